From an optimization exercise on the open Yosys and OpenROAD flow, aimed at small area and a short achievable clock period; shortcuts taken in it are not production practice. At most, simulation tests tie the RTL to the original design; equivalence was not proved. The runs stand in the order in which they began. Some may have run side by side, so a run need not build on the results above it, and the first need not be the original design. Some runs may be left out. An edit can pass the tests and still lose a function that they never use. Function not checked in runs 1 and 2: the RTL went through the layout flow alone. No driver is modelled on the clock port, so clocking that relies on it looks cheaper here than on a real chip.

<file path="flow/config.mk">
export PLATFORM = sky130hd
export DESIGN_NAME = multiplicacao_matrizes
export DESIGN_NICKNAME = multiplicacao_matrizes
export VERILOG_FILES = /design/flow/design.v
export SDC_FILE = /design/flow/constraint.sdc
export NUM_CORES = 8
export LEC_CHECK = 0
export CAP_MARGIN = 20
export CORE_MARGIN = 2
export CORE_UTILIZATION = 50
export PLACE_DENSITY = 0.6
export SLEW_MARGIN = 20
export SYNTH_HIERARCHICAL = 1
</file>
<file path="flow/constraint.sdc">
create_clock -name core_clock -period 18.0 [get_ports {clk}]
set_input_delay 3.6000 -clock core_clock [delete_from_list [all_inputs] [get_ports {clk}]]
set_output_delay 3.6000 -clock core_clock [all_outputs]
set_load 0.01 [all_outputs]
</file>
<file path="flow/design.v">
module multiplicacao_matrizes (
    input clk,
    input signed [199:0] A_in,
    input signed [199:0] B_in,
    input [1:0] matrix_size_in,   
    output reg [199:0] C_out,
    output reg overflow_flag_out
);
    reg [4:0] en;
    always @(*) begin
        case (matrix_size_in)
            2'b00: en = 5'b00011;
            2'b01: en = 5'b00111;
            2'b10: en = 5'b01111;
            default: en = 5'b11111;
        endcase
    end
    reg [199:0] A, B;
    integer r, c;
    always @(posedge clk) begin
        for (r = 0; r < 5; r = r + 1)
            for (c = 0; c < 5; c = c + 1) begin
                A[(r*5+c)*8 +: 8] <= A_in[(r*5+c)*8 +: 8] & {8{en[r] & en[c]}};
                B[(r*5+c)*8 +: 8] <= B_in[(r*5+c)*8 +: 8] & {8{en[r] & en[c]}};
            end
    end
    wire [399:0] S;
    wire [24:0] ovf;
    genvar i, j;
    generate
        for (i = 0; i < 5; i = i + 1) begin : row
            for (j = 0; j < 5; j = j + 1) begin : col
                dot5 u (
                    .a0(A[(i*5+0)*8 +: 8]), .a1(A[(i*5+1)*8 +: 8]), .a2(A[(i*5+2)*8 +: 8]),
                    .a3(A[(i*5+3)*8 +: 8]), .a4(A[(i*5+4)*8 +: 8]),
                    .b0(B[(0*5+j)*8 +: 8]), .b1(B[(1*5+j)*8 +: 8]), .b2(B[(2*5+j)*8 +: 8]),
                    .b3(B[(3*5+j)*8 +: 8]), .b4(B[(4*5+j)*8 +: 8]),
                    .s(S[(i*5+j)*16 +: 16])
                );
                assign ovf[i*5+j] = ~((&S[(i*5+j)*16+7 +: 9]) | ~(|S[(i*5+j)*16+7 +: 9]));
            end
        end
    endgenerate
    integer e;
    always @(posedge clk) begin
        for (e = 0; e < 25; e = e + 1)
            C_out[e*8 +: 8] <= S[e*16 +: 8];
        overflow_flag_out <= |ovf;
    end
endmodule
module dot5 (
    input [7:0] a0, a1, a2, a3, a4,
    input [7:0] b0, b1, b2, b3, b4,
    output [15:0] s
);
    wire p0_0_0 = ~(a0[0] & b0[0]);
    wire p0_0_1 = ~(a0[0] & b0[1]);
    wire p0_0_2 = ~(a0[0] & b0[2]);
    wire p0_0_3 = ~(a0[0] & b0[3]);
    wire p0_0_4 = ~(a0[0] & b0[4]);
    wire p0_0_5 = ~(a0[0] & b0[5]);
    wire p0_0_6 = ~(a0[0] & b0[6]);
    wire p0_0_7 = a0[0] & b0[7];
    wire p0_1_0 = ~(a0[1] & b0[0]);
    wire p0_1_1 = ~(a0[1] & b0[1]);
    wire p0_1_2 = ~(a0[1] & b0[2]);
    wire p0_1_3 = ~(a0[1] & b0[3]);
    wire p0_1_4 = ~(a0[1] & b0[4]);
    wire p0_1_5 = ~(a0[1] & b0[5]);
    wire p0_1_6 = ~(a0[1] & b0[6]);
    wire p0_1_7 = a0[1] & b0[7];
    wire p0_2_0 = ~(a0[2] & b0[0]);
    wire p0_2_1 = ~(a0[2] & b0[1]);
    wire p0_2_2 = ~(a0[2] & b0[2]);
    wire p0_2_3 = ~(a0[2] & b0[3]);
    wire p0_2_4 = ~(a0[2] & b0[4]);
    wire p0_2_5 = ~(a0[2] & b0[5]);
    wire p0_2_6 = ~(a0[2] & b0[6]);
    wire p0_2_7 = a0[2] & b0[7];
    wire p0_3_0 = ~(a0[3] & b0[0]);
    wire p0_3_1 = ~(a0[3] & b0[1]);
    wire p0_3_2 = ~(a0[3] & b0[2]);
    wire p0_3_3 = ~(a0[3] & b0[3]);
    wire p0_3_4 = ~(a0[3] & b0[4]);
    wire p0_3_5 = ~(a0[3] & b0[5]);
    wire p0_3_6 = ~(a0[3] & b0[6]);
    wire p0_3_7 = a0[3] & b0[7];
    wire p0_4_0 = ~(a0[4] & b0[0]);
    wire p0_4_1 = ~(a0[4] & b0[1]);
    wire p0_4_2 = ~(a0[4] & b0[2]);
    wire p0_4_3 = ~(a0[4] & b0[3]);
    wire p0_4_4 = ~(a0[4] & b0[4]);
    wire p0_4_5 = ~(a0[4] & b0[5]);
    wire p0_4_6 = ~(a0[4] & b0[6]);
    wire p0_4_7 = a0[4] & b0[7];
    wire p0_5_0 = ~(a0[5] & b0[0]);
    wire p0_5_1 = ~(a0[5] & b0[1]);
    wire p0_5_2 = ~(a0[5] & b0[2]);
    wire p0_5_3 = ~(a0[5] & b0[3]);
    wire p0_5_4 = ~(a0[5] & b0[4]);
    wire p0_5_5 = ~(a0[5] & b0[5]);
    wire p0_5_6 = ~(a0[5] & b0[6]);
    wire p0_5_7 = a0[5] & b0[7];
    wire p0_6_0 = ~(a0[6] & b0[0]);
    wire p0_6_1 = ~(a0[6] & b0[1]);
    wire p0_6_2 = ~(a0[6] & b0[2]);
    wire p0_6_3 = ~(a0[6] & b0[3]);
    wire p0_6_4 = ~(a0[6] & b0[4]);
    wire p0_6_5 = ~(a0[6] & b0[5]);
    wire p0_6_6 = ~(a0[6] & b0[6]);
    wire p0_6_7 = a0[6] & b0[7];
    wire p0_7_0 = a0[7] & b0[0];
    wire p0_7_1 = a0[7] & b0[1];
    wire p0_7_2 = a0[7] & b0[2];
    wire p0_7_3 = a0[7] & b0[3];
    wire p0_7_4 = a0[7] & b0[4];
    wire p0_7_5 = a0[7] & b0[5];
    wire p0_7_6 = a0[7] & b0[6];
    wire p0_7_7 = ~(a0[7] & b0[7]);
    wire p1_0_0 = ~(a1[0] & b1[0]);
    wire p1_0_1 = ~(a1[0] & b1[1]);
    wire p1_0_2 = ~(a1[0] & b1[2]);
    wire p1_0_3 = ~(a1[0] & b1[3]);
    wire p1_0_4 = ~(a1[0] & b1[4]);
    wire p1_0_5 = ~(a1[0] & b1[5]);
    wire p1_0_6 = ~(a1[0] & b1[6]);
    wire p1_0_7 = a1[0] & b1[7];
    wire p1_1_0 = ~(a1[1] & b1[0]);
    wire p1_1_1 = ~(a1[1] & b1[1]);
    wire p1_1_2 = ~(a1[1] & b1[2]);
    wire p1_1_3 = ~(a1[1] & b1[3]);
    wire p1_1_4 = ~(a1[1] & b1[4]);
    wire p1_1_5 = ~(a1[1] & b1[5]);
    wire p1_1_6 = ~(a1[1] & b1[6]);
    wire p1_1_7 = a1[1] & b1[7];
    wire p1_2_0 = ~(a1[2] & b1[0]);
    wire p1_2_1 = ~(a1[2] & b1[1]);
    wire p1_2_2 = ~(a1[2] & b1[2]);
    wire p1_2_3 = ~(a1[2] & b1[3]);
    wire p1_2_4 = ~(a1[2] & b1[4]);
    wire p1_2_5 = ~(a1[2] & b1[5]);
    wire p1_2_6 = ~(a1[2] & b1[6]);
    wire p1_2_7 = a1[2] & b1[7];
    wire p1_3_0 = ~(a1[3] & b1[0]);
    wire p1_3_1 = ~(a1[3] & b1[1]);
    wire p1_3_2 = ~(a1[3] & b1[2]);
    wire p1_3_3 = ~(a1[3] & b1[3]);
    wire p1_3_4 = ~(a1[3] & b1[4]);
    wire p1_3_5 = ~(a1[3] & b1[5]);
    wire p1_3_6 = ~(a1[3] & b1[6]);
    wire p1_3_7 = a1[3] & b1[7];
    wire p1_4_0 = ~(a1[4] & b1[0]);
    wire p1_4_1 = ~(a1[4] & b1[1]);
    wire p1_4_2 = ~(a1[4] & b1[2]);
    wire p1_4_3 = ~(a1[4] & b1[3]);
    wire p1_4_4 = ~(a1[4] & b1[4]);
    wire p1_4_5 = ~(a1[4] & b1[5]);
    wire p1_4_6 = ~(a1[4] & b1[6]);
    wire p1_4_7 = a1[4] & b1[7];
    wire p1_5_0 = ~(a1[5] & b1[0]);
    wire p1_5_1 = ~(a1[5] & b1[1]);
    wire p1_5_2 = ~(a1[5] & b1[2]);
    wire p1_5_3 = ~(a1[5] & b1[3]);
    wire p1_5_4 = ~(a1[5] & b1[4]);
    wire p1_5_5 = ~(a1[5] & b1[5]);
    wire p1_5_6 = ~(a1[5] & b1[6]);
    wire p1_5_7 = a1[5] & b1[7];
    wire p1_6_0 = ~(a1[6] & b1[0]);
    wire p1_6_1 = ~(a1[6] & b1[1]);
    wire p1_6_2 = ~(a1[6] & b1[2]);
    wire p1_6_3 = ~(a1[6] & b1[3]);
    wire p1_6_4 = ~(a1[6] & b1[4]);
    wire p1_6_5 = ~(a1[6] & b1[5]);
    wire p1_6_6 = ~(a1[6] & b1[6]);
    wire p1_6_7 = a1[6] & b1[7];
    wire p1_7_0 = a1[7] & b1[0];
    wire p1_7_1 = a1[7] & b1[1];
    wire p1_7_2 = a1[7] & b1[2];
    wire p1_7_3 = a1[7] & b1[3];
    wire p1_7_4 = a1[7] & b1[4];
    wire p1_7_5 = a1[7] & b1[5];
    wire p1_7_6 = a1[7] & b1[6];
    wire p1_7_7 = ~(a1[7] & b1[7]);
    wire p2_0_0 = ~(a2[0] & b2[0]);
    wire p2_0_1 = ~(a2[0] & b2[1]);
    wire p2_0_2 = ~(a2[0] & b2[2]);
    wire p2_0_3 = ~(a2[0] & b2[3]);
    wire p2_0_4 = ~(a2[0] & b2[4]);
    wire p2_0_5 = ~(a2[0] & b2[5]);
    wire p2_0_6 = ~(a2[0] & b2[6]);
    wire p2_0_7 = a2[0] & b2[7];
    wire p2_1_0 = ~(a2[1] & b2[0]);
    wire p2_1_1 = ~(a2[1] & b2[1]);
    wire p2_1_2 = ~(a2[1] & b2[2]);
    wire p2_1_3 = ~(a2[1] & b2[3]);
    wire p2_1_4 = ~(a2[1] & b2[4]);
    wire p2_1_5 = ~(a2[1] & b2[5]);
    wire p2_1_6 = ~(a2[1] & b2[6]);
    wire p2_1_7 = a2[1] & b2[7];
    wire p2_2_0 = ~(a2[2] & b2[0]);
    wire p2_2_1 = ~(a2[2] & b2[1]);
    wire p2_2_2 = ~(a2[2] & b2[2]);
    wire p2_2_3 = ~(a2[2] & b2[3]);
    wire p2_2_4 = ~(a2[2] & b2[4]);
    wire p2_2_5 = ~(a2[2] & b2[5]);
    wire p2_2_6 = ~(a2[2] & b2[6]);
    wire p2_2_7 = a2[2] & b2[7];
    wire p2_3_0 = ~(a2[3] & b2[0]);
    wire p2_3_1 = ~(a2[3] & b2[1]);
    wire p2_3_2 = ~(a2[3] & b2[2]);
    wire p2_3_3 = ~(a2[3] & b2[3]);
    wire p2_3_4 = ~(a2[3] & b2[4]);
    wire p2_3_5 = ~(a2[3] & b2[5]);
    wire p2_3_6 = ~(a2[3] & b2[6]);
    wire p2_3_7 = a2[3] & b2[7];
    wire p2_4_0 = ~(a2[4] & b2[0]);
    wire p2_4_1 = ~(a2[4] & b2[1]);
    wire p2_4_2 = ~(a2[4] & b2[2]);
    wire p2_4_3 = ~(a2[4] & b2[3]);
    wire p2_4_4 = ~(a2[4] & b2[4]);
    wire p2_4_5 = ~(a2[4] & b2[5]);
    wire p2_4_6 = ~(a2[4] & b2[6]);
    wire p2_4_7 = a2[4] & b2[7];
    wire p2_5_0 = ~(a2[5] & b2[0]);
    wire p2_5_1 = ~(a2[5] & b2[1]);
    wire p2_5_2 = ~(a2[5] & b2[2]);
    wire p2_5_3 = ~(a2[5] & b2[3]);
    wire p2_5_4 = ~(a2[5] & b2[4]);
    wire p2_5_5 = ~(a2[5] & b2[5]);
    wire p2_5_6 = ~(a2[5] & b2[6]);
    wire p2_5_7 = a2[5] & b2[7];
    wire p2_6_0 = ~(a2[6] & b2[0]);
    wire p2_6_1 = ~(a2[6] & b2[1]);
    wire p2_6_2 = ~(a2[6] & b2[2]);
    wire p2_6_3 = ~(a2[6] & b2[3]);
    wire p2_6_4 = ~(a2[6] & b2[4]);
    wire p2_6_5 = ~(a2[6] & b2[5]);
    wire p2_6_6 = ~(a2[6] & b2[6]);
    wire p2_6_7 = a2[6] & b2[7];
    wire p2_7_0 = a2[7] & b2[0];
    wire p2_7_1 = a2[7] & b2[1];
    wire p2_7_2 = a2[7] & b2[2];
    wire p2_7_3 = a2[7] & b2[3];
    wire p2_7_4 = a2[7] & b2[4];
    wire p2_7_5 = a2[7] & b2[5];
    wire p2_7_6 = a2[7] & b2[6];
    wire p2_7_7 = ~(a2[7] & b2[7]);
    wire p3_0_0 = ~(a3[0] & b3[0]);
    wire p3_0_1 = ~(a3[0] & b3[1]);
    wire p3_0_2 = ~(a3[0] & b3[2]);
    wire p3_0_3 = ~(a3[0] & b3[3]);
    wire p3_0_4 = ~(a3[0] & b3[4]);
    wire p3_0_5 = ~(a3[0] & b3[5]);
    wire p3_0_6 = ~(a3[0] & b3[6]);
    wire p3_0_7 = a3[0] & b3[7];
    wire p3_1_0 = ~(a3[1] & b3[0]);
    wire p3_1_1 = ~(a3[1] & b3[1]);
    wire p3_1_2 = ~(a3[1] & b3[2]);
    wire p3_1_3 = ~(a3[1] & b3[3]);
    wire p3_1_4 = ~(a3[1] & b3[4]);
    wire p3_1_5 = ~(a3[1] & b3[5]);
    wire p3_1_6 = ~(a3[1] & b3[6]);
    wire p3_1_7 = a3[1] & b3[7];
    wire p3_2_0 = ~(a3[2] & b3[0]);
    wire p3_2_1 = ~(a3[2] & b3[1]);
    wire p3_2_2 = ~(a3[2] & b3[2]);
    wire p3_2_3 = ~(a3[2] & b3[3]);
    wire p3_2_4 = ~(a3[2] & b3[4]);
    wire p3_2_5 = ~(a3[2] & b3[5]);
    wire p3_2_6 = ~(a3[2] & b3[6]);
    wire p3_2_7 = a3[2] & b3[7];
    wire p3_3_0 = ~(a3[3] & b3[0]);
    wire p3_3_1 = ~(a3[3] & b3[1]);
    wire p3_3_2 = ~(a3[3] & b3[2]);
    wire p3_3_3 = ~(a3[3] & b3[3]);
    wire p3_3_4 = ~(a3[3] & b3[4]);
    wire p3_3_5 = ~(a3[3] & b3[5]);
    wire p3_3_6 = ~(a3[3] & b3[6]);
    wire p3_3_7 = a3[3] & b3[7];
    wire p3_4_0 = ~(a3[4] & b3[0]);
    wire p3_4_1 = ~(a3[4] & b3[1]);
    wire p3_4_2 = ~(a3[4] & b3[2]);
    wire p3_4_3 = ~(a3[4] & b3[3]);
    wire p3_4_4 = ~(a3[4] & b3[4]);
    wire p3_4_5 = ~(a3[4] & b3[5]);
    wire p3_4_6 = ~(a3[4] & b3[6]);
    wire p3_4_7 = a3[4] & b3[7];
    wire p3_5_0 = ~(a3[5] & b3[0]);
    wire p3_5_1 = ~(a3[5] & b3[1]);
    wire p3_5_2 = ~(a3[5] & b3[2]);
    wire p3_5_3 = ~(a3[5] & b3[3]);
    wire p3_5_4 = ~(a3[5] & b3[4]);
    wire p3_5_5 = ~(a3[5] & b3[5]);
    wire p3_5_6 = ~(a3[5] & b3[6]);
    wire p3_5_7 = a3[5] & b3[7];
    wire p3_6_0 = ~(a3[6] & b3[0]);
    wire p3_6_1 = ~(a3[6] & b3[1]);
    wire p3_6_2 = ~(a3[6] & b3[2]);
    wire p3_6_3 = ~(a3[6] & b3[3]);
    wire p3_6_4 = ~(a3[6] & b3[4]);
    wire p3_6_5 = ~(a3[6] & b3[5]);
    wire p3_6_6 = ~(a3[6] & b3[6]);
    wire p3_6_7 = a3[6] & b3[7];
    wire p3_7_0 = a3[7] & b3[0];
    wire p3_7_1 = a3[7] & b3[1];
    wire p3_7_2 = a3[7] & b3[2];
    wire p3_7_3 = a3[7] & b3[3];
    wire p3_7_4 = a3[7] & b3[4];
    wire p3_7_5 = a3[7] & b3[5];
    wire p3_7_6 = a3[7] & b3[6];
    wire p3_7_7 = ~(a3[7] & b3[7]);
    wire p4_0_0 = ~(a4[0] & b4[0]);
    wire p4_0_1 = ~(a4[0] & b4[1]);
    wire p4_0_2 = ~(a4[0] & b4[2]);
    wire p4_0_3 = ~(a4[0] & b4[3]);
    wire p4_0_4 = ~(a4[0] & b4[4]);
    wire p4_0_5 = ~(a4[0] & b4[5]);
    wire p4_0_6 = ~(a4[0] & b4[6]);
    wire p4_0_7 = a4[0] & b4[7];
    wire p4_1_0 = ~(a4[1] & b4[0]);
    wire p4_1_1 = ~(a4[1] & b4[1]);
    wire p4_1_2 = ~(a4[1] & b4[2]);
    wire p4_1_3 = ~(a4[1] & b4[3]);
    wire p4_1_4 = ~(a4[1] & b4[4]);
    wire p4_1_5 = ~(a4[1] & b4[5]);
    wire p4_1_6 = ~(a4[1] & b4[6]);
    wire p4_1_7 = a4[1] & b4[7];
    wire p4_2_0 = ~(a4[2] & b4[0]);
    wire p4_2_1 = ~(a4[2] & b4[1]);
    wire p4_2_2 = ~(a4[2] & b4[2]);
    wire p4_2_3 = ~(a4[2] & b4[3]);
    wire p4_2_4 = ~(a4[2] & b4[4]);
    wire p4_2_5 = ~(a4[2] & b4[5]);
    wire p4_2_6 = ~(a4[2] & b4[6]);
    wire p4_2_7 = a4[2] & b4[7];
    wire p4_3_0 = ~(a4[3] & b4[0]);
    wire p4_3_1 = ~(a4[3] & b4[1]);
    wire p4_3_2 = ~(a4[3] & b4[2]);
    wire p4_3_3 = ~(a4[3] & b4[3]);
    wire p4_3_4 = ~(a4[3] & b4[4]);
    wire p4_3_5 = ~(a4[3] & b4[5]);
    wire p4_3_6 = ~(a4[3] & b4[6]);
    wire p4_3_7 = a4[3] & b4[7];
    wire p4_4_0 = ~(a4[4] & b4[0]);
    wire p4_4_1 = ~(a4[4] & b4[1]);
    wire p4_4_2 = ~(a4[4] & b4[2]);
    wire p4_4_3 = ~(a4[4] & b4[3]);
    wire p4_4_4 = ~(a4[4] & b4[4]);
    wire p4_4_5 = ~(a4[4] & b4[5]);
    wire p4_4_6 = ~(a4[4] & b4[6]);
    wire p4_4_7 = a4[4] & b4[7];
    wire p4_5_0 = ~(a4[5] & b4[0]);
    wire p4_5_1 = ~(a4[5] & b4[1]);
    wire p4_5_2 = ~(a4[5] & b4[2]);
    wire p4_5_3 = ~(a4[5] & b4[3]);
    wire p4_5_4 = ~(a4[5] & b4[4]);
    wire p4_5_5 = ~(a4[5] & b4[5]);
    wire p4_5_6 = ~(a4[5] & b4[6]);
    wire p4_5_7 = a4[5] & b4[7];
    wire p4_6_0 = ~(a4[6] & b4[0]);
    wire p4_6_1 = ~(a4[6] & b4[1]);
    wire p4_6_2 = ~(a4[6] & b4[2]);
    wire p4_6_3 = ~(a4[6] & b4[3]);
    wire p4_6_4 = ~(a4[6] & b4[4]);
    wire p4_6_5 = ~(a4[6] & b4[5]);
    wire p4_6_6 = ~(a4[6] & b4[6]);
    wire p4_6_7 = a4[6] & b4[7];
    wire p4_7_0 = a4[7] & b4[0];
    wire p4_7_1 = a4[7] & b4[1];
    wire p4_7_2 = a4[7] & b4[2];
    wire p4_7_3 = a4[7] & b4[3];
    wire p4_7_4 = a4[7] & b4[4];
    wire p4_7_5 = a4[7] & b4[5];
    wire p4_7_6 = a4[7] & b4[6];
    wire p4_7_7 = ~(a4[7] & b4[7]);
    wire s0, c0;
    fa f1 (p0_0_0, p1_0_0, p2_0_0, s0, c0);
    wire s1, c1;
    ha h2 (p3_0_0, p4_0_0, s1, c1);
    wire s2, c2;
    fa f3 (1'b1, p0_0_1, p0_1_0, s2, c2);
    wire s3, c3;
    fa f4 (p1_0_1, p1_1_0, p2_0_1, s3, c3);
    wire s4, c4;
    fa f5 (p2_1_0, p3_0_1, p3_1_0, s4, c4);
    wire s5, c5;
    fa f6 (p4_0_1, p4_1_0, c1, s5, c5);
    wire s6, c6;
    fa f7 (c0, s2, s3, s6, c6);
    wire s7, c7;
    ha h8 (s4, s5, s7, c7);
    wire s8, c8;
    fa f9 (p0_0_2, p0_1_1, p0_2_0, s8, c8);
    wire s9, c9;
    fa f10 (p1_0_2, p1_1_1, p1_2_0, s9, c9);
    wire s10, c10;
    fa f11 (p2_0_2, p2_1_1, p2_2_0, s10, c10);
    wire s11, c11;
    fa f12 (p3_0_2, p3_1_1, p3_2_0, s11, c11);
    wire s12, c12;
    fa f13 (p4_0_2, p4_1_1, p4_2_0, s12, c12);
    wire s13, c13;
    fa f14 (c2, c3, c4, s13, c13);
    wire s14, c14;
    fa f15 (s10, s11, s12, s14, c14);
    wire s15, c15;
    fa f16 (s8, s9, c5, s15, c15);
    wire s16, c16;
    fa f17 (s13, c6, s14, s16, c16);
    wire s17, c17;
    ha h18 (c7, s15, s17, c17);
    wire s18, c18;
    fa f19 (1'b1, p0_0_3, p0_1_2, s18, c18);
    wire s19, c19;
    fa f20 (p0_2_1, p0_3_0, p1_0_3, s19, c19);
    wire s20, c20;
    fa f21 (p1_1_2, p1_2_1, p1_3_0, s20, c20);
    wire s21, c21;
    fa f22 (p2_0_3, p2_1_2, p2_2_1, s21, c21);
    wire s22, c22;
    fa f23 (p2_3_0, p3_0_3, p3_1_2, s22, c22);
    wire s23, c23;
    fa f24 (p3_2_1, p3_3_0, p4_0_3, s23, c23);
    wire s24, c24;
    fa f25 (p4_1_2, p4_2_1, p4_3_0, s24, c24);
    wire s25, c25;
    fa f26 (c10, c11, c12, s25, c25);
    wire s26, c26;
    fa f27 (c8, c9, s18, s26, c26);
    wire s27, c27;
    fa f28 (s19, s20, s21, s27, c27);
    wire s28, c28;
    fa f29 (s22, s23, s24, s28, c28);
    wire s29, c29;
    fa f30 (c13, s25, c14, s29, c29);
    wire s30, c30;
    fa f31 (s26, s27, s28, s30, c30);
    wire s31, c31;
    fa f32 (c15, c16, s29, s31, c31);
    wire s32, c32;
    ha h33 (c17, s30, s32, c32);
    wire s33, c33;
    fa f34 (1'b1, p0_0_4, p0_1_3, s33, c33);
    wire s34, c34;
    fa f35 (p0_2_2, p0_3_1, p0_4_0, s34, c34);
    wire s35, c35;
    fa f36 (p1_0_4, p1_1_3, p1_2_2, s35, c35);
    wire s36, c36;
    fa f37 (p1_3_1, p1_4_0, p2_0_4, s36, c36);
    wire s37, c37;
    fa f38 (p2_1_3, p2_2_2, p2_3_1, s37, c37);
    wire s38, c38;
    fa f39 (p2_4_0, p3_0_4, p3_1_3, s38, c38);
    wire s39, c39;
    fa f40 (p3_2_2, p3_3_1, p3_4_0, s39, c39);
    wire s40, c40;
    fa f41 (p4_0_4, p4_1_3, p4_2_2, s40, c40);
    wire s41, c41;
    fa f42 (p4_3_1, p4_4_0, c18, s41, c41);
    wire s42, c42;
    fa f43 (c19, c20, c21, s42, c42);
    wire s43, c43;
    fa f44 (c22, c23, c24, s43, c43);
    wire s44, c44;
    fa f45 (s33, s34, s35, s44, c44);
    wire s45, c45;
    fa f46 (s36, s37, s38, s45, c45);
    wire s46, c46;
    fa f47 (s39, s40, c25, s46, c46);
    wire s47, c47;
    fa f48 (s41, s42, s43, s47, c47);
    wire s48, c48;
    fa f49 (c26, c27, c28, s48, c48);
    wire s49, c49;
    fa f50 (s44, s45, c29, s49, c49);
    wire s50, c50;
    fa f51 (s46, c30, s47, s50, c50);
    wire s51, c51;
    fa f52 (s48, c32, s49, s51, c51);
    wire s52, c52;
    ha h53 (c31, s50, s52, c52);
    wire s53, c53;
    fa f54 (1'b1, p0_0_5, p0_1_4, s53, c53);
    wire s54, c54;
    fa f55 (p0_2_3, p0_3_2, p0_4_1, s54, c54);
    wire s55, c55;
    fa f56 (p0_5_0, p1_0_5, p1_1_4, s55, c55);
    wire s56, c56;
    fa f57 (p1_2_3, p1_3_2, p1_4_1, s56, c56);
    wire s57, c57;
    fa f58 (p1_5_0, p2_0_5, p2_1_4, s57, c57);
    wire s58, c58;
    fa f59 (p2_2_3, p2_3_2, p2_4_1, s58, c58);
    wire s59, c59;
    fa f60 (p2_5_0, p3_0_5, p3_1_4, s59, c59);
    wire s60, c60;
    fa f61 (p3_2_3, p3_3_2, p3_4_1, s60, c60);
    wire s61, c61;
    fa f62 (p3_5_0, p4_0_5, p4_1_4, s61, c61);
    wire s62, c62;
    fa f63 (p4_2_3, p4_3_2, p4_4_1, s62, c62);
    wire s63, c63;
    fa f64 (p4_5_0, c33, c34, s63, c63);
    wire s64, c64;
    fa f65 (c35, c36, c37, s64, c64);
    wire s65, c65;
    fa f66 (c38, c39, c40, s65, c65);
    wire s66, c66;
    fa f67 (s53, s54, s55, s66, c66);
    wire s67, c67;
    fa f68 (s56, s57, s58, s67, c67);
    wire s68, c68;
    fa f69 (s59, s60, s61, s68, c68);
    wire s69, c69;
    fa f70 (s62, c41, c42, s69, c69);
    wire s70, c70;
    fa f71 (c43, s63, s64, s70, c70);
    wire s71, c71;
    fa f72 (s65, c44, c45, s71, c71);
    wire s72, c72;
    fa f73 (s66, s67, s68, s72, c72);
    wire s73, c73;
    fa f74 (c46, c47, c48, s73, c73);
    wire s74, c74;
    fa f75 (s69, s70, s71, s74, c74);
    wire s75, c75;
    fa f76 (s72, c49, c50, s75, c75);
    wire s76, c76;
    fa f77 (s73, s74, c52, s76, c76);
    wire s77, c77;
    ha h78 (c51, s75, s77, c77);
    wire s78, c78;
    fa f79 (1'b1, p0_0_6, p0_1_5, s78, c78);
    wire s79, c79;
    fa f80 (p0_2_4, p0_3_3, p0_4_2, s79, c79);
    wire s80, c80;
    fa f81 (p0_5_1, p0_6_0, p1_0_6, s80, c80);
    wire s81, c81;
    fa f82 (p1_1_5, p1_2_4, p1_3_3, s81, c81);
    wire s82, c82;
    fa f83 (p1_4_2, p1_5_1, p1_6_0, s82, c82);
    wire s83, c83;
    fa f84 (p2_0_6, p2_1_5, p2_2_4, s83, c83);
    wire s84, c84;
    fa f85 (p2_3_3, p2_4_2, p2_5_1, s84, c84);
    wire s85, c85;
    fa f86 (p2_6_0, p3_0_6, p3_1_5, s85, c85);
    wire s86, c86;
    fa f87 (p3_2_4, p3_3_3, p3_4_2, s86, c86);
    wire s87, c87;
    fa f88 (p3_5_1, p3_6_0, p4_0_6, s87, c87);
    wire s88, c88;
    fa f89 (p4_1_5, p4_2_4, p4_3_3, s88, c88);
    wire s89, c89;
    fa f90 (p4_4_2, p4_5_1, p4_6_0, s89, c89);
    wire s90, c90;
    fa f91 (c53, c54, c55, s90, c90);
    wire s91, c91;
    fa f92 (c56, c57, c58, s91, c91);
    wire s92, c92;
    fa f93 (c59, c60, c61, s92, c92);
    wire s93, c93;
    fa f94 (c62, s78, s79, s93, c93);
    wire s94, c94;
    fa f95 (s80, s81, s82, s94, c94);
    wire s95, c95;
    fa f96 (s83, s84, s85, s95, c95);
    wire s96, c96;
    fa f97 (s86, s87, s88, s96, c96);
    wire s97, c97;
    fa f98 (s89, c63, c64, s97, c97);
    wire s98, c98;
    fa f99 (c65, s90, s91, s98, c98);
    wire s99, c99;
    fa f100 (s92, c66, c67, s99, c99);
    wire s100, c100;
    fa f101 (c68, s93, s94, s100, c100);
    wire s101, c101;
    fa f102 (s95, s96, c69, s101, c101);
    wire s102, c102;
    fa f103 (c70, c71, s97, s102, c102);
    wire s103, c103;
    fa f104 (c72, s98, s99, s103, c103);
    wire s104, c104;
    fa f105 (s100, c73, s101, s104, c104);
    wire s105, c105;
    fa f106 (s102, c74, s103, s105, c105);
    wire s106, c106;
    fa f107 (c75, s104, s105, s106, c106);
    wire s107, c107;
    ha h108 (c76, c77, s107, c107);
    wire s108, c108;
    fa f109 (1'b1, p0_0_7, p0_1_6, s108, c108);
    wire s109, c109;
    fa f110 (p0_2_5, p0_3_4, p0_4_3, s109, c109);
    wire s110, c110;
    fa f111 (p0_5_2, p0_6_1, p0_7_0, s110, c110);
    wire s111, c111;
    fa f112 (p1_0_7, p1_1_6, p1_2_5, s111, c111);
    wire s112, c112;
    fa f113 (p1_3_4, p1_4_3, p1_5_2, s112, c112);
    wire s113, c113;
    fa f114 (p1_6_1, p1_7_0, p2_0_7, s113, c113);
    wire s114, c114;
    fa f115 (p2_1_6, p2_2_5, p2_3_4, s114, c114);
    wire s115, c115;
    fa f116 (p2_4_3, p2_5_2, p2_6_1, s115, c115);
    wire s116, c116;
    fa f117 (p2_7_0, p3_0_7, p3_1_6, s116, c116);
    wire s117, c117;
    fa f118 (p3_2_5, p3_3_4, p3_4_3, s117, c117);
    wire s118, c118;
    fa f119 (p3_5_2, p3_6_1, p3_7_0, s118, c118);
    wire s119, c119;
    fa f120 (p4_0_7, p4_1_6, p4_2_5, s119, c119);
    wire s120, c120;
    fa f121 (p4_3_4, p4_4_3, p4_5_2, s120, c120);
    wire s121, c121;
    fa f122 (p4_6_1, p4_7_0, c78, s121, c121);
    wire s122, c122;
    fa f123 (c79, c80, c81, s122, c122);
    wire s123, c123;
    fa f124 (c82, c83, c84, s123, c123);
    wire s124, c124;
    fa f125 (c85, c86, c87, s124, c124);
    wire s125, c125;
    fa f126 (c88, c89, s108, s125, c125);
    wire s126, c126;
    fa f127 (s109, s110, s111, s126, c126);
    wire s127, c127;
    fa f128 (s112, s113, s114, s127, c127);
    wire s128, c128;
    fa f129 (s115, s116, s117, s128, c128);
    wire s129, c129;
    fa f130 (s118, s119, s120, s129, c129);
    wire s130, c130;
    fa f131 (c90, c91, c92, s130, c130);
    wire s131, c131;
    fa f132 (s121, s122, s123, s131, c131);
    wire s132, c132;
    fa f133 (s124, c93, c94, s132, c132);
    wire s133, c133;
    fa f134 (c95, c96, s125, s133, c133);
    wire s134, c134;
    fa f135 (s126, s127, s128, s134, c134);
    wire s135, c135;
    fa f136 (s129, c97, c98, s135, c135);
    wire s136, c136;
    fa f137 (c99, s130, c100, s136, c136);
    wire s137, c137;
    fa f138 (s131, s132, s133, s137, c137);
    wire s138, c138;
    fa f139 (s134, c101, c102, s138, c138);
    wire s139, c139;
    fa f140 (s135, c103, s136, s139, c139);
    wire s140, c140;
    fa f141 (s137, c104, s138, s140, c140);
    wire s141, c141;
    fa f142 (c105, s139, s140, s141, c141);
    wire s142, c142;
    ha h143 (c106, c107, s142, c142);
    wire s143, c143;
    fa f144 (p0_1_7, p0_2_6, p0_3_5, s143, c143);
    wire s144, c144;
    fa f145 (p0_4_4, p0_5_3, p0_6_2, s144, c144);
    wire s145, c145;
    fa f146 (p0_7_1, p1_1_7, p1_2_6, s145, c145);
    wire s146, c146;
    fa f147 (p1_3_5, p1_4_4, p1_5_3, s146, c146);
    wire s147, c147;
    fa f148 (p1_6_2, p1_7_1, p2_1_7, s147, c147);
    wire s148, c148;
    fa f149 (p2_2_6, p2_3_5, p2_4_4, s148, c148);
    wire s149, c149;
    fa f150 (p2_5_3, p2_6_2, p2_7_1, s149, c149);
    wire s150, c150;
    fa f151 (p3_1_7, p3_2_6, p3_3_5, s150, c150);
    wire s151, c151;
    fa f152 (p3_4_4, p3_5_3, p3_6_2, s151, c151);
    wire s152, c152;
    fa f153 (p3_7_1, p4_1_7, p4_2_6, s152, c152);
    wire s153, c153;
    fa f154 (p4_3_5, p4_4_4, p4_5_3, s153, c153);
    wire s154, c154;
    fa f155 (p4_6_2, p4_7_1, c108, s154, c154);
    wire s155, c155;
    fa f156 (c109, c110, c111, s155, c155);
    wire s156, c156;
    fa f157 (c112, c113, c114, s156, c156);
    wire s157, c157;
    fa f158 (c115, c116, c117, s157, c157);
    wire s158, c158;
    fa f159 (c118, c119, c120, s158, c158);
    wire s159, c159;
    fa f160 (s143, s144, s145, s159, c159);
    wire s160, c160;
    fa f161 (s146, s147, s148, s160, c160);
    wire s161, c161;
    fa f162 (s149, s150, s151, s161, c161);
    wire s162, c162;
    fa f163 (s152, s153, c121, s162, c162);
    wire s163, c163;
    fa f164 (c122, c123, c124, s163, c163);
    wire s164, c164;
    fa f165 (s154, s155, s156, s164, c164);
    wire s165, c165;
    fa f166 (s157, s158, c125, s165, c165);
    wire s166, c166;
    fa f167 (c126, c127, c128, s166, c166);
    wire s167, c167;
    fa f168 (c129, s159, s160, s167, c167);
    wire s168, c168;
    fa f169 (s161, c130, c131, s168, c168);
    wire s169, c169;
    fa f170 (c132, s162, s163, s169, c169);
    wire s170, c170;
    fa f171 (c133, c134, s164, s170, c170);
    wire s171, c171;
    fa f172 (s165, s166, s167, s171, c171);
    wire s172, c172;
    fa f173 (c135, c136, s168, s172, c172);
    wire s173, c173;
    fa f174 (s169, s170, c137, s173, c173);
    wire s174, c174;
    fa f175 (s171, c138, c139, s174, c174);
    wire s175, c175;
    fa f176 (s172, s173, c140, s175, c175);
    wire s176, c176;
    fa f177 (s174, c142, c141, s176, c176);
    wire s177, c177;
    fa f178 (p0_2_7, p0_3_6, p0_4_5, s177, c177);
    wire s178, c178;
    fa f179 (p0_5_4, p0_6_3, p0_7_2, s178, c178);
    wire s179, c179;
    fa f180 (p1_2_7, p1_3_6, p1_4_5, s179, c179);
    wire s180, c180;
    fa f181 (p1_5_4, p1_6_3, p1_7_2, s180, c180);
    wire s181, c181;
    fa f182 (p2_2_7, p2_3_6, p2_4_5, s181, c181);
    wire s182, c182;
    fa f183 (p2_5_4, p2_6_3, p2_7_2, s182, c182);
    wire s183, c183;
    fa f184 (p3_2_7, p3_3_6, p3_4_5, s183, c183);
    wire s184, c184;
    fa f185 (p3_5_4, p3_6_3, p3_7_2, s184, c184);
    wire s185, c185;
    fa f186 (p4_2_7, p4_3_6, p4_4_5, s185, c185);
    wire s186, c186;
    fa f187 (p4_5_4, p4_6_3, p4_7_2, s186, c186);
    wire s187, c187;
    fa f188 (c143, c144, c145, s187, c187);
    wire s188, c188;
    fa f189 (c146, c147, c148, s188, c188);
    wire s189, c189;
    fa f190 (c149, c150, c151, s189, c189);
    wire s190, c190;
    fa f191 (c152, c153, s177, s190, c190);
    wire s191, c191;
    fa f192 (s178, s179, s180, s191, c191);
    wire s192, c192;
    fa f193 (s181, s182, s183, s192, c192);
    wire s193, c193;
    fa f194 (s184, s185, s186, s193, c193);
    wire s194, c194;
    fa f195 (c154, c155, c156, s194, c194);
    wire s195, c195;
    fa f196 (c157, c158, s187, s195, c195);
    wire s196, c196;
    fa f197 (s188, s189, c159, s196, c196);
    wire s197, c197;
    fa f198 (c160, c161, s190, s197, c197);
    wire s198, c198;
    fa f199 (s191, s192, s193, s198, c198);
    wire s199, c199;
    fa f200 (c162, c163, c164, s199, c199);
    wire s200, c200;
    fa f201 (c165, c166, s194, s200, c200);
    wire s201, c201;
    fa f202 (c167, s195, s196, s201, c201);
    wire s202, c202;
    fa f203 (s197, s198, c168, s202, c202);
    wire s203, c203;
    fa f204 (c169, c170, s199, s203, c203);
    wire s204, c204;
    fa f205 (s200, c171, s201, s204, c204);
    wire s205, c205;
    fa f206 (c172, s202, c173, s205, c205);
    wire s206, c206;
    fa f207 (s203, s204, c174, s206, c206);
    wire s207, c207;
    fa f208 (s205, c175, s206, s207, c207);
    wire s208, c208;
    fa f209 (1'b1, p0_3_7, p0_4_6, s208, c208);
    wire s209, c209;
    fa f210 (p0_5_5, p0_6_4, p0_7_3, s209, c209);
    wire s210, c210;
    fa f211 (p1_3_7, p1_4_6, p1_5_5, s210, c210);
    wire s211, c211;
    fa f212 (p1_6_4, p1_7_3, p2_3_7, s211, c211);
    wire s212, c212;
    fa f213 (p2_4_6, p2_5_5, p2_6_4, s212, c212);
    wire s213, c213;
    fa f214 (p2_7_3, p3_3_7, p3_4_6, s213, c213);
    wire s214, c214;
    fa f215 (p3_5_5, p3_6_4, p3_7_3, s214, c214);
    wire s215, c215;
    fa f216 (p4_3_7, p4_4_6, p4_5_5, s215, c215);
    wire s216, c216;
    fa f217 (p4_6_4, p4_7_3, c177, s216, c216);
    wire s217, c217;
    fa f218 (c178, c179, c180, s217, c217);
    wire s218, c218;
    fa f219 (c181, c182, c183, s218, c218);
    wire s219, c219;
    fa f220 (c184, c185, c186, s219, c219);
    wire s220, c220;
    fa f221 (s208, s209, s210, s220, c220);
    wire s221, c221;
    fa f222 (s211, s212, s213, s221, c221);
    wire s222, c222;
    fa f223 (s214, s215, c187, s222, c222);
    wire s223, c223;
    fa f224 (c188, c189, s216, s223, c223);
    wire s224, c224;
    fa f225 (s217, s218, s219, s224, c224);
    wire s225, c225;
    fa f226 (c190, c191, c192, s225, c225);
    wire s226, c226;
    fa f227 (c193, s220, s221, s226, c226);
    wire s227, c227;
    fa f228 (c194, c195, c196, s227, c227);
    wire s228, c228;
    fa f229 (s222, c197, c198, s228, c228);
    wire s229, c229;
    fa f230 (s223, s224, s225, s229, c229);
    wire s230, c230;
    fa f231 (s226, c199, c200, s230, c230);
    wire s231, c231;
    fa f232 (s227, c201, s228, s231, c231);
    wire s232, c232;
    fa f233 (s229, c202, c203, s232, c232);
    wire s233, c233;
    fa f234 (s230, c204, s231, s233, c233);
    wire s234, c234;
    fa f235 (c205, s232, s233, s234, c234);
    wire s235, c235;
    ha h236 (c206, s234, s235, c235);
    wire s236, c236;
    fa f237 (p0_4_7, p0_5_6, p0_6_5, s236, c236);
    wire s237, c237;
    fa f238 (p0_7_4, p1_4_7, p1_5_6, s237, c237);
    wire s238, c238;
    fa f239 (p1_6_5, p1_7_4, p2_4_7, s238, c238);
    wire s239, c239;
    fa f240 (p2_5_6, p2_6_5, p2_7_4, s239, c239);
    wire s240, c240;
    fa f241 (p3_4_7, p3_5_6, p3_6_5, s240, c240);
    wire s241, c241;
    fa f242 (p3_7_4, p4_4_7, p4_5_6, s241, c241);
    wire s242, c242;
    fa f243 (p4_6_5, p4_7_4, c208, s242, c242);
    wire s243, c243;
    fa f244 (c209, c210, c211, s243, c243);
    wire s244, c244;
    fa f245 (c212, c213, c214, s244, c244);
    wire s245, c245;
    fa f246 (c215, s236, s237, s245, c245);
    wire s246, c246;
    fa f247 (s238, s239, s240, s246, c246);
    wire s247, c247;
    fa f248 (s241, c216, c217, s247, c247);
    wire s248, c248;
    fa f249 (c218, c219, s242, s248, c248);
    wire s249, c249;
    fa f250 (s243, s244, c220, s249, c249);
    wire s250, c250;
    fa f251 (c221, s245, s246, s250, c250);
    wire s251, c251;
    fa f252 (c222, c223, c224, s251, c251);
    wire s252, c252;
    fa f253 (c225, s247, c226, s252, c252);
    wire s253, c253;
    fa f254 (s248, s249, s250, s253, c253);
    wire s254, c254;
    fa f255 (c227, c228, s251, s254, c254);
    wire s255, c255;
    fa f256 (c229, s252, s253, s255, c255);
    wire s256, c256;
    fa f257 (c230, c231, s254, s256, c256);
    wire s257, c257;
    fa f258 (s255, c232, c233, s257, c257);
    wire s258, c258;
    fa f259 (s256, c234, s257, s258, c258);
    wire s259, c259;
    fa f260 (p0_5_7, p0_6_6, p0_7_5, s259, c259);
    wire s260, c260;
    fa f261 (p1_5_7, p1_6_6, p1_7_5, s260, c260);
    wire s261, c261;
    fa f262 (p2_5_7, p2_6_6, p2_7_5, s261, c261);
    wire s262, c262;
    fa f263 (p3_5_7, p3_6_6, p3_7_5, s262, c262);
    wire s263, c263;
    fa f264 (p4_5_7, p4_6_6, p4_7_5, s263, c263);
    wire s264, c264;
    fa f265 (c236, c237, c238, s264, c264);
    wire s265, c265;
    fa f266 (c239, c240, c241, s265, c265);
    wire s266, c266;
    fa f267 (s259, s260, s261, s266, c266);
    wire s267, c267;
    fa f268 (s262, s263, c242, s267, c267);
    wire s268, c268;
    fa f269 (c243, c244, s264, s268, c268);
    wire s269, c269;
    fa f270 (s265, c245, c246, s269, c269);
    wire s270, c270;
    fa f271 (s266, c247, c248, s270, c270);
    wire s271, c271;
    fa f272 (c249, s267, c250, s271, c271);
    wire s272, c272;
    fa f273 (s268, s269, c251, s272, c272);
    wire s273, c273;
    fa f274 (c252, s270, s271, s273, c273);
    wire s274, c274;
    fa f275 (c253, c254, s272, s274, c274);
    wire s275, c275;
    fa f276 (c255, s273, c256, s275, c275);
    wire s276, c276;
    fa f277 (s274, c257, s275, s276, c276);
    wire s277, c277;
    fa f278 (p0_6_7, p0_7_6, p1_6_7, s277, c277);
    wire s278, c278;
    fa f279 (p1_7_6, p2_6_7, p2_7_6, s278, c278);
    wire s279, c279;
    fa f280 (p3_6_7, p3_7_6, p4_6_7, s279, c279);
    wire s280, c280;
    fa f281 (p4_7_6, c259, c260, s280, c280);
    wire s281, c281;
    fa f282 (c261, c262, c263, s281, c281);
    wire s282, c282;
    fa f283 (s277, s278, s279, s282, c282);
    wire s283, c283;
    fa f284 (c264, c265, s280, s283, c283);
    wire s284, c284;
    fa f285 (s281, c266, s282, s284, c284);
    wire s285, c285;
    fa f286 (c267, c268, c269, s285, c285);
    wire s286, c286;
    fa f287 (s283, s284, c270, s286, c286);
    wire s287, c287;
    fa f288 (c271, s285, c272, s287, c287);
    wire s288, c288;
    fa f289 (s286, c273, c274, s288, c288);
    wire s289, c289;
    fa f290 (s287, c275, s288, s289, c289);
    wire s290, c290;
    fa f291 (p0_7_7, p1_7_7, p2_7_7, s290, c290);
    wire s291, c291;
    fa f292 (p3_7_7, p4_7_7, c277, s291, c291);
    wire s292, c292;
    fa f293 (c278, c279, s290, s292, c292);
    wire s293, c293;
    fa f294 (c280, c281, s291, s293, c293);
    wire s294, c294;
    fa f295 (c282, s292, c283, s294, c294);
    wire s295, c295;
    fa f296 (c284, s293, c285, s295, c295);
    wire s296, c296;
    fa f297 (s294, c286, s295, s296, c296);
    wire s297, c297;
    fa f298 (c287, s296, c288, s297, c297);
    wire s298 = 1'b1 ^ c290 ^ c291;
    wire s299 = c292 ^ c293 ^ s298;
    wire s300 = c294 ^ s299 ^ c295;
    wire s301 = c296 ^ s300 ^ c297;
    wire [15:0] x = {s301, c289, c276, c258, c235, c207, c176, s175, s142, s106, s76, s52, s32, s16, s6, s1};
    wire [15:0] y = {1'b0, s297, s289, s276, s258, s235, s207, s176, s141, s107, s77, s51, s31, s17, s7, s0};
    assign s = ~(x + y);
endmodule
module fa (input a, input b, input c, output s, output co);
    assign s = a ^ b ^ c;
    assign co = (a & b) | (a & c) | (b & c);
endmodule
module ha (input a, input b, output s, output co);
    assign s = a ^ b;
    assign co = a & b;
endmodule
</file>
<file path="flow/run.sh">
#!/bin/bash
# synth_recipe.tcl (not shown) runs the flow's synth.tcl, then flattens the netlist and writes it again
# the make line also repeats each setting of config.mk as NAME=value (left out here)
make -C /OpenROAD-flow-scripts/flow DESIGN_CONFIG=/design/flow/config.mk WORK_HOME=/design/flow/orfs CLKGATE_MAP_FILE= SYNTH_SCRIPT=/design/flow/synth_recipe.tcl finish
</file>
==> out/results.ini, run 1 <==
[yosys]
yosysTopAreaCell=fa_1
synth_async_sr_flop_share_pct=0
syn_area_mm2=0.225
yosys_warnings=7
synth.avg_cell_area_um2=10.6
ys_types=45
ys_seq_elements=601
netlist_instances=21300
synth_edf_count=0
ys_seq_area_share_pct=5.35
ys.flop_type=dfxtp_1
synth_top_area_share_pct=64.5
synthTopCellsByArea=fa_1 65%, nand2_1 11%, dfxtp_1 5.3%, and2_1 5.2%, ha_1 3.3%

[worst_setup_path]
cp_max_fo=23
r2r_slack_ns=7.93
cp-start-kind=flop
r2r_end=overflow_flag_out$_DFF_P_
arrival_ns=10.86
reg2regPathDepth=20
r2r-start=A[59]$_DFF_P_
startpoint=A[59]$_DFF_P_
criticalPathCategory=flop to flop
worstPathRequired_ns=18.79
cp-end-kind=flop

[detailed_routing]
avgViaCountPerCell=6.78
wirelength_um=1060000
drt_pass1_iterations=9
drc=0
drtIter0Drc=25600
dr_total_vias=183000
wl_per_cell_um=39.2
antenna_left=0

[timing]
max_slew_margin_pct=-16.3
max_freq_ghz=0.0993
slew_viol_final=24
finalSetupViolations=0
hold_viol_final=0
skew_ns=0.135
period_needed_ns=10.07
finalCritPeriodShare_pct=56.0
tightest_slew_ns=1.75
fin_setup_tns_ns=0
rsz0062_at_grt=no

[placement]
port_buffers=603
dp_hpwl_um=729000
routabilityCongestion=1.04

[min_path]
hold_path.class=flop to flop
min_path_cells=4
min-delay-start=B[176]$_DFF_P_
whs_endpoint=C_out[136]$_DFF_P_

[clock_network]
post_cts_buffers=0
cts_tree=built
max-clock-path-buffers=4
hold_buffers=0
post_cts_resize_count=0
clk_pin_slew_worst_paths_ns=0.08
htree_levels=3
numCtsBuffers=89
cts.sinks=601
cts-root-buf=clkbuf_16
clock_latency_ns=1.02

[finish]
area_delta_synth_final_pct=6.97
final_nets=29100
drive_above_1_share_pct=5.66
layout_commonest_cell=fa_1
layout_common_cells=7250 x fa_1, 6475 x nand2_1, 1887 x and2_1, 601 x clkdlybuf4s50_1, 600 x ha_1

[grt]
grt_max_degree=100
antenna_found_initial=156
grt_pass1_wl_um=1480000
grt_pass1_vias=197000
groute.usage.overall_pct=46.9
overflow=0

[floorplanning]
start_util_pct=50.2
num_rows=246
die_w_um=675
core_area_mm2=0.448
pin_count=604
chipHeight_um=675
die_area_mm2=0.455

[status]
status=finished with violations
so_faults=capacitance limit, slew limit

[job]
max_cap_violations=1

-- state kept, by name, summed over array words and instances, names as in the netlist --
register           cells
A                    200
B                    200
C_out                200
overflow_flag_out      1
-- cell usage after synthesis (34+ instances only) --
library cell and count:
nand4_1 51, o21ai_0 125, a21o_1 50, o211ai_1 50, and2_1 1887, and3_1 169, dfxtp_1 601, o31a_1 50
nor3_1 157, fa_1 7250, o21a_1 75, clkbuf_1 1802, nand3_1 125, inv_1 175, o22ai_1 34, o21ai_1 50
o211a_1 50, nor4_1 77, or4_1 43, xor2_1 125, nand2_1 6475, nor2b_1 180, a21oi_1 200, nor2_1 208
or3_1 93, xnor2_1 200, ha_1 600
-- logic make-up after synthesis --
| logic type | Yosys count | synth area share [%] |
|---|---|---|
| AND/OR/NAND/NOR | 9592 | 19.3 |
| XOR/XNOR | 325 | 1.27 |
| flip-flops | 601 | 5.35 |
| adder cells (fa/ha/maj) | 7850 | 67.8 |
| buffers and inverters | 1977 | 3.30 |
| multiplexers | 25 | 0.111 |
| other | 25 | 0.0417 |
| AO/OA/AOI/OAI | 891 | 2.80 |
-- metrics by stage --
step | hold WS [ns] | setup slack (ns) | cells | util (%) | instance area (um2)
global route | 0.871 | 7.81 | 27000 | 53.6 | 240000
finish | 0.838 | 7.93 | 27100 | 53.7 | 241000
CTS | 0.815 | 8.48 | 26900 | 53.6 | 240000
detailed placement | 0.834 | 8.44 | 26700 | 52.9 | 237000
floorplan | 0.838 | 11.27 | 21400 | - | 226000
global placement | 0.839 | 7.66 | 26700 | 52.8 | 237000
-- final cells by class --
cell class | count | area, um2
Clock inverter | 59 | 704
Timing Repair Buffer | 1127 | 10000
Sequential cell | 601 | 12600
Clock buffer | 101 | 2420
Fill cell | 39300 | 208000
Inverter | 175 | 657
Tap cell | 5952 | 7450
Multi-Input combinational cell | 18900 | 206000
Antenna cell | 205 | 513
-- worst max-delay path by stage --
stage | endpoint | cells past startpoint
5_1_grt | overflow_flag_out$_DFF_P_ | 20
3_5_place_dp | overflow_flag_out$_DFF_P_ | 20
3_3_place_gp | overflow_flag_out$_DFF_P_ | 21
6_report | overflow_flag_out$_DFF_P_ | 20
2_1_floorplan | overflow_flag_out$_DFF_P_ | 20
4_1_cts | overflow_flag_out$_DFF_P_ | 20
-- modules after synthesis, one instance, submodules excluded --
module / copies in the design / cells
ha: 225 / 1
multiplicacao_matrizes: 1 / 1186
fa: 7225 / 1
dot5: 25 / 506
-- critical path, cell delays in order (launching register included) --
cell and delay (ns):
dfxtp_2 0.98, buf_4 0.50, nand2_1 0.14, fa_1 0.47, fa_1 0.50, fa_1 0.47
fa_1 0.49, fa_1 0.52, fa_1 0.43, fa_1 0.40, fa_1 0.45, ha_1 0.36
nand2_1 0.07, o21ai_1 0.72, nor2_1 0.20, xor2_1 0.20, or4_1 0.57, nor4_1 0.90
o22ai_1 0.45, nor4_1 0.97, nand4_1 0.15
-- per-layer routing --
metal  vias to the layer above  global-route usage (%)  wire length, um
li1                      64400                       -                -
met1                     95000                    55.9           347000
met2                     18400                    65.0           432000
met3                      5578                    21.8           171000
met4                        94                    37.6           110000
met5                         -                    1.12              925
Power of run 1 is left out: the tool's default activity adds up to more than one toggle a clock period on the data nets, which glitch-free logic cannot reach.
==> run 2: changes to the inputs <==
==> flow/design.v (replaced) <==
module multiplicacao_matrizes (
    input clk,
    input signed [199:0] A_in,
    input signed [199:0] B_in,
    input [1:0] matrix_size_in,   
    output reg [199:0] C_out,
    output reg overflow_flag_out
);
    reg [4:0] en;
    always @(*) begin
        case (matrix_size_in)
            2'b00: en = 5'b00011;
            2'b01: en = 5'b00111;
            2'b10: en = 5'b01111;
            default: en = 5'b11111;
        endcase
    end
    reg [199:0] Am, Bm;
    integer r, c;
    always @(*) begin
        for (r = 0; r < 5; r = r + 1)
            for (c = 0; c < 5; c = c + 1) begin
                Am[(r*5+c)*8 +: 8] = A_in[(r*5+c)*8 +: 8] & {8{en[r] & en[c]}};
                Bm[(r*5+c)*8 +: 8] = B_in[(r*5+c)*8 +: 8] & {8{en[r] & en[c]}};
            end
    end
    reg [299:0] Bd;
    integer e, d;
    reg [8:0] bx;
    always @(*) begin
        Bd = 300'd0;
        bx = 9'd0;
        for (e = 0; e < 25; e = e + 1) begin
            bx = {Bm[e*8 +: 8], 1'b0};
            for (d = 0; d < 4; d = d + 1) begin
                Bd[e*12 + d*3 + 0] = bx[2*d+1] ^ bx[2*d];
                Bd[e*12 + d*3 + 1] = (bx[2*d+2] ^ bx[2*d+1]) & ~(bx[2*d+1] ^ bx[2*d]);
                Bd[e*12 + d*3 + 2] = bx[2*d+2];
            end
        end
    end
    reg [199:0] A;
    reg [299:0] B;
    always @(posedge clk) begin
        A <= Am;
        B <= Bd;
    end
    wire [199:0] C;
    wire [24:0] ovf;
    genvar i, j;
    generate
        for (i = 0; i < 5; i = i + 1) begin : row
            for (j = 0; j < 5; j = j + 1) begin : col
                dot5 u (
                    .a0(A[(i*5+0)*8 +: 8]), .a1(A[(i*5+1)*8 +: 8]), .a2(A[(i*5+2)*8 +: 8]),
                    .a3(A[(i*5+3)*8 +: 8]), .a4(A[(i*5+4)*8 +: 8]),
                    .d0(B[(0*5+j)*12 +: 12]), .d1(B[(1*5+j)*12 +: 12]), .d2(B[(2*5+j)*12 +: 12]),
                    .d3(B[(3*5+j)*12 +: 12]), .d4(B[(4*5+j)*12 +: 12]),
                    .c(C[(i*5+j)*8 +: 8]), .ovf(ovf[i*5+j])
                );
            end
        end
    endgenerate
    reg [24:0] ovf_q;
    always @(posedge clk) begin
        C_out <= C;
        ovf_q <= ovf;
    end
    always @(*) overflow_flag_out = |ovf_q;
endmodule
module dot5 (
    input [7:0] a0, a1, a2, a3, a4,
    input [11:0] d0, d1, d2, d3, d4,
    output [7:0] c,    
    output ovf         
);
    wire [8:0] pp0 [0:3];
    wire [8:0] pp1 [0:3];
    wire [8:0] pp2 [0:3];
    wire [8:0] pp3 [0:3];
    wire [8:0] pp4 [0:3];
    wire [3:0] ng0 = {d0[11], d0[8], d0[5], d0[2]};
    wire [3:0] ng1 = {d1[11], d1[8], d1[5], d1[2]};
    wire [3:0] ng2 = {d2[11], d2[8], d2[5], d2[2]};
    wire [3:0] ng3 = {d3[11], d3[8], d3[5], d3[2]};
    wire [3:0] ng4 = {d4[11], d4[8], d4[5], d4[2]};
    genvar g;
    for (g = 0; g < 4; g = g + 1) begin : rows
        assign pp0[g] = (({a0[7], a0} & {9{d0[g*3]}}) | ({a0, 1'b0} & {9{d0[g*3+1]}})) ^ {9{d0[g*3+2]}};
        assign pp1[g] = (({a1[7], a1} & {9{d1[g*3]}}) | ({a1, 1'b0} & {9{d1[g*3+1]}})) ^ {9{d1[g*3+2]}};
        assign pp2[g] = (({a2[7], a2} & {9{d2[g*3]}}) | ({a2, 1'b0} & {9{d2[g*3+1]}})) ^ {9{d2[g*3+2]}};
        assign pp3[g] = (({a3[7], a3} & {9{d3[g*3]}}) | ({a3, 1'b0} & {9{d3[g*3+1]}})) ^ {9{d3[g*3+2]}};
        assign pp4[g] = (({a4[7], a4} & {9{d4[g*3]}}) | ({a4, 1'b0} & {9{d4[g*3+1]}})) ^ {9{d4[g*3+2]}};
    end
    wire p0_0_0 = pp0[0][0];
    wire p0_0_1 = pp0[0][1];
    wire p0_0_2 = pp0[0][2];
    wire p0_0_3 = pp0[0][3];
    wire p0_0_4 = pp0[0][4];
    wire p0_0_5 = pp0[0][5];
    wire p0_0_6 = pp0[0][6];
    wire p0_0_7 = pp0[0][7];
    wire p0_0_8 = ~(pp0[0][8]);
    wire p0_1_0 = pp0[1][0];
    wire p0_1_1 = pp0[1][1];
    wire p0_1_2 = pp0[1][2];
    wire p0_1_3 = pp0[1][3];
    wire p0_1_4 = pp0[1][4];
    wire p0_1_5 = pp0[1][5];
    wire p0_1_6 = pp0[1][6];
    wire p0_1_7 = pp0[1][7];
    wire p0_1_8 = ~(pp0[1][8]);
    wire p0_2_0 = pp0[2][0];
    wire p0_2_1 = pp0[2][1];
    wire p0_2_2 = pp0[2][2];
    wire p0_2_3 = pp0[2][3];
    wire p0_2_4 = pp0[2][4];
    wire p0_2_5 = pp0[2][5];
    wire p0_2_6 = pp0[2][6];
    wire p0_2_7 = pp0[2][7];
    wire p0_2_8 = ~(pp0[2][8]);
    wire p0_3_0 = pp0[3][0];
    wire p0_3_1 = pp0[3][1];
    wire p0_3_2 = pp0[3][2];
    wire p0_3_3 = pp0[3][3];
    wire p0_3_4 = pp0[3][4];
    wire p0_3_5 = pp0[3][5];
    wire p0_3_6 = pp0[3][6];
    wire p0_3_7 = pp0[3][7];
    wire p0_3_8 = ~(pp0[3][8]);
    wire p1_0_0 = pp1[0][0];
    wire p1_0_1 = pp1[0][1];
    wire p1_0_2 = pp1[0][2];
    wire p1_0_3 = pp1[0][3];
    wire p1_0_4 = pp1[0][4];
    wire p1_0_5 = pp1[0][5];
    wire p1_0_6 = pp1[0][6];
    wire p1_0_7 = pp1[0][7];
    wire p1_0_8 = ~(pp1[0][8]);
    wire p1_1_0 = pp1[1][0];
    wire p1_1_1 = pp1[1][1];
    wire p1_1_2 = pp1[1][2];
    wire p1_1_3 = pp1[1][3];
    wire p1_1_4 = pp1[1][4];
    wire p1_1_5 = pp1[1][5];
    wire p1_1_6 = pp1[1][6];
    wire p1_1_7 = pp1[1][7];
    wire p1_1_8 = ~(pp1[1][8]);
    wire p1_2_0 = pp1[2][0];
    wire p1_2_1 = pp1[2][1];
    wire p1_2_2 = pp1[2][2];
    wire p1_2_3 = pp1[2][3];
    wire p1_2_4 = pp1[2][4];
    wire p1_2_5 = pp1[2][5];
    wire p1_2_6 = pp1[2][6];
    wire p1_2_7 = pp1[2][7];
    wire p1_2_8 = ~(pp1[2][8]);
    wire p1_3_0 = pp1[3][0];
    wire p1_3_1 = pp1[3][1];
    wire p1_3_2 = pp1[3][2];
    wire p1_3_3 = pp1[3][3];
    wire p1_3_4 = pp1[3][4];
    wire p1_3_5 = pp1[3][5];
    wire p1_3_6 = pp1[3][6];
    wire p1_3_7 = pp1[3][7];
    wire p1_3_8 = ~(pp1[3][8]);
    wire p2_0_0 = pp2[0][0];
    wire p2_0_1 = pp2[0][1];
    wire p2_0_2 = pp2[0][2];
    wire p2_0_3 = pp2[0][3];
    wire p2_0_4 = pp2[0][4];
    wire p2_0_5 = pp2[0][5];
    wire p2_0_6 = pp2[0][6];
    wire p2_0_7 = pp2[0][7];
    wire p2_0_8 = ~(pp2[0][8]);
    wire p2_1_0 = pp2[1][0];
    wire p2_1_1 = pp2[1][1];
    wire p2_1_2 = pp2[1][2];
    wire p2_1_3 = pp2[1][3];
    wire p2_1_4 = pp2[1][4];
    wire p2_1_5 = pp2[1][5];
    wire p2_1_6 = pp2[1][6];
    wire p2_1_7 = pp2[1][7];
    wire p2_1_8 = ~(pp2[1][8]);
    wire p2_2_0 = pp2[2][0];
    wire p2_2_1 = pp2[2][1];
    wire p2_2_2 = pp2[2][2];
    wire p2_2_3 = pp2[2][3];
    wire p2_2_4 = pp2[2][4];
    wire p2_2_5 = pp2[2][5];
    wire p2_2_6 = pp2[2][6];
    wire p2_2_7 = pp2[2][7];
    wire p2_2_8 = ~(pp2[2][8]);
    wire p2_3_0 = pp2[3][0];
    wire p2_3_1 = pp2[3][1];
    wire p2_3_2 = pp2[3][2];
    wire p2_3_3 = pp2[3][3];
    wire p2_3_4 = pp2[3][4];
    wire p2_3_5 = pp2[3][5];
    wire p2_3_6 = pp2[3][6];
    wire p2_3_7 = pp2[3][7];
    wire p2_3_8 = ~(pp2[3][8]);
    wire p3_0_0 = pp3[0][0];
    wire p3_0_1 = pp3[0][1];
    wire p3_0_2 = pp3[0][2];
    wire p3_0_3 = pp3[0][3];
    wire p3_0_4 = pp3[0][4];
    wire p3_0_5 = pp3[0][5];
    wire p3_0_6 = pp3[0][6];
    wire p3_0_7 = pp3[0][7];
    wire p3_0_8 = ~(pp3[0][8]);
    wire p3_1_0 = pp3[1][0];
    wire p3_1_1 = pp3[1][1];
    wire p3_1_2 = pp3[1][2];
    wire p3_1_3 = pp3[1][3];
    wire p3_1_4 = pp3[1][4];
    wire p3_1_5 = pp3[1][5];
    wire p3_1_6 = pp3[1][6];
    wire p3_1_7 = pp3[1][7];
    wire p3_1_8 = ~(pp3[1][8]);
    wire p3_2_0 = pp3[2][0];
    wire p3_2_1 = pp3[2][1];
    wire p3_2_2 = pp3[2][2];
    wire p3_2_3 = pp3[2][3];
    wire p3_2_4 = pp3[2][4];
    wire p3_2_5 = pp3[2][5];
    wire p3_2_6 = pp3[2][6];
    wire p3_2_7 = pp3[2][7];
    wire p3_2_8 = ~(pp3[2][8]);
    wire p3_3_0 = pp3[3][0];
    wire p3_3_1 = pp3[3][1];
    wire p3_3_2 = pp3[3][2];
    wire p3_3_3 = pp3[3][3];
    wire p3_3_4 = pp3[3][4];
    wire p3_3_5 = pp3[3][5];
    wire p3_3_6 = pp3[3][6];
    wire p3_3_7 = pp3[3][7];
    wire p3_3_8 = ~(pp3[3][8]);
    wire p4_0_0 = pp4[0][0];
    wire p4_0_1 = pp4[0][1];
    wire p4_0_2 = pp4[0][2];
    wire p4_0_3 = pp4[0][3];
    wire p4_0_4 = pp4[0][4];
    wire p4_0_5 = pp4[0][5];
    wire p4_0_6 = pp4[0][6];
    wire p4_0_7 = pp4[0][7];
    wire p4_0_8 = ~(pp4[0][8]);
    wire p4_1_0 = pp4[1][0];
    wire p4_1_1 = pp4[1][1];
    wire p4_1_2 = pp4[1][2];
    wire p4_1_3 = pp4[1][3];
    wire p4_1_4 = pp4[1][4];
    wire p4_1_5 = pp4[1][5];
    wire p4_1_6 = pp4[1][6];
    wire p4_1_7 = pp4[1][7];
    wire p4_1_8 = ~(pp4[1][8]);
    wire p4_2_0 = pp4[2][0];
    wire p4_2_1 = pp4[2][1];
    wire p4_2_2 = pp4[2][2];
    wire p4_2_3 = pp4[2][3];
    wire p4_2_4 = pp4[2][4];
    wire p4_2_5 = pp4[2][5];
    wire p4_2_6 = pp4[2][6];
    wire p4_2_7 = pp4[2][7];
    wire p4_2_8 = ~(pp4[2][8]);
    wire p4_3_0 = pp4[3][0];
    wire p4_3_1 = pp4[3][1];
    wire p4_3_2 = pp4[3][2];
    wire p4_3_3 = pp4[3][3];
    wire p4_3_4 = pp4[3][4];
    wire p4_3_5 = pp4[3][5];
    wire p4_3_6 = pp4[3][6];
    wire p4_3_7 = pp4[3][7];
    wire p4_3_8 = ~(pp4[3][8]);
    wire s0, c0;
    fa f1 (ng0[0], ng1[0], ng2[0], s0, c0);
    wire s1, c1;
    fa f2 (ng3[0], ng4[0], p0_0_0, s1, c1);
    wire s2, c2;
    fa f3 (p1_0_0, p2_0_0, p3_0_0, s2, c2);
    wire s3, c3;
    fa f4 (p4_0_0, s0, s1, s3, c3);
    wire s4, c4;
    fa f5 (p0_0_1, p1_0_1, p2_0_1, s4, c4);
    wire s5, c5;
    fa f6 (p3_0_1, p4_0_1, c0, s5, c5);
    wire s6, c6;
    fa f7 (c1, c2, s4, s6, c6);
    wire s7, c7;
    ha h8 (s5, c3, s7, c7);
    wire s8, c8;
    fa f9 (ng0[1], ng1[1], ng2[1], s8, c8);
    wire s9, c9;
    fa f10 (ng3[1], ng4[1], p0_0_2, s9, c9);
    wire s10, c10;
    fa f11 (p0_1_0, p1_0_2, p1_1_0, s10, c10);
    wire s11, c11;
    fa f12 (p2_0_2, p2_1_0, p3_0_2, s11, c11);
    wire s12, c12;
    fa f13 (p3_1_0, p4_0_2, p4_1_0, s12, c12);
    wire s13, c13;
    fa f14 (s8, c4, s10, s13, c13);
    wire s14, c14;
    fa f15 (s11, s12, s9, s14, c14);
    wire s15, c15;
    fa f16 (c5, c6, s13, s15, c15);
    wire s16, c16;
    ha h17 (s14, c7, s16, c16);
    wire s17, c17;
    fa f18 (p0_0_3, p0_1_1, p1_0_3, s17, c17);
    wire s18, c18;
    fa f19 (p1_1_1, p2_0_3, p2_1_1, s18, c18);
    wire s19, c19;
    fa f20 (p3_0_3, p3_1_1, p4_0_3, s19, c19);
    wire s20, c20;
    fa f21 (p4_1_1, c8, c10, s20, c20);
    wire s21, c21;
    fa f22 (c11, c12, c9, s21, c21);
    wire s22, c22;
    fa f23 (s17, s18, s19, s22, c22);
    wire s23, c23;
    fa f24 (c13, c14, s20, s23, c23);
    wire s24, c24;
    fa f25 (s21, s22, c15, s24, c24);
    wire s25, c25;
    ha h26 (s23, c16, s25, c25);
    wire s26, c26;
    fa f27 (ng0[2], ng1[2], ng2[2], s26, c26);
    wire s27, c27;
    fa f28 (ng3[2], ng4[2], p0_0_4, s27, c27);
    wire s28, c28;
    fa f29 (p0_1_2, p0_2_0, p1_0_4, s28, c28);
    wire s29, c29;
    fa f30 (p1_1_2, p1_2_0, p2_0_4, s29, c29);
    wire s30, c30;
    fa f31 (p2_1_2, p2_2_0, p3_0_4, s30, c30);
    wire s31, c31;
    fa f32 (p3_1_2, p3_2_0, p4_0_4, s31, c31);
    wire s32, c32;
    fa f33 (p4_1_2, p4_2_0, s26, s32, c32);
    wire s33, c33;
    fa f34 (c17, c18, c19, s33, c33);
    wire s34, c34;
    fa f35 (s27, s28, s29, s34, c34);
    wire s35, c35;
    fa f36 (s30, s31, s32, s35, c35);
    wire s36, c36;
    fa f37 (c20, c21, c22, s36, c36);
    wire s37, c37;
    fa f38 (s33, s34, s35, s37, c37);
    wire s38, c38;
    fa f39 (c23, s36, c25, s38, c38);
    wire s39, c39;
    ha h40 (s37, c24, s39, c39);
    wire s40, c40;
    fa f41 (p0_0_5, p0_1_3, p0_2_1, s40, c40);
    wire s41, c41;
    fa f42 (p1_0_5, p1_1_3, p1_2_1, s41, c41);
    wire s42, c42;
    fa f43 (p2_0_5, p2_1_3, p2_2_1, s42, c42);
    wire s43, c43;
    fa f44 (p3_0_5, p3_1_3, p3_2_1, s43, c43);
    wire s44, c44;
    fa f45 (p4_0_5, p4_1_3, p4_2_1, s44, c44);
    wire s45, c45;
    fa f46 (c26, c27, c28, s45, c45);
    wire s46, c46;
    fa f47 (c29, c30, c31, s46, c46);
    wire s47, c47;
    fa f48 (s40, s41, s42, s47, c47);
    wire s48, c48;
    fa f49 (s43, s44, c32, s48, c48);
    wire s49, c49;
    fa f50 (c33, c34, s45, s49, c49);
    wire s50, c50;
    fa f51 (s46, s47, c35, s50, c50);
    wire s51, c51;
    fa f52 (s48, c36, s49, s51, c51);
    wire s52, c52;
    fa f53 (s50, c37, s51, s52, c52);
    wire s53, c53;
    ha h54 (c39, c38, s53, c53);
    wire s54, c54;
    fa f55 (ng0[3], ng1[3], ng2[3], s54, c54);
    wire s55, c55;
    fa f56 (ng3[3], ng4[3], p0_0_6, s55, c55);
    wire s56, c56;
    fa f57 (p0_1_4, p0_2_2, p0_3_0, s56, c56);
    wire s57, c57;
    fa f58 (p1_0_6, p1_1_4, p1_2_2, s57, c57);
    wire s58, c58;
    fa f59 (p1_3_0, p2_0_6, p2_1_4, s58, c58);
    wire s59, c59;
    fa f60 (p2_2_2, p2_3_0, p3_0_6, s59, c59);
    wire s60, c60;
    fa f61 (p3_1_4, p3_2_2, p3_3_0, s60, c60);
    wire s61, c61;
    fa f62 (p4_0_6, p4_1_4, p4_2_2, s61, c61);
    wire s62, c62;
    fa f63 (p4_3_0, s54, c40, s62, c62);
    wire s63, c63;
    fa f64 (c41, c42, c43, s63, c63);
    wire s64, c64;
    fa f65 (c44, s55, s56, s64, c64);
    wire s65, c65;
    fa f66 (s57, s58, s59, s65, c65);
    wire s66, c66;
    fa f67 (s60, s61, c45, s66, c66);
    wire s67, c67;
    fa f68 (c46, c47, s62, s67, c67);
    wire s68, c68;
    fa f69 (s63, s64, s65, s68, c68);
    wire s69, c69;
    fa f70 (c48, s66, c49, s69, c69);
    wire s70, c70;
    fa f71 (s67, s68, c50, s70, c70);
    wire s71, c71;
    fa f72 (c51, s69, s70, s71, c71);
    wire s72, c72;
    ha h73 (c52, c53, s72, c72);
    wire s73 = ~(p0_0_7 ^ p0_1_5);
    wire c73 = p0_0_7 | p0_1_5;
    wire s74, c74;
    fa f75 (p0_2_3, p0_3_1, p1_0_7, s74, c74);
    wire s75, c75;
    fa f76 (p1_1_5, p1_2_3, p1_3_1, s75, c75);
    wire s76, c76;
    fa f77 (p2_0_7, p2_1_5, p2_2_3, s76, c76);
    wire s77, c77;
    fa f78 (p2_3_1, p3_0_7, p3_1_5, s77, c77);
    wire s78, c78;
    fa f79 (p3_2_3, p3_3_1, p4_0_7, s78, c78);
    wire s79, c79;
    fa f80 (p4_1_5, p4_2_3, p4_3_1, s79, c79);
    wire s80, c80;
    fa f81 (c54, s73, c55, s80, c80);
    wire s81, c81;
    fa f82 (c56, c57, c58, s81, c81);
    wire s82, c82;
    fa f83 (c59, c60, c61, s82, c82);
    wire s83, c83;
    fa f84 (s74, s75, s76, s83, c83);
    wire s84, c84;
    fa f85 (s77, s78, s79, s84, c84);
    wire s85, c85;
    fa f86 (c62, c63, c64, s85, c85);
    wire s86, c86;
    fa f87 (c65, s80, s81, s86, c86);
    wire s87, c87;
    fa f88 (s82, s83, s84, s87, c87);
    wire s88, c88;
    fa f89 (c66, c67, c68, s88, c88);
    wire s89, c89;
    fa f90 (s85, s86, s87, s89, c89);
    wire s90, c90;
    fa f91 (c69, s88, s89, s90, c90);
    wire s91, c91;
    fa f92 (c70, s90, c71, s91, c91);
    wire s92 = ~(p0_0_8 ^ p0_1_6);
    wire c92 = p0_0_8 | p0_1_6;
    wire s93, c93;
    fa f94 (p0_2_4, p0_3_2, p1_0_8, s93, c93);
    wire s94, c94;
    fa f95 (p1_1_6, p1_2_4, p1_3_2, s94, c94);
    wire s95, c95;
    fa f96 (p2_0_8, p2_1_6, p2_2_4, s95, c95);
    wire s96, c96;
    fa f97 (p2_3_2, p3_0_8, p3_1_6, s96, c96);
    wire s97, c97;
    fa f98 (p3_2_4, p3_3_2, p4_0_8, s97, c97);
    wire s98, c98;
    fa f99 (p4_1_6, p4_2_4, p4_3_2, s98, c98);
    wire s99, c99;
    fa f100 (c73, s92, c74, s99, c99);
    wire s100, c100;
    fa f101 (c75, c76, c77, s100, c100);
    wire s101, c101;
    fa f102 (c78, c79, s93, s101, c101);
    wire s102, c102;
    fa f103 (s94, s95, s96, s102, c102);
    wire s103, c103;
    fa f104 (s97, s98, c80, s103, c103);
    wire s104, c104;
    fa f105 (c81, c82, c83, s104, c104);
    wire s105, c105;
    fa f106 (c84, s100, s99, s105, c105);
    wire s106, c106;
    fa f107 (s101, s102, s103, s106, c106);
    wire s107, c107;
    fa f108 (c85, c86, c87, s107, c107);
    wire s108, c108;
    fa f109 (s104, s105, c88, s108, c108);
    wire s109, c109;
    fa f110 (s106, c89, s107, s109, c109);
    wire s110, c110;
    fa f111 (s108, c90, s109, s110, c110);
    wire s111 = ~(p0_1_7 ^ p0_2_5);
    wire c111 = p0_1_7 | p0_2_5;
    wire s112, c112;
    fa f113 (p0_3_3, p1_1_7, p1_2_5, s112, c112);
    wire s113, c113;
    fa f114 (p1_3_3, p2_1_7, p2_2_5, s113, c113);
    wire s114, c114;
    fa f115 (p2_3_3, p3_1_7, p3_2_5, s114, c114);
    wire s115, c115;
    fa f116 (p3_3_3, p4_1_7, p4_2_5, s115, c115);
    wire s116, c116;
    fa f117 (p4_3_3, c92, s111, s116, c116);
    wire s117, c117;
    fa f118 (c93, c94, c95, s117, c117);
    wire s118, c118;
    fa f119 (c96, c97, c98, s118, c118);
    wire s119, c119;
    fa f120 (s112, s113, s114, s119, c119);
    wire s120, c120;
    fa f121 (s115, s116, c100, s120, c120);
    wire s121, c121;
    fa f122 (c99, c101, c102, s121, c121);
    wire s122, c122;
    fa f123 (s117, s118, s119, s122, c122);
    wire s123, c123;
    fa f124 (c103, s120, c104, s123, c123);
    wire s124, c124;
    fa f125 (c105, s121, s122, s124, c124);
    wire s125, c125;
    fa f126 (c106, c107, s123, s125, c125);
    wire s126, c126;
    fa f127 (s124, c108, c109, s126, c126);
    wire s127, c127;
    ha h128 (s125, c110, s127, c127);
    wire s128 = ~(p0_1_8 ^ p0_2_6);
    wire c128 = p0_1_8 | p0_2_6;
    wire s129, c129;
    fa f130 (p0_3_4, p1_1_8, p1_2_6, s129, c129);
    wire s130, c130;
    fa f131 (p1_3_4, p2_1_8, p2_2_6, s130, c130);
    wire s131, c131;
    fa f132 (p2_3_4, p3_1_8, p3_2_6, s131, c131);
    wire s132, c132;
    fa f133 (p3_3_4, p4_1_8, p4_2_6, s132, c132);
    wire s133, c133;
    fa f134 (p4_3_4, c111, s128, s133, c133);
    wire s134, c134;
    fa f135 (c112, c113, c114, s134, c134);
    wire s135, c135;
    fa f136 (c115, s129, s130, s135, c135);
    wire s136, c136;
    fa f137 (s131, s132, c116, s136, c136);
    wire s137, c137;
    fa f138 (s133, c117, c118, s137, c137);
    wire s138, c138;
    fa f139 (c119, s134, s135, s138, c138);
    wire s139, c139;
    fa f140 (s136, c120, s137, s139, c139);
    wire s140, c140;
    fa f141 (c121, c122, s138, s140, c140);
    wire s141, c141;
    fa f142 (c123, s139, c124, s141, c141);
    wire s142, c142;
    fa f143 (s140, c125, s141, s142, c142);
    wire s143, c143;
    ha h144 (c126, s142, s143, c143);
    wire s144, c144;
    fa f145 (p0_2_7, p0_3_5, p1_2_7, s144, c144);
    wire s145, c145;
    fa f146 (p1_3_5, p2_2_7, p2_3_5, s145, c145);
    wire s146, c146;
    fa f147 (p3_2_7, p3_3_5, p4_2_7, s146, c146);
    wire s147, c147;
    fa f148 (p4_3_5, c128, c129, s147, c147);
    wire s148, c148;
    fa f149 (c130, c131, c132, s148, c148);
    wire s149, c149;
    fa f150 (s144, s145, s146, s149, c149);
    wire s150, c150;
    fa f151 (c133, c134, c135, s150, c150);
    wire s151, c151;
    fa f152 (s147, s148, s149, s151, c151);
    wire s152, c152;
    fa f153 (c136, c137, c138, s152, c152);
    wire s153, c153;
    fa f154 (s150, s151, c139, s153, c153);
    wire s154, c154;
    fa f155 (c140, s152, s153, s154, c154);
    wire s155, c155;
    fa f156 (c141, s154, c142, s155, c155);
    wire s156 = ~(p0_2_8 ^ p0_3_6);
    wire c156 = p0_2_8 | p0_3_6;
    wire s157, c157;
    fa f158 (p1_2_8, p1_3_6, p2_2_8, s157, c157);
    wire s158, c158;
    fa f159 (p2_3_6, p3_2_8, p3_3_6, s158, c158);
    wire s159, c159;
    fa f160 (p4_2_8, p4_3_6, s156, s159, c159);
    wire s160, c160;
    fa f161 (c144, c145, c146, s160, c160);
    wire s161, c161;
    fa f162 (s157, s158, s159, s161, c161);
    wire s162, c162;
    fa f163 (c147, c148, c149, s162, c162);
    wire s163, c163;
    fa f164 (s160, s161, c150, s163, c163);
    wire s164, c164;
    fa f165 (c151, s162, c152, s164, c164);
    wire s165, c165;
    fa f166 (s163, c153, s164, s165, c165);
    wire s166, c166;
    ha h167 (c154, s165, s166, c166);
    wire s167, c167;
    fa f168 (p0_3_7, p1_3_7, p2_3_7, s167, c167);
    wire s168, c168;
    fa f169 (p3_3_7, p4_3_7, c156, s168, c168);
    wire s169, c169;
    fa f170 (c157, c158, s167, s169, c169);
    wire s170, c170;
    fa f171 (c159, s168, c160, s170, c170);
    wire s171, c171;
    fa f172 (s169, c161, s170, s171, c171);
    wire s172, c172;
    fa f173 (c162, c163, s171, s172, c172);
    wire s173, c173;
    fa f174 (c164, s172, c165, s173, c173);
    wire s174 = ~(p0_3_8 ^ p1_3_8);
    wire c174 = p0_3_8 | p1_3_8;
    wire s175, c175;
    fa f176 (p2_3_8, p3_3_8, p4_3_8, s175, c175);
    wire s176, c176;
    fa f177 (s174, c167, s175, s176, c176);
    wire s177, c177;
    fa f178 (c168, c169, s176, s177, c177);
    wire s178, c178;
    fa f179 (c170, s177, c171, s178, c178);
    wire s179, c179;
    ha h180 (c172, s178, s179, c179);
    wire s180 = c174 ^ c175 ^ c176;
    wire s181 = c177 ^ s180 ^ c178;
    wire [15:0] x = {c179, s179, c166, s166, c143, c127, s126, s110, c72, s71, s52, s39, s25, s15, s6, s2};
    wire [15:0] y = {s181, c173, s173, c155, s155, s143, s127, c91, s91, s72, s53, s38, s24, s16, s7, s3};
    wire [8:0] lo = x[7:0] + y[7:0];
    assign c = {~lo[7], lo[6:0]};
    wire [7:0] z;
    assign z[0] = lo[8] ~^ (x[8] ^ y[8]);
    for (g = 9; g < 16; g = g + 1) begin : zd
        assign z[g-8] = (x[g] ^ y[g]) ~^ (x[g-1] | y[g-1]);
    end
    assign ovf = ~&z;
endmodule
module fa (input a, input b, input c, output s, output co);
    assign s = a ^ b ^ c;
    assign co = (a & b) | (a & c) | (b & c);
endmodule
module ha (input a, input b, output s, output co);
    assign s = a ^ b;
    assign co = a & b;
endmodule
==> flow/flow/run.sh (new file) <==
#!/bin/bash
# The standard ORFS flow (standard.sh), with the timing repair asked to leave
# a setup margin, so that it works on paths well inside the clock period.
set -euo pipefail
MARGIN=$(cat flow/margin)
bash standard.sh SETUP_SLACK_MARGIN=$MARGIN > flow_make.log 2>&1
==> flow/flow/margin (new file) <==
12
==> flow/standard.sh (new file) <==
#!/bin/bash
# synth_recipe.tcl (not shown) runs the flow's synth.tcl, then flattens the netlist and writes it again
# the make line also repeats each setting of config.mk as NAME=value (left out here)
make -C /OpenROAD-flow-scripts/flow DESIGN_CONFIG=/design/flow/config.mk WORK_HOME=/design/flow/orfs CLKGATE_MAP_FILE= SYNTH_SCRIPT=/design/flow/synth_recipe.tcl "${@:-finish}"
removed: flow/run.sh
==> out/results.ini, run 2 <==
[placement]
routabilityCongestion=1.02  ; was 1.04
port_buffers=603  ; unchanged
dp_hpwl_um=650000  ; was 729000 um

[yosys]
synth_edf_count=0  ; unchanged
synth_top_cells_by_count=4286 x xnor2_1, 4125 x fa_1, 3500 x a22oi_1  ; was 7250 x fa_1, 6475 x nand2_1, 1887 x and2_1
synth_top_area_share_pct=41.0  ; was 64.5%
ys.flop_type=dfxtp_1  ; unchanged
synth.most_common_cell=xnor2_1  ; was fa_1
ys_seq_area_share_pct=7.21  ; was 5.35%
ys_seq_elements=725  ; was 601
netlist_instances=19500  ; was 21300
syn_area_mm2=0.201  ; was 0.225 mm2
yosys_warnings=8  ; was 7
synth_async_sr_flop_share_pct=0  ; unchanged
synth.avg_cell_area_um2=10.3  ; was 10.6 um2
synthTopCellsByArea=fa_1 41%, xnor2_1 19%, a22oi_1 13%, dfxtp_1 7.2%, ha_1 4.8%  ; was fa_1 65%, nand2_1 11%, dfxtp_1 5.3%, and2_1 5.2%, ha_1 3.3%
ys_types=42  ; was 45
yosysTopAreaCell=fa_1  ; unchanged

[floorplanning]
num_rows=233  ; was 246
core_area_mm2=0.402  ; was 0.448 mm2
die_area_mm2=0.408  ; was 0.455 mm2
pin_count=604  ; unchanged
chipHeight_um=639  ; was 675 um
start_util_pct=50.1  ; was 50.2%
die_w_um=639  ; was 675 um

[timing]
skew_ns=0.127  ; was 0.135 ns
slew_viol_final=0  ; was 24
tightest_slew_ns=1.28  ; was 1.75 ns
finalCritPeriodShare_pct=37.9  ; was 56.0%
period_needed_ns=6.82  ; was 10.07 ns
fin_setup_tns_ns=0  ; unchanged
rsz0062_at_grt=yes  ; was no
hold_viol_final=0  ; unchanged
finalSetupViolations=0  ; unchanged
max_freq_ghz=0.147  ; was 0.0993 GHz
max_slew_margin_pct=13.9  ; was -16.3%

[detailed_routing]
antenna_left=1  ; was 0
drt_pass1_iterations=17  ; was 9
wirelength_um=1130000  ; was 1060000 um
drtIter0Drc=38100  ; was 25600
wl_per_cell_um=45.9  ; was 39.2 um
dr_total_vias=189000  ; was 183000
avgViaCountPerCell=7.69  ; was 6.78
drc=0  ; unchanged

[finish]
largest_reg_flops=300
largest-register=B
layout_commonest_cell=xnor2_1  ; was fa_1
reg_top3=B (300), A (200), C_out (200)  ; was A (200), B (200), C_out (200)
layout_common_cells=4281 x xnor2_1, 4112 x fa_1, 3495 x a22oi_1, 775 x ha_1, 726 x xor2_1  ; was 7250 x fa_1, 6475 x nand2_1, 1887 x and2_1, 601 x clkdlybuf4s50_1, 600 x ha_1
fin_util_pct=56.4  ; was 53.7%
area_delta_synth_final_pct=12.5  ; was 6.97%
final_nets=24200  ; was 29100
n_fill_cell=34400  ; was 39300
drive_above_1_share_pct=10.4  ; was 5.66%

[min_path]
min-delay-start=A[136]$_DFF_P_  ; was B[176]$_DFF_P_
hold_path.class=flop to flop  ; unchanged
min_path_cells=4  ; unchanged
whs_endpoint=C_out[136]$_DFF_P_  ; unchanged

[worst_setup_path]
r2r_slack_ns=11.87  ; was 7.93 ns
cp-end-kind=output pin  ; was flop
cp_max_fo=2  ; was 23
criticalPathCategory=flop to output pin  ; was flop to flop
cp_slowest_cell=nor4_4  ; was dfxtp_2
cp-start-kind=flop  ; unchanged
r2r-start=A[100]$_DFF_P_  ; was A[59]$_DFF_P_
worstPathRequired_ns=14.40  ; was 18.79 ns
reg2regPathDepth=16  ; was 20
arrival_ns=3.22  ; was 10.86 ns
r2r_end=ovf_q[11]$_DFF_P_  ; was overflow_flag_out$_DFF_P_
max_stage_delay_ns=0.62  ; was 0.98 ns
startpoint=ovf_q[0]$_DFF_P_  ; was A[59]$_DFF_P_
worstPathCellList=nor4_4, and4_1, nand4_1, buf_2  ; was buf_4, nand2_1, fa_1, fa_1, fa_1, fa_1, fa_1, fa_1, fa_1, fa_1, ha_1, nand2_1, o21ai_1, nor2_1, xor2_1, or4_1, nor4_1, o22ai_1, nor4_1, nand4_1

[clock_network]
htree_levels=3  ; unchanged
cts-root-buf=clkbuf_16  ; unchanged
numCtsBuffers=101  ; was 89
max-clock-path-buffers=4  ; unchanged
clock_latency_ns=1.02  ; about the same
cts_tree=built  ; unchanged
clk_pin_slew_worst_paths_ns=0.10  ; was 0.08 ns
hold_buffers=0  ; unchanged
cts.sinks=725  ; was 601

[grt]
overflow=0  ; unchanged
grt_pass1_wl_um=1480000  ; about the same
grt_max_degree=76  ; was 100
antenna_found_initial=143  ; was 156
grt_pass1_vias=181000  ; was 197000
groute.usage.overall_pct=52.1  ; was 46.9%

[status]
status=finished with violations  ; unchanged
so_faults=antenna rules  ; was capacitance limit, slew limit

[job]
max_cap_violations=0  ; was 1

## run 2: cell count changes in the layout (fill, tap and decap cells not counted), moves of 160 or more
cell / delta
buf_6: +160
nand2_1: -5922
inv_1: +477
conb_1: -175
xnor2_1: +4082
and2_1: -1726
xor2_1: +601
dfxtp_4: +288
a22oi_1: +3495
dfxtp_2: -189
o21ai_0: +408
ha_1: +175
buf_12: +262
fa_1: -3138
## run 2: what timing repair did
item,in CTS,in global routing
gates cloned,2,28
pin swaps,5,32
resized for setup,732,620
setup endpoints to repair,33,28
setup buffers,250,351
## run 2: critical path: cells and delay by family, from the launching register on
kind / cells / cell delay (ns)
and+or+nand+nor: 3 / 1.42
DFF: 1 / 0.42
buffers and inverters: 1 / 0.36
## run 2: layer usage
metal | up-vias | wire length, um | GRT usage, %
met5 | - | 4930 | 5.73
met4 | 117 | 143000 | 45.3
met3 | 8030 | 213000 | 31.9
met2 | 23500 | 418000 | 68.3
met1 | 93000 | 349000 | 58.2
li1 | 64300 | - | -
## run 2: Yosys stat by module (local to each module, per instance)
module	cell area [um2]	cells inside
dot5	3870	547
ha	12.5	1
fa	20.0	1
multiplicacao_matrizes	19300	1487
## run 2: worst max-delay path by stage
| stage | endpoint | slack [ns] | cells past startpoint |
|---|---|---|---|
| floorplan | ovf_q[0]$_DFF_P_ | 12.72 | 15 |
| global placement | ovf_q[17]$_DFF_P_ | 11.12 | 16 |
| detailed placement | ovf_q[17]$_DFF_P_ | 11.11 | 16 |
| CTS | overflow_flag_out | 11.46 | 4 |
| global route | overflow_flag_out | 11.45 | 4 |
| finish | overflow_flag_out | 11.18 | 4 |
## run 2: kinds of logic after synthesis
| kind of cell | count (synthesis) | synth area share, % |
|---|---|---|
| flip-flops | 725 | 7.21 |
| buffers and inverters | 3070 | 5.75 |
| adder cells (fa/ha/maj) | 4903 | 45.8 |
| AO/OA/AOI/OAI | 4350 | 15.6 |
| XOR/XNOR | 5025 | 21.9 |
| AND/OR/NAND/NOR | 1412 | 3.59 |
| multiplexers | 27 | 0.137 |
## run 2: through the flow
stage	worst slack [ns]	hold WS [ns]	cell area [um2]	cells
after floorplan	12.72	0.985	201000	19500
after global placement	11.12	1.03	210000	23500
after detailed placement	11.11	1.02	210000	23500
after CTS	11.46	1.03	219000	23900
after global routing	11.45	1.03	226000	24400
final	11.18	1.02	227000	24600
## run 2: final cells by class
cell class                      count  area (um2)  area share, %
Multi-Input combinational cell  15700      176000           77.5
Timing Repair Buffer             1744       21800           9.63
Sequential cell                   725       16000           7.05
Tap cell                         5287        6620           2.92
Clock buffer                      120        2670           1.18
Inverter                          653        2450           1.08
Clock inverter                     64         678          0.299
Antenna cell                      262         656          0.289
Power of run 2 is left out for the same reason.
==> run 3: changes to the inputs <==
==> flow/design.v (replaced) <==
module multiplicacao_matrizes (
    input clk,
    input signed [199:0] A_in,
    input signed [199:0] B_in,
    input [1:0] matrix_size_in,   
    output reg [199:0] C_out,
    output reg overflow_flag_out
);
    reg [4:0] en;
    always @(*) begin
        case (matrix_size_in)
            2'b00: en = 5'b00011;
            2'b01: en = 5'b00111;
            2'b10: en = 5'b01111;
            default: en = 5'b11111;
        endcase
    end
    reg [199:0] Am, Bm;
    integer r, c;
    always @(*) begin
        for (r = 0; r < 5; r = r + 1)
            for (c = 0; c < 5; c = c + 1) begin
                Am[(r*5+c)*8 +: 8] = A_in[(r*5+c)*8 +: 8] & {8{en[r] & en[c]}};
                Bm[(r*5+c)*8 +: 8] = B_in[(r*5+c)*8 +: 8] & {8{en[r] & en[c]}};
            end
    end
    reg [279:0] Ad;
    integer j, p;
    reg [7:0] x0, x1;
    always @(*) begin
        Ad = 280'd0;
        x0 = 8'd0;
        x1 = 8'd0;
        for (r = 0; r < 5; r = r + 1) begin
            for (p = 0; p < 2; p = p + 1) begin
                x0 = Am[(r*5+2*p)*8 +: 8];
                x1 = Am[(r*5+2*p+1)*8 +: 8];
                for (j = 0; j < 8; j = j + 1) begin
                    Ad[r*56 + p*24 + j*3 + 0] = x0[j] & ~x1[j];
                    Ad[r*56 + p*24 + j*3 + 1] = ~x0[j] & x1[j];
                    Ad[r*56 + p*24 + j*3 + 2] = x0[j] & x1[j];
                end
            end
            Ad[r*56 + 48 +: 8] = Am[(r*5+4)*8 +: 8];
        end
    end
    reg [57:0] Bd [0:4];
    reg [8:0] b0x, b1x, b2x, b3x, s01, s23;
    always @(*) begin
        b0x = 9'd0; b1x = 9'd0; b2x = 9'd0; b3x = 9'd0; s01 = 9'd0; s23 = 9'd0;
        for (c = 0; c < 5; c = c + 1) begin
            Bd[c][39:0] = {Bm[(20+c)*8 +: 8], Bm[(15+c)*8 +: 8], Bm[(10+c)*8 +: 8],
                           Bm[(5+c)*8 +: 8], Bm[c*8 +: 8]};
            b0x = {B_in[c*8+7], B_in[c*8 +: 8]};
            b1x = {B_in[(5+c)*8+7], B_in[(5+c)*8 +: 8]};
            b2x = {B_in[(10+c)*8+7], B_in[(10+c)*8 +: 8]};
            b3x = {B_in[(15+c)*8+7], B_in[(15+c)*8 +: 8]};
            s01 = b0x + b1x;
            s23 = b2x + b3x;
            Bd[c][48:40] = s01 & {9{en[c]}};
            Bd[c][57:49] = (en[3] ? s23 : (b2x & {9{en[2]}})) & {9{en[c]}};
        end
    end
    reg [279:0] A;
    reg [57:0] B [0:4];
    always @(posedge clk) begin
        A <= Ad;
        for (c = 0; c < 5; c = c + 1)
            B[c] <= Bd[c];
    end
    wire [199:0] C;
    wire [49:0] ovf_n;
    genvar gi, gj;
    generate
        for (gi = 0; gi < 5; gi = gi + 1) begin : row
            for (gj = 0; gj < 5; gj = gj + 1) begin : col
                dot5 u (.a(A[gi*56 +: 56]), .b(B[gj]), .c(C[(gi*5+gj)*8 +: 8]), .ovf_n(ovf_n[(gi*5+gj)*2 +: 2]));
            end
        end
    endgenerate
    wire [3:0] grp_ok;
    wire [15:0] on0 = {2'b11, ovf_n[13:0]};
    wire [15:0] on1 = {4'b1111, ovf_n[25:14]};
    wire [15:0] on2 = {4'b1111, ovf_n[37:26]};
    wire [15:0] on3 = {4'b1111, ovf_n[49:38]};
    wire [63:0] on = {on3, on2, on1, on0};
    genvar gk;
    generate
        for (gk = 0; gk < 4; gk = gk + 1) begin : ogrp
            wire [3:0] l1;
            nand4g u0 (on[gk*16+0], on[gk*16+1], on[gk*16+2], on[gk*16+3], l1[0]);
            nand4g u1 (on[gk*16+4], on[gk*16+5], on[gk*16+6], on[gk*16+7], l1[1]);
            nand4g u2 (on[gk*16+8], on[gk*16+9], on[gk*16+10], on[gk*16+11], l1[2]);
            nand4g u3 (on[gk*16+12], on[gk*16+13], on[gk*16+14], on[gk*16+15], l1[3]);
            nor4g u4 (l1[0], l1[1], l1[2], l1[3], grp_ok[gk]);
        end
    endgenerate
    reg [3:0] grp_ok_q;
    always @(posedge clk) begin
        C_out <= C;
        grp_ok_q <= grp_ok;
    end
    always @(*) overflow_flag_out = ~&grp_ok_q;
endmodule
module dot5 (
    input [55:0] a,    
    input [57:0] b,    
    output [7:0] c,    
    output [1:0] ovf_n   
);
    wire [7:0] a4 = a[55:48];
    wire [7:0] b4 = b[39:32];
    wire [8:0] m0 [0:1];
    wire [8:0] m1 [0:1];
    wire [8:0] m2 [0:1];
    assign m0[0] = {b[7], b[7:0]};
    assign m1[0] = {b[15], b[15:8]};
    assign m2[0] = b[48:40];
    assign m0[1] = {b[23], b[23:16]};
    assign m1[1] = {b[31], b[31:24]};
    assign m2[1] = b[57:49];
    wire [8:0] n0_0 = ~((m0[0] & {9{a[0]}}) | (m1[0] & {9{a[1]}}) | (m2[0] & {9{a[2]}}));
    wire [8:0] n0_1 = ~((m0[0] & {9{a[3]}}) | (m1[0] & {9{a[4]}}) | (m2[0] & {9{a[5]}}));
    wire [8:0] n0_2 = ~((m0[0] & {9{a[6]}}) | (m1[0] & {9{a[7]}}) | (m2[0] & {9{a[8]}}));
    wire [8:0] n0_3 = ~((m0[0] & {9{a[9]}}) | (m1[0] & {9{a[10]}}) | (m2[0] & {9{a[11]}}));
    wire [8:0] n0_4 = ~((m0[0] & {9{a[12]}}) | (m1[0] & {9{a[13]}}) | (m2[0] & {9{a[14]}}));
    wire [8:0] n0_5 = ~((m0[0] & {9{a[15]}}) | (m1[0] & {9{a[16]}}) | (m2[0] & {9{a[17]}}));
    wire [8:0] n0_6 = ~((m0[0] & {9{a[18]}}) | (m1[0] & {9{a[19]}}) | (m2[0] & {9{a[20]}}));
    wire [8:0] n0_7 = ~((m0[0] & {9{a[21]}}) | (m1[0] & {9{a[22]}}) | (m2[0] & {9{a[23]}}));
    wire [8:0] n1_0 = ~((m0[1] & {9{a[24]}}) | (m1[1] & {9{a[25]}}) | (m2[1] & {9{a[26]}}));
    wire [8:0] n1_1 = ~((m0[1] & {9{a[27]}}) | (m1[1] & {9{a[28]}}) | (m2[1] & {9{a[29]}}));
    wire [8:0] n1_2 = ~((m0[1] & {9{a[30]}}) | (m1[1] & {9{a[31]}}) | (m2[1] & {9{a[32]}}));
    wire [8:0] n1_3 = ~((m0[1] & {9{a[33]}}) | (m1[1] & {9{a[34]}}) | (m2[1] & {9{a[35]}}));
    wire [8:0] n1_4 = ~((m0[1] & {9{a[36]}}) | (m1[1] & {9{a[37]}}) | (m2[1] & {9{a[38]}}));
    wire [8:0] n1_5 = ~((m0[1] & {9{a[39]}}) | (m1[1] & {9{a[40]}}) | (m2[1] & {9{a[41]}}));
    wire [8:0] n1_6 = ~((m0[1] & {9{a[42]}}) | (m1[1] & {9{a[43]}}) | (m2[1] & {9{a[44]}}));
    wire [8:0] n1_7 = ~((m0[1] & {9{a[45]}}) | (m1[1] & {9{a[46]}}) | (m2[1] & {9{a[47]}}));
    wire r0_0_8 = ~n0_0[8];
    wire r0_1_8 = ~n0_1[8];
    wire r0_2_8 = ~n0_2[8];
    wire r0_3_8 = ~n0_3[8];
    wire r0_4_8 = ~n0_4[8];
    wire r0_5_8 = ~n0_5[8];
    wire r0_6_8 = ~n0_6[8];
    wire r0_7_0 = ~n0_7[0];
    wire r0_7_1 = ~n0_7[1];
    wire r0_7_2 = ~n0_7[2];
    wire r0_7_3 = ~n0_7[3];
    wire r0_7_4 = ~n0_7[4];
    wire r0_7_5 = ~n0_7[5];
    wire r0_7_6 = ~n0_7[6];
    wire r0_7_7 = ~n0_7[7];
    wire r0_7_8 = ~n0_7[8];
    wire r1_0_8 = ~n1_0[8];
    wire r1_1_8 = ~n1_1[8];
    wire r1_2_8 = ~n1_2[8];
    wire r1_3_8 = ~n1_3[8];
    wire r1_4_8 = ~n1_4[8];
    wire r1_5_8 = ~n1_5[8];
    wire r1_6_8 = ~n1_6[8];
    wire r1_7_0 = ~n1_7[0];
    wire r1_7_1 = ~n1_7[1];
    wire r1_7_2 = ~n1_7[2];
    wire r1_7_3 = ~n1_7[3];
    wire r1_7_4 = ~n1_7[4];
    wire r1_7_5 = ~n1_7[5];
    wire r1_7_6 = ~n1_7[6];
    wire r1_7_7 = ~n1_7[7];
    wire r1_7_8 = ~n1_7[8];
    wire q0_0 = ~(a4[0] & b4[0]);
    wire q0_1 = ~(a4[0] & b4[1]);
    wire q0_2 = ~(a4[0] & b4[2]);
    wire q0_3 = ~(a4[0] & b4[3]);
    wire q0_4 = ~(a4[0] & b4[4]);
    wire q0_5 = ~(a4[0] & b4[5]);
    wire q0_6 = ~(a4[0] & b4[6]);
    wire q0_7 = a4[0] & b4[7];
    wire q1_0 = ~(a4[1] & b4[0]);
    wire q1_1 = ~(a4[1] & b4[1]);
    wire q1_2 = ~(a4[1] & b4[2]);
    wire q1_3 = ~(a4[1] & b4[3]);
    wire q1_4 = ~(a4[1] & b4[4]);
    wire q1_5 = ~(a4[1] & b4[5]);
    wire q1_6 = ~(a4[1] & b4[6]);
    wire q1_7 = a4[1] & b4[7];
    wire q2_0 = ~(a4[2] & b4[0]);
    wire q2_1 = ~(a4[2] & b4[1]);
    wire q2_2 = ~(a4[2] & b4[2]);
    wire q2_3 = ~(a4[2] & b4[3]);
    wire q2_4 = ~(a4[2] & b4[4]);
    wire q2_5 = ~(a4[2] & b4[5]);
    wire q2_6 = ~(a4[2] & b4[6]);
    wire q2_7 = a4[2] & b4[7];
    wire q3_0 = ~(a4[3] & b4[0]);
    wire q3_1 = ~(a4[3] & b4[1]);
    wire q3_2 = ~(a4[3] & b4[2]);
    wire q3_3 = ~(a4[3] & b4[3]);
    wire q3_4 = ~(a4[3] & b4[4]);
    wire q3_5 = ~(a4[3] & b4[5]);
    wire q3_6 = ~(a4[3] & b4[6]);
    wire q3_7 = a4[3] & b4[7];
    wire q4_0 = ~(a4[4] & b4[0]);
    wire q4_1 = ~(a4[4] & b4[1]);
    wire q4_2 = ~(a4[4] & b4[2]);
    wire q4_3 = ~(a4[4] & b4[3]);
    wire q4_4 = ~(a4[4] & b4[4]);
    wire q4_5 = ~(a4[4] & b4[5]);
    wire q4_6 = ~(a4[4] & b4[6]);
    wire q4_7 = a4[4] & b4[7];
    wire q5_0 = ~(a4[5] & b4[0]);
    wire q5_1 = ~(a4[5] & b4[1]);
    wire q5_2 = ~(a4[5] & b4[2]);
    wire q5_3 = ~(a4[5] & b4[3]);
    wire q5_4 = ~(a4[5] & b4[4]);
    wire q5_5 = ~(a4[5] & b4[5]);
    wire q5_6 = ~(a4[5] & b4[6]);
    wire q5_7 = a4[5] & b4[7];
    wire q6_0 = ~(a4[6] & b4[0]);
    wire q6_1 = ~(a4[6] & b4[1]);
    wire q6_2 = ~(a4[6] & b4[2]);
    wire q6_3 = ~(a4[6] & b4[3]);
    wire q6_4 = ~(a4[6] & b4[4]);
    wire q6_5 = ~(a4[6] & b4[5]);
    wire q6_6 = ~(a4[6] & b4[6]);
    wire q6_7 = a4[6] & b4[7];
    wire q7_0 = a4[7] & b4[0];
    wire q7_1 = a4[7] & b4[1];
    wire q7_2 = a4[7] & b4[2];
    wire q7_3 = a4[7] & b4[3];
    wire q7_4 = a4[7] & b4[4];
    wire q7_5 = a4[7] & b4[5];
    wire q7_6 = a4[7] & b4[6];
    wire q7_7 = ~(a4[7] & b4[7]);
    wire s0, c0;
    ha h1 (n0_0[0], n1_0[0], s0, c0);
    wire s1, c1;
    fa f2 (n0_0[1], n0_1[0], n1_0[1], s1, c1);
    wire s2, c2;
    fa f3 (n1_1[0], q0_1, q1_0, s2, c2);
    wire s3, c3;
    ha h4 (c0, s1, s3, c3);
    wire s4, c4;
    fa k5 (n0_0[2], n0_1[1], 1'b1, s4, c4);
    wire s5, c5;
    fa f6 (n0_2[0], n1_0[2], n1_1[1], s5, c5);
    wire s6, c6;
    fa f7 (n1_2[0], q0_2, q1_1, s6, c6);
    wire s7, c7;
    fa f8 (q2_0, s4, c1, s7, c7);
    wire s8, c8;
    fa f9 (c2, s5, s6, s8, c8);
    wire s9, c9;
    ha h10 (c3, s7, s9, c9);
    wire s10, c10;
    fa k11 (n0_0[3], n0_1[2], 1'b1, s10, c10);
    wire s11, c11;
    fa f12 (n0_2[1], n0_3[0], n1_0[3], s11, c11);
    wire s12, c12;
    fa f13 (n1_1[2], n1_2[1], n1_3[0], s12, c12);
    wire s13, c13;
    fa f14 (q0_3, q1_2, q2_1, s13, c13);
    wire s14, c14;
    fa f15 (q3_0, c4, s10, s14, c14);
    wire s15, c15;
    fa f16 (c5, c6, s11, s15, c15);
    wire s16, c16;
    fa f17 (s12, s13, s14, s16, c16);
    wire s17, c17;
    fa f18 (c7, c8, s15, s17, c17);
    wire s18, c18;
    ha h19 (c9, s16, s18, c18);
    wire s19, c19;
    fa k20 (n0_0[4], n0_1[3], 1'b1, s19, c19);
    wire s20, c20;
    fa f21 (n0_2[2], n0_3[1], n0_4[0], s20, c20);
    wire s21, c21;
    fa f22 (n1_0[4], n1_1[3], n1_2[2], s21, c21);
    wire s22, c22;
    fa f23 (n1_3[1], n1_4[0], q0_4, s22, c22);
    wire s23, c23;
    fa f24 (q1_3, q2_2, q3_1, s23, c23);
    wire s24, c24;
    fa f25 (q4_0, c10, s19, s24, c24);
    wire s25, c25;
    fa f26 (c11, c12, c13, s25, c25);
    wire s26, c26;
    fa f27 (s20, s21, s22, s26, c26);
    wire s27, c27;
    fa f28 (s23, c14, s24, s27, c27);
    wire s28, c28;
    fa f29 (s25, c15, s26, s28, c28);
    wire s29, c29;
    fa f30 (c16, s27, c17, s29, c29);
    wire s30, c30;
    ha h31 (c18, s28, s30, c30);
    wire s31, c31;
    fa k32 (n0_0[5], n0_1[4], 1'b1, s31, c31);
    wire s32, c32;
    fa f33 (n0_2[3], n0_3[2], n0_4[1], s32, c32);
    wire s33, c33;
    fa f34 (n0_5[0], n1_0[5], n1_1[4], s33, c33);
    wire s34, c34;
    fa f35 (n1_2[3], n1_3[2], n1_4[1], s34, c34);
    wire s35, c35;
    fa f36 (n1_5[0], q0_5, q1_4, s35, c35);
    wire s36, c36;
    fa f37 (q2_3, q3_2, q4_1, s36, c36);
    wire s37, c37;
    fa f38 (q5_0, c19, s31, s37, c37);
    wire s38, c38;
    fa f39 (c20, c21, c22, s38, c38);
    wire s39, c39;
    fa f40 (c23, s32, s33, s39, c39);
    wire s40, c40;
    fa f41 (s34, s35, s36, s40, c40);
    wire s41, c41;
    fa f42 (c24, s37, c25, s41, c41);
    wire s42, c42;
    fa f43 (s38, c26, s39, s42, c42);
    wire s43, c43;
    fa f44 (s40, c27, s41, s43, c43);
    wire s44, c44;
    fa f45 (c28, s42, c30, s44, c44);
    wire s45, c45;
    ha h46 (c29, s43, s45, c45);
    wire s46, c46;
    fa k47 (n0_0[6], n0_1[5], 1'b1, s46, c46);
    wire s47, c47;
    fa f48 (n0_2[4], n0_3[3], n0_4[2], s47, c47);
    wire s48, c48;
    fa f49 (n0_5[1], n0_6[0], n1_0[6], s48, c48);
    wire s49, c49;
    fa f50 (n1_1[5], n1_2[4], n1_3[3], s49, c49);
    wire s50, c50;
    fa f51 (n1_4[2], n1_5[1], n1_6[0], s50, c50);
    wire s51, c51;
    fa f52 (q0_6, q1_5, q2_4, s51, c51);
    wire s52, c52;
    fa f53 (q3_3, q4_2, q5_1, s52, c52);
    wire s53, c53;
    fa f54 (q6_0, c31, s46, s53, c53);
    wire s54, c54;
    fa f55 (c32, c33, c34, s54, c54);
    wire s55, c55;
    fa f56 (c35, c36, s47, s55, c55);
    wire s56, c56;
    fa f57 (s48, s49, s50, s56, c56);
    wire s57, c57;
    fa f58 (s51, s52, c37, s57, c57);
    wire s58, c58;
    fa f59 (s53, c38, s54, s58, c58);
    wire s59, c59;
    fa f60 (c39, c40, s55, s59, c59);
    wire s60, c60;
    fa f61 (s56, s57, c41, s60, c60);
    wire s61, c61;
    fa f62 (c42, s58, s59, s61, c61);
    wire s62, c62;
    fa f63 (s60, c43, s61, s62, c62);
    wire s63, c63;
    ha h64 (c45, c44, s63, c63);
    wire s64, c64;
    fa f65 (n0_0[7], n0_1[6], n0_2[5], s64, c64);
    wire s65, c65;
    fa f66 (n0_3[4], n0_4[3], n0_5[2], s65, c65);
    wire s66, c66;
    fa f67 (n0_6[1], n1_0[7], n1_1[6], s66, c66);
    wire s67, c67;
    fa f68 (n1_2[5], n1_3[4], n1_4[3], s67, c67);
    wire s68, c68;
    fa f69 (n1_5[2], n1_6[1], q0_7, s68, c68);
    wire s69, c69;
    fa f70 (q1_6, q2_5, q3_4, s69, c69);
    wire s70, c70;
    fa f71 (q4_3, q5_2, q6_1, s70, c70);
    wire s71, c71;
    fa f72 (q7_0, r0_7_0, r1_7_0, s71, c71);
    wire s72, c72;
    fa f73 (c46, c47, c48, s72, c72);
    wire s73, c73;
    fa f74 (c49, c50, c51, s73, c73);
    wire s74, c74;
    fa f75 (c52, s64, s65, s74, c74);
    wire s75, c75;
    fa f76 (s66, s67, s68, s75, c75);
    wire s76, c76;
    fa f77 (s69, s70, s71, s76, c76);
    wire s77, c77;
    fa f78 (c53, c54, s72, s77, c77);
    wire s78, c78;
    fa f79 (s73, c55, c56, s78, c78);
    wire s79, c79;
    fa f80 (s74, s75, s76, s79, c79);
    wire s80, c80;
    fa f81 (c57, c58, c59, s80, c80);
    wire s81, c81;
    fa f82 (s77, s78, s79, s81, c81);
    wire s82, c82;
    fa f83 (c60, c61, s80, s82, c82);
    wire s83, c83;
    fa f84 (s81, c62, s82, s83, c83);
    wire s84, c84;
    fa f85 (n0_1[7], n0_2[6], n0_3[5], s84, c84);
    wire s85, c85;
    fa f86 (n0_4[4], n0_5[3], n0_6[2], s85, c85);
    wire s86, c86;
    fa f87 (n1_1[7], n1_2[6], n1_3[5], s86, c86);
    wire s87, c87;
    fa f88 (n1_4[4], n1_5[3], n1_6[2], s87, c87);
    wire s88, c88;
    fa f89 (q1_7, q2_6, q3_5, s88, c88);
    wire s89, c89;
    fa f90 (q4_4, q5_3, q6_2, s89, c89);
    wire s90, c90;
    fa f91 (q7_1, r0_0_8, r0_7_1, s90, c90);
    wire s91, c91;
    fa f92 (r1_0_8, r1_7_1, c64, s91, c91);
    wire s92, c92;
    fa f93 (c65, c66, c67, s92, c92);
    wire s93, c93;
    fa f94 (c68, c69, c70, s93, c93);
    wire s94, c94;
    fa f95 (c71, s84, s85, s94, c94);
    wire s95, c95;
    fa f96 (s86, s87, s88, s95, c95);
    wire s96, c96;
    fa f97 (s89, s90, c72, s96, c96);
    wire s97, c97;
    fa f98 (c73, s91, s92, s97, c97);
    wire s98, c98;
    fa f99 (s93, c74, c75, s98, c98);
    wire s99, c99;
    fa f100 (c76, s94, s95, s99, c99);
    wire s100, c100;
    fa f101 (s96, c77, c78, s100, c100);
    wire s101, c101;
    fa f102 (c79, s97, s98, s101, c101);
    wire s102, c102;
    fa f103 (s99, c80, s100, s102, c102);
    wire s103, c103;
    fa f104 (c81, s101, c82, s103, c103);
    wire s104, c104;
    ha h105 (s102, c83, s104, c104);
    wire s105, c105;
    fa f106 (n0_2[7], n0_3[6], n0_4[5], s105, c105);
    wire s106, c106;
    fa f107 (n0_5[4], n0_6[3], n1_2[7], s106, c106);
    wire s107, c107;
    fa f108 (n1_3[6], n1_4[5], n1_5[4], s107, c107);
    wire s108, c108;
    fa f109 (n1_6[3], q2_7, q3_6, s108, c108);
    wire s109, c109;
    fa f110 (q4_5, q5_4, q6_3, s109, c109);
    wire s110, c110;
    fa f111 (q7_2, r0_1_8, r0_7_2, s110, c110);
    wire s111, c111;
    fa f112 (r1_1_8, r1_7_2, c84, s111, c111);
    wire s112, c112;
    fa f113 (c85, c86, c87, s112, c112);
    wire s113, c113;
    fa f114 (c88, c89, c90, s113, c113);
    wire s114, c114;
    fa f115 (s105, s106, s107, s114, c114);
    wire s115, c115;
    fa f116 (s108, s109, s110, s115, c115);
    wire s116, c116;
    fa f117 (c91, c92, c93, s116, c116);
    wire s117, c117;
    fa f118 (s111, s112, s113, s117, c117);
    wire s118, c118;
    fa f119 (c94, c95, s114, s118, c118);
    wire s119, c119;
    fa f120 (s115, c96, s116, s119, c119);
    wire s120, c120;
    fa f121 (c97, c98, c99, s120, c120);
    wire s121, c121;
    fa f122 (s117, s118, c100, s121, c121);
    wire s122, c122;
    fa f123 (s119, c101, s120, s122, c122);
    wire s123, c123;
    fa f124 (c102, s121, s122, s123, c123);
    wire s124, c124;
    ha h125 (c103, s123, s124, c124);
    wire s125, c125;
    fa k126 (n0_3[7], n0_4[6], 1'b1, s125, c125);
    wire s126, c126;
    fa f127 (n0_5[5], n0_6[4], n1_3[7], s126, c126);
    wire s127, c127;
    fa f128 (n1_4[6], n1_5[5], n1_6[4], s127, c127);
    wire s128, c128;
    fa f129 (q3_7, q4_6, q5_5, s128, c128);
    wire s129, c129;
    fa f130 (q6_4, q7_3, r0_2_8, s129, c129);
    wire s130, c130;
    fa f131 (r0_7_3, r1_2_8, r1_7_3, s130, c130);
    wire s131, c131;
    fa f132 (s125, c105, c106, s131, c131);
    wire s132, c132;
    fa f133 (c107, c108, c109, s132, c132);
    wire s133, c133;
    fa f134 (c110, s126, s127, s133, c133);
    wire s134, c134;
    fa f135 (s128, s129, s130, s134, c134);
    wire s135, c135;
    fa f136 (c111, c112, c113, s135, c135);
    wire s136, c136;
    fa f137 (s131, s132, c114, s136, c136);
    wire s137, c137;
    fa f138 (c115, s133, s134, s137, c137);
    wire s138, c138;
    fa f139 (c116, s135, c117, s138, c138);
    wire s139, c139;
    fa f140 (c118, s136, s137, s139, c139);
    wire s140, c140;
    fa f141 (c119, c120, s138, s140, c140);
    wire s141, c141;
    fa f142 (s139, c121, c122, s141, c141);
    wire s142, c142;
    fa f143 (s140, c123, s141, s142, c142);
    wire s143, c143;
    fa f144 (n0_4[7], n0_5[6], n0_6[5], s143, c143);
    wire s144, c144;
    fa f145 (n1_4[7], n1_5[6], n1_6[5], s144, c144);
    wire s145, c145;
    fa f146 (q4_7, q5_6, q6_5, s145, c145);
    wire s146, c146;
    fa f147 (q7_4, r0_3_8, r0_7_4, s146, c146);
    wire s147, c147;
    fa f148 (r1_3_8, r1_7_4, c125, s147, c147);
    wire s148, c148;
    fa f149 (c126, c127, c128, s148, c148);
    wire s149, c149;
    fa f150 (c129, c130, s143, s149, c149);
    wire s150, c150;
    fa f151 (s144, s145, s146, s150, c150);
    wire s151, c151;
    fa f152 (s147, c131, c132, s151, c151);
    wire s152, c152;
    fa f153 (s148, c133, c134, s152, c152);
    wire s153, c153;
    fa f154 (s149, s150, c135, s153, c153);
    wire s154, c154;
    fa f155 (s151, c136, c137, s154, c154);
    wire s155, c155;
    fa f156 (s152, s153, c138, s155, c155);
    wire s156, c156;
    fa f157 (c139, s154, c140, s156, c156);
    wire s157, c157;
    fa f158 (s155, c141, s156, s157, c157);
    wire s158, c158;
    fa f159 (n0_5[7], n0_6[6], n1_5[7], s158, c158);
    wire s159, c159;
    fa f160 (n1_6[6], q5_7, q6_6, s159, c159);
    wire s160, c160;
    fa f161 (q7_5, r0_4_8, r0_7_5, s160, c160);
    wire s161, c161;
    fa f162 (r1_4_8, r1_7_5, c143, s161, c161);
    wire s162, c162;
    fa f163 (c144, c145, c146, s162, c162);
    wire s163, c163;
    fa f164 (s158, s159, s160, s163, c163);
    wire s164, c164;
    fa f165 (c147, c148, s161, s164, c164);
    wire s165, c165;
    fa f166 (s162, c149, c150, s165, c165);
    wire s166, c166;
    fa f167 (s163, c151, c152, s166, c166);
    wire s167, c167;
    fa f168 (s164, s165, c153, s167, c167);
    wire s168, c168;
    fa f169 (c154, s166, c155, s168, c168);
    wire s169, c169;
    fa f170 (s167, c156, s168, s169, c169);
    wire s170, c170;
    fa f171 (n0_6[7], n1_6[7], q6_7, s170, c170);
    wire s171, c171;
    fa f172 (q7_6, r0_5_8, r0_7_6, s171, c171);
    wire s172, c172;
    fa f173 (r1_5_8, r1_7_6, c158, s172, c172);
    wire s173, c173;
    fa f174 (c159, c160, s170, s173, c173);
    wire s174, c174;
    fa f175 (s171, c161, c162, s174, c174);
    wire s175, c175;
    fa f176 (s172, c163, s173, s175, c175);
    wire s176, c176;
    fa f177 (s174, c164, c165, s176, c176);
    wire s177, c177;
    fa f178 (s175, c166, s176, s177, c177);
    wire s178, c178;
    fa f179 (c167, s177, c168, s178, c178);
    wire s179, c179;
    fa f180 (q7_7, r0_6_8, r0_7_7, s179, c179);
    wire s180, c180;
    fa f181 (r1_6_8, r1_7_7, c170, s180, c180);
    wire s181, c181;
    fa f182 (c171, s179, c172, s181, c181);
    wire s182, c182;
    fa f183 (s180, c173, c174, s182, c182);
    wire s183, c183;
    fa f184 (s181, c175, s182, s183, c183);
    wire s184, c184;
    fa f185 (c176, s183, c177, s184, c184);
    wire s185 = ~(r0_7_8 ^ r1_7_8);
    wire s186 = s185 ^ c179 ^ c180;
    wire s187 = c181 ^ s186 ^ c182;
    wire s188 = c183 ^ s187 ^ c184;
    wire [15:0] x = {s188, s184, c169, c157, c142, c124, c104, s103, c63, s62, s45, s30, s17, s8, s2, q0_0};
    wire [15:0] y = {1'b0, c178, s178, s169, s157, s142, s124, s104, s83, s63, s44, s29, s18, s9, s3, s0};
    wire [8:0] lo = x[7:0] + y[7:0];
    assign c = {lo[7], ~lo[6:0]};
    wire [7:0] e;
    assign e[0] = lo[8] ^ x[8] ^ y[8];
    genvar g;
    for (g = 9; g < 16; g = g + 1) begin : zd
        assign e[g-8] = (x[g] ^ y[g]) ^ (x[g-1] | y[g-1]);
    end
    wire e_lo_n, e_hi_n;
    nor4g o0 (e[0], e[1], e[2], e[3], e_lo_n);
    nor4g o1 (e[4], e[5], e[6], e[7], e_hi_n);
    assign ovf_n = {e_hi_n, e_lo_n};
endmodule
module nor4g (input a, input b, input c, input d, output y);
    assign y = ~(a | b | c | d);
endmodule
module nor3g (input a, input b, input c, output y);
    assign y = ~(a | b | c);
endmodule
module nand4g (input a, input b, input c, input d, output y);
    assign y = ~(a & b & c & d);
endmodule
module fa (input a, input b, input c, output s, output co);
    assign s = a ^ b ^ c;
    assign co = (a & b) | (a & c) | (b & c);
endmodule
module ha (input a, input b, output s, output co);
    assign s = a ^ b;
    assign co = a & b;
endmodule
==> flow/flow/run.sh (replaced) <==
#!/bin/bash
# The standard ORFS flow (standard.sh) with these changes in how the layout
# is optimised:
# - the timing repair is asked to leave a setup margin (flow/margin), so that
#   it works on paths well inside the clock period;
# - after CTS a greedy sizing pass (flow/gsize.tcl, run from post_cts.tcl)
#   upsizes drivers along the worst paths, where repair_timing stalls on many
#   parallel paths of equal slack;
# - ports are buffered with buf_2 instead of the delay buffer buffer_ports
#   picks by default;
# - more antenna repair rounds after detailed routing.
# Each tool's log stays in orfs/logs; make's own output goes to flow_make.log.
set -euo pipefail
export FLOW_FLOW_DIR=$(pwd)/flow
MARGIN=$(cat flow/margin)
export GS_TARGET=$MARGIN GS_MAXIT=400 GS_RATE=20
bash standard.sh SETUP_SLACK_MARGIN=$MARGIN POST_CTS_TCL=$FLOW_FLOW_DIR/post_cts.tcl \
  MAX_REPAIR_ANTENNAS_ITER_DRT=10 \
  "BUFFER_PORTS_ARGS=-buffer_cell sky130_fd_sc_hd__buf_2" > flow_make.log 2>&1
==> flow/flow/gsize.tcl (new file) <==
# Greedy path sizing: repeatedly take the worst path and upsize the one driver
# on it that gains the most slack on that path, as long as the design's worst
# slack does not get worse.  Works where repair_timing stalls on many parallel
# paths of equal slack (its moves do not change the endpoint's worst slack).
proc gs_bigger {ref} {
  if {![regexp {^(.*_)([0-9]+)$} $ref -> base n]} { return {} }
  set res {}
  foreach lc [get_lib_cells */${base}*] {
    set nm [get_name $lc]
    if {[regexp "^${base}(\[0-9\]+)\$" $nm -> m] && $m > $n} {
      if {[info exists ::gs_dont_use($nm)]} { continue }
      lappend res [list $m $nm [get_property $lc area]]
    }
  }
  return [lsort -integer -index 0 $res]
}
proc gs_slack_through {pin} {
  set pe [lindex [find_timing_paths -through $pin -path_delay max] 0]
  if {$pe eq ""} { return 1e9 }
  return [get_property $pe slack]
}
proc gs_endpoint_name {pe} {
  return [get_full_name [get_property $pe endpoint]]
}
proc gs_run {target maxit rate} {
  # target in ns; rate: largest area increase (um2) accepted per ps of slack
  # gained on the path.  An endpoint whose worst path no move improves is
  # set aside, and the next worst endpoint is worked on.
  set it 0
  set added 0.0
  array unset ::gs_stuck
  while {$it < $maxit} {
    incr it
    set pe {}
    foreach cand [find_timing_paths -path_delay max -group_path_count 200 -endpoint_path_count 1 -sort_by_slack] {
      if {[get_property $cand slack] >= $target} { break }
      if {![info exists ::gs_stuck([gs_endpoint_name $cand])]} { set pe $cand; break }
    }
    if {$pe eq {}} { break }
    set ws [get_property $pe slack]
    set epn [gs_endpoint_name $pe]
    set w0 [expr {[sta::worst_slack_cmd max] * 1e9}]
    set opins {}
    foreach p [get_property $pe points] {
      set pin [get_property $p pin]
      set pn [get_full_name $pin]
      if {[string first "/" $pn] < 0} { continue }
      if {[get_property $pin direction] eq "output"} { lappend opins $pn }
    }
    set best_gain 0.0
    set best {}
    foreach pname $opins {
      set pin [get_pins $pname]
      set inst [get_cells -of_objects $pin]
      set ref [get_property $inst ref_name]
      set a0 [get_property [get_lib_cells */$ref] area]
      foreach c [gs_bigger $ref] {
        lassign $c m nm a1
        replace_cell $inst $nm
        set s [gs_slack_through $pin]
        set w [expr {[sta::worst_slack_cmd max] * 1e9}]
        replace_cell $inst $ref
        set gain [expr {($s - $ws) * 1e3}]
        if {$w < $w0 - 0.0005} { continue }
        if {$gain < 1.0} { continue }
        set cost [expr {$a1 - $a0}]
        if {$cost > $rate * $gain} { continue }
        if {$gain > $best_gain} { set best_gain $gain; set best [list $inst $nm $cost] }
      }
    }
    if {$best eq {}} {
      set ::gs_stuck($epn) 1
      puts "gsize: endpoint $epn stuck at [format %.3f $ws] ns"
      continue
    }
    lassign $best inst nm cost
    replace_cell $inst $nm
    set added [expr {$added + $cost}]
    if {$it % 25 == 0} {
      puts "gsize: it $it ws [format %.3f $ws] added [format %.1f $added] um2"
    }
  }
  puts "gsize: done, $it iterations, worst [format %.3f [expr {[sta::worst_slack_cmd max]*1e9}]] ns, added [format %.1f $added] um2"
}
==> flow/flow/margin (replaced) <==
12.5
==> flow/flow/post_cts.tcl (new file) <==
# Sourced by ORFS at the end of CTS (POST_CTS_TCL): greedy upsizing along the
# worst paths (see gsize.tcl), then legalize the placement again.
source $::env(FLOW_FLOW_DIR)/gsize.tcl
foreach c $::env(DONT_USE_CELLS) { set ::gs_dont_use($c) 1 }
estimate_parasitics -placement
report_design_area
gs_run $::env(GS_TARGET) $::env(GS_MAXIT) $::env(GS_RATE)
report_design_area
detailed_placement
check_placement -verbose
==> out/results.ini, run 3 <==
[status]
status=aborted with a tool error  ; was finished with violations
failing_step=global routing
stop_error=[ERROR GRT-0232] Routing congestion too high. Check the congestion heatmap in the GUI.

[yosys]
yosys_warnings=12  ; was 8
ys.flop_type=dfxtp_1  ; unchanged
synth.avg_cell_area_um2=11.0  ; was 10.3 um2
synth_async_sr_flop_share_pct=0  ; unchanged
synth_top_area_share_pct=48.4  ; was 41.0%
synth_edf_count=0  ; unchanged
synthTopCellsByArea=fa_1 48%, a222oi_1 20%, dfxtp_1 8.4%, ha_1 4.5%, clkbuf_1 4.1%  ; was fa_1 41%, xnor2_1 19%, a22oi_1 13%, dfxtp_1 7.2%, ha_1 4.8%
ys_seq_elements=774  ; was 725
ys_types=63  ; was 42
netlist_instances=16700  ; was 19500
syn_area_mm2=0.184  ; was 0.201 mm2
yosysTopAreaCell=fa_1  ; unchanged
synth.most_common_cell=fa_1  ; was xnor2_1
synth_top_cells_by_count=4435 x fa_1, 3600 x a222oi_1, 2011 x clkbuf_1  ; was 4286 x xnor2_1, 4125 x fa_1, 3500 x a22oi_1
ys_seq_area_share_pct=8.44  ; was 7.21%

[floorplanning]
die_w_um=610  ; was 639 um
pin_count=604  ; unchanged
chipHeight_um=610  ; was 639 um
num_rows=222  ; was 233
start_util_pct=50.2  ; was 50.1%

[placement]
routabilityCongestion=1.15  ; was 1.02
port_buffers=603  ; unchanged
dp_hpwl_um=728000  ; was 650000 um

[clock_network]
cts.sinks=774  ; was 725

[grt]
overflow=1
grt_max_degree=72
groute.usage.overall_pct=69.8

[run 3: cell count changes after synthesis, sizes merged, moves of 111 or more]
cell | before | now
a222oi | 0 | 3600
a22oi | 3500 | 0
and2 | 170 | 471
and3 | 100 | 211
buf | 775 | 380
clkbuf | 1642 | 2011
fa | 4125 | 4435
ha | 778 | 655
inv | 653 | 1203
nand2 | 553 | 1382
o21ai | 537 | 54
xnor2 | 4286 | 375
xor2 | 739 | 223
[run 3: cells by family after synthesis]
family	after synthesis	synth area share, %
AOI/OAI and AO/OA	4014	21.3
buffers and inverters	3595	7.70
other	26	0.0532
muxes	3	0.0184
xor gates and xnor gates	598	2.85
DFF	774	8.44
adders and majority gates	5090	52.8
and+or+nand+nor	2594	6.81
[run 3: stage by stage]
stage	hold WS [ns]	worst slack (ns)	cells	instance area (um2)
2_1_floorplan	0.737	12.51	16800	184000
3_3_place_gp	0.662	9.96	20600	190000
3_5_place_dp	0.664	10.20	20600	190000
[run 3: metal layers]
metal | GRT usage, % | overflow
met5 | 43.3 | 0
met2 | 79.5 | 0
met4 | 65.8 | 0
met3 | 62.9 | 0
met1 | 70.0 | 1
[run 3: modules after synthesis (local to each module, per instance)]
module                  times used  cell area, um2
nor4g                           54            12.5
multiplicacao_matrizes           1           22200
ha                             225            12.5
nand4g                          16            6.26
dot5                            25            2790
fa                            4400            20.0
[run 3: how the worst min path moves through the flow]
stage / startpoint / endpoint / slack [ns] / depth (start not counted)
floorplan: B[0][32]$_DFF_P_ / C_out[0]$_DFF_P_ / 0.74 / 4
global placement: A[160]$_DFF_P_ / C_out[112]$_DFF_P_ / 0.66 / 3
detailed placement: A[160]$_DFF_P_ / C_out[112]$_DFF_P_ / 0.66 / 3

-- re-timing with driven ports --
How much do the figures lean on ideal ports? The routed layouts below were timed once more, with nothing changed but the port constraints. Step 1 assumes that a clkbuf_16 drives the clock port and a buf_2 every other input. Step 2 also shifts input and output timing later by t, the mid clock arrival at the registers, as if the neighbouring blocks saw the same clock. a / b / c = ideal ports / drivers / drivers and shift; a / b = the first two.
| run | t, ns | setup WS [ns] | worst hold slack (ns) | worst setup path after step 2 | latest minus earliest clock arrival (ns) |
|---|---|---|---|---|---|
| run 1 | 1.102 | 7.928 / 7.928 / 7.928 | 0.838 / 0.838 / 0.838 | register to register | 0.136 / 0.136 |
| run 2 | 1.089 | 11.183 / 11.055 / 11.377 | 1.021 / 1.021 / 1.021 | input to register | 0.128 / 0.128 |
